From an optimization exercise on the open Yosys and OpenROAD flow, aimed at small area; shortcuts taken in it are not production practice.
At most, simulation tests tie the RTL to the original design; equivalence was not proved.
Order is by start time. A run may have started before the one above it ended, and the first run may already hold edits.
Some runs may be left out. An edit can pass the tests and still lose a function that they never use.
For run 1, only the layout was checked, not whether the RTL still works.
Power and IR drop assume default switching activity.

--- flow/config.mk ---
export PLATFORM = sky130hd
export DESIGN_NAME = riscv_final
export DESIGN_NICKNAME = riscv_final
export VERILOG_FILES = /design/flow/design.v
export SDC_FILE = /design/flow/constraint.sdc
export NUM_CORES = 4
export LEC_CHECK = 0
export CAP_MARGIN = 20
export CORE_MARGIN = 2
export CORE_UTILIZATION = 40
export SLEW_MARGIN = 20
--- flow/constraint.sdc ---
create_clock -name core_clock -period 11.0 [get_ports {clk}]
set_input_delay 2.2000 -clock core_clock [delete_from_list [all_inputs] [get_ports {clk}]]
set_output_delay 2.2000 -clock core_clock [all_outputs]
set_load 0.01 [all_outputs]
--- flow/design.v ---
`timescale 1 ns / 1 ps 
module alu(op1, op2, alu_op, zero, result);
    input wire logic [31:0] op1, op2;
    input wire logic [3:0] alu_op;
    output logic zero;
    output logic [31:0] result;
localparam[3:0] ALUOP_AND = 4'b0000;
localparam[3:0] ALUOP_OR = 4'b0001;
localparam[3:0] ALUOP_ADD = 4'b0010;
localparam[3:0] ALUOP_SUB = 4'b0110;
localparam[3:0] ALUOP_LESS = 4'b0111;
localparam[3:0] ALUOP_SRL = 4'b1000;
localparam[3:0] ALUOP_SLL = 4'b1001;
localparam[3:0] ALUOP_SRA = 4'b1010;
localparam[3:0] ALUOP_XOR = 4'b1101;
    assign zero = (result == 0);
    always_comb
        case(alu_op)
            ALUOP_AND: result = op1 & op2;
            ALUOP_OR: result = op1 | op2;
            ALUOP_ADD: result = op1 + op2;
            ALUOP_SUB: result = op1 - op2;
            ALUOP_LESS: result = $signed(op1) < $signed(op2);
            ALUOP_SRL: result = op1 >> op2[4:0];
            ALUOP_SLL: result = op1 << op2[4:0];
            ALUOP_SRA: result = $unsigned($signed(op1) >>> op2[4:0]);
            ALUOP_XOR: result = op1 ^ op2; 
            default: result = op1 + op2;
        endcase
endmodule
`timescale 1ns / 1ps
module regfile(clk, readReg1, readReg2, writeReg, writeData, write, readData1, readData2);
    input wire logic clk;
    input wire logic [4:0] readReg1, readReg2, writeReg;
    input wire logic [31:0] writeData;
    input wire logic write;
    output logic [31:0] readData1, readData2;
    logic [31:0] register[31:0];
    always_ff@(posedge clk) begin
        readData1 <= (readReg1 == 0) ? 32'd0 : register[readReg1];
        readData2 <= (readReg2 == 0) ? 32'd0 : register[readReg2];
        if (write && (writeReg!=0)) begin
          register[writeReg] <= writeData;
          if (readReg1 == writeReg)
              readData1 <= writeData;
          if (readReg2 == writeReg)
              readData2 <= writeData;
       end
     end
endmodule
`timescale 1 ns / 1 ps 
module riscv_final(clk, rst, instruction, ALUResult, dReadData, PC, dAddress,
    dWriteData, MemRead, MemWrite, WriteBackData, iMemRead);
    parameter INITIAL_PC = 32'h00400000;
localparam[31:0] SINGLE_INSTRUCTION_OFFSET = 32'h00000004;
localparam[6:0] I_TYPE_OP = 7'b0010011;
localparam[6:0] LOAD_OP = 7'b0000011;
localparam[6:0] R_TYPE_OP = 7'b0110011;
localparam[6:0] U_TYPE_OP = 7'b0110111;
localparam[6:0] S_TYPE_OP = 7'b0100011;
localparam[6:0] SB_TYPE_OP = 7'b1100011;
localparam[6:0] JAL_OP = 7'b1101111;
localparam[6:0] JALR_OP = 7'b1100111;
localparam[2:0] ADD_SUB_F3 = 3'b000;
localparam[2:0] SL_F3 = 3'b001;
localparam[2:0] SLL_F3 = 3'b001;
localparam[2:0] SRL_F3 = 3'b101;
localparam[2:0] SRA_F3 = 3'b101;
localparam[6:0] LOGICAL_F7 = 7'b0000000;
localparam[2:0] SLT_F3 = 3'b010;
localparam[2:0] SLTU_F3 = 3'b011;
localparam[2:0] XOR_F3 = 3'b100;
localparam[2:0] SR_F3 = 3'b101;
localparam[2:0] OR_F3 = 3'b110;
localparam[2:0] AND_F3 = 3'b111;
localparam[6:0] SUB_F7 = 7'b0100000;
localparam[2:0] BEQ = 3'b000;
localparam[2:0] BNE = 3'b001;
localparam[2:0] BLT = 3'b100;
localparam[2:0] BGE = 3'b101;
localparam[3:0] ALUOP_AND = 4'b0000;
localparam[3:0] ALUOP_OR = 4'b0001;
localparam[3:0] ALUOP_ADD = 4'b0010;
localparam[3:0] ALUOP_SUB = 4'b0110;
localparam[3:0] ALUOP_LESS = 4'b0111;
localparam[3:0] ALUOP_SRL = 4'b1000;
localparam[3:0] ALUOP_SLL = 4'b1001;
localparam[3:0] ALUOP_SRA = 4'b1010;
localparam[3:0] ALUOP_XOR = 4'b1101;
    input wire logic clk;
    input wire logic rst;
    input wire logic [31:0] instruction;
    input wire logic [31:0] dReadData;
    output logic [31:0] PC;
    output logic [31:0] ALUResult;
    output logic [31:0] dAddress;
    output logic [31:0] dWriteData;
    output logic [31:0] WriteBackData;
    output logic MemRead;
    output logic MemWrite;
    output logic iMemRead;
    logic Zero;
    logic [4:0] readReg1;
    logic [4:0] readReg2;
    logic [4:0] write_Reg;
    logic LESS_THAN;
    logic [2:0] funct_3;
    logic [31:0] if_PC;
    logic [31:0] id_immediateData;
    logic [31:0] id_PC;
    logic id_ALUSrc;
    logic [3:0] id_ALUCtrl;
    logic id_RegWrite;
    logic id_MemToReg;
    logic id_MemWrite;
    logic id_MemRead;
    logic [31:0] id_op2;   
    logic [4:0] id_writeReg;
    logic [31:0] id_readData1;
    logic [31:0] id_readData2;
    logic id_Branch;
    logic[4:0] id_rs1;
    logic[4:0] id_rs2;
    logic id_isImmed;
    logic [6:0] id_opcode;
    logic [6:0] opcode;
    assign opcode = instruction[6:0];
    logic [31:0] ex_PC;
    logic [31:0] ex_immediateData;
    logic ex_RegWrite;
    logic ex_MemToReg;
    logic ex_MemWrite;
    logic ex_MemRead;  
    logic [4:0] ex_writeReg;
    logic [31:0] ex_readData2;
    logic [31:0] ex_ALUResult;
    logic ex_Branch;
    logic ex_Zero;
    logic [2:0] ex_funct_3;
    logic [31:0] ex_PC_plus_4;
    logic [6:0] ex_opcode;
    logic [31:0] ex_NEW_ALUResult;
    logic ex_jump;
    logic [31:0] ex_readData1;
    logic mem_PCSrc;
    logic mem_RegWrite;
    logic [4:0] mem_writeReg;
    logic mem_MemToReg;
    logic [31:0] mem_ReadData;
    logic [31:0] mem_branchTarget;
    logic [31:0] mem_ALUResult;
    logic mem_LESS_THAN;
    logic [2:0] mem_funct_3;
    logic mem_jump;
    logic [31:0] mem_op1;
    logic wb_regWrite;
    logic [4:0] wb_writeReg;
    logic wb_PCSrc;
    logic wb_jump;
    logic wbwb_jump;
    logic load_use_hazard;
    logic branch_mem_taken;
    logic branch_wb_taken;
    always_comb begin
        iMemRead = 0;
        branch_mem_taken = 0;
        load_use_hazard = 0;
        if(id_MemRead && (id_writeReg == readReg1 || id_writeReg == readReg2) && !ex_jump && !wb_jump) begin
            load_use_hazard = 1'b1;
            iMemRead = 0;
        end
        else begin
            load_use_hazard = 1'b0;
            iMemRead = 1;
        end
        if(ex_Branch && ex_Zero && mem_funct_3 == BNE)
            branch_mem_taken = 1'b0;
        else if(ex_Branch && !ex_Zero && mem_funct_3 == BNE)
            branch_mem_taken = 1'b1;
        else if(ex_Branch && !ex_Zero && mem_funct_3 == BLT && mem_LESS_THAN)
            branch_mem_taken = 1'b1;
        else if(ex_Branch && mem_funct_3 == BGE && !mem_LESS_THAN)
            branch_mem_taken = 1'b1;
        else if(ex_Branch && ex_Zero && mem_funct_3 == BEQ)
            branch_mem_taken = 1'b1;
        else
            branch_mem_taken = 1'b0;
        if(wb_PCSrc)
            branch_wb_taken = 1'b1;
        else
            branch_wb_taken = 1'b0;
        if(load_use_hazard && (branch_mem_taken || branch_wb_taken)) begin
            load_use_hazard = 1'b0;
            iMemRead = 1;
        end
    end
    always_comb begin
        PC = if_PC;
    end
    always_ff@(posedge clk) begin
        if(rst) begin
            if_PC <= INITIAL_PC;
        end
        else if(mem_PCSrc || wb_jump) begin
            if_PC <= mem_branchTarget;
        end
        else if(!load_use_hazard)begin
            if_PC <= PC + SINGLE_INSTRUCTION_OFFSET;
        end
    end    
    logic ALUSrc;
    logic [31:0] immediateData;    
    logic [3:0] ALUCtrl;
    logic RegWrite;
    logic MemToReg;
    logic MemWriteLocal;     
    logic MemReadLocal;
    logic Branch;
    logic isImmediate;
    always_comb begin
        ALUSrc = 0;
        if(instruction[6:0] == LOAD_OP || instruction[6:0] == S_TYPE_OP
            || instruction[6:0] == I_TYPE_OP)
            ALUSrc = 1'b1;
        else
            ALUSrc = 1'b0;
    end   
    always_comb begin
        ALUCtrl = 0;
        if(instruction[6:0] == LOAD_OP || instruction[6:0] == S_TYPE_OP)
            ALUCtrl = ALUOP_ADD;
        else if(instruction[6:0] == SB_TYPE_OP)
            ALUCtrl = ALUOP_SUB;                
        else if(instruction[6:0] == I_TYPE_OP || instruction[6:0] == R_TYPE_OP)
            if(instruction[14:12] == ADD_SUB_F3) begin
                if(instruction[6:0] == R_TYPE_OP && instruction[31:25] == SUB_F7)
                    ALUCtrl = ALUOP_SUB;
                else
                    ALUCtrl = ALUOP_ADD;
            end
            else if(instruction[14:12] == SLT_F3)
                ALUCtrl = ALUOP_LESS;
            else if(instruction[14:12] == AND_F3)
                ALUCtrl = ALUOP_AND;
            else if(instruction[14:12] == OR_F3)
                ALUCtrl = ALUOP_OR;
            else if(instruction[14:12] == XOR_F3)
                ALUCtrl = ALUOP_XOR;
            else if(instruction[14:12] == SLL_F3)
                ALUCtrl = ALUOP_SLL;
            else if(instruction[14:12] == SRL_F3 && instruction[31:25] == LOGICAL_F7)
                ALUCtrl = ALUOP_SRL;
            else if(instruction[14:12] == SRA_F3 && instruction[31:25] == SUB_F7)
                ALUCtrl = ALUOP_SRA;
            else
                ALUCtrl = ALUOP_AND;
        else
            ALUCtrl = ALUOP_ADD;
    end
    always_comb begin
        MemReadLocal = 0;
        if(instruction[6:0] == LOAD_OP)
            MemReadLocal = 1'b1;
        else
            MemReadLocal = 1'b0;
    end
    always_comb begin
        MemWriteLocal = 0;
        if(instruction[6:0] == S_TYPE_OP)
            MemWriteLocal = 1'b1;
        else
            MemWriteLocal = 1'b0;
    end
    always_comb begin
        MemToReg = 0;
        if(instruction[6:0] == LOAD_OP)
            MemToReg = 1'b1;
        else
            MemToReg = 1'b0;
    end
    always_comb begin
        RegWrite = 0;
        if(instruction[6:0] == LOAD_OP || instruction[6:0] == I_TYPE_OP || instruction[6:0] == R_TYPE_OP || instruction[6:0] == U_TYPE_OP || instruction[6:0] == JAL_OP || instruction[6:0] == JALR_OP)
            RegWrite = 1'b1;
        else
            RegWrite = 1'b0;
    end  
    regfile myRegister(.clk(clk), .readReg1(readReg1), .readReg2(readReg2),
	   .writeReg(wb_writeReg), .writeData(WriteBackData), .write(wb_regWrite),
	   .readData1(id_readData1), .readData2(id_readData2));
    always_comb begin
       readReg1 = 0;
       readReg2 = 0;
       write_Reg = 0;
       immediateData = 0;
       isImmediate = 0;
       Branch = 0;
       funct_3 = instruction[14:12];
       if(instruction[6:0] == SB_TYPE_OP)                
           Branch = 1'b1;
       else
           Branch = 1'b0;
	   if(instruction[6:0] == I_TYPE_OP || instruction[6:0] == LOAD_OP || instruction[6:0] == JALR_OP) begin
	       immediateData = {{20{instruction[31]}}, instruction[31:20] };
	       readReg1 = instruction[19:15];
	       write_Reg = instruction[11:7];
	       isImmediate = 1'b1;
	   end
	   else if(instruction[6:0] == JAL_OP) begin
	       immediateData = {{12{instruction[31]}}, instruction[19:12], instruction[20], instruction[30:21], 1'b0 };
	       write_Reg = instruction[11:7];
	       isImmediate = 1'b1;
	   end
	   else if(instruction[6:0] == R_TYPE_OP) begin
	       readReg1 = instruction[19:15];
	       readReg2 = instruction[24:20];
	       write_Reg = instruction[11:7];
	       isImmediate = 1'b0;
	   end
	   else if(instruction[6:0] == S_TYPE_OP) begin
	       readReg1 = instruction[19:15];
	       readReg2 = instruction[24:20];
	       immediateData = {{20{instruction[31]}}, instruction[31:25], instruction[11:7] };
	       isImmediate = 1'b1;
	   end
	   else if(instruction[6:0] == SB_TYPE_OP) begin
	       readReg1 = instruction[19:15];
	       readReg2 = instruction[24:20];
	       immediateData = {{20{instruction[31]}}, instruction[7], instruction[30:25], instruction[11:8], 1'b0 };
	       isImmediate = 1'b0;
	   end
	   else if(instruction[6:0] == U_TYPE_OP) begin
	       readReg1 = 5'b00000;
	       readReg2 = instruction[24:20];
	       immediateData = { instruction[31:12], 12'b000000000000}; 
	       write_Reg = instruction[11:7];
	       isImmediate = 1'b1;      
       end
	end
	always_ff@(posedge clk) begin
	   if(rst) begin
           id_PC <= INITIAL_PC;
           id_ALUSrc <= 0;
           id_immediateData <= 0;
           id_ALUCtrl <= 0;
           id_RegWrite <= 0;
           id_MemToReg <= 0;
           id_MemWrite <= 0;
           id_MemRead <= 0;
           id_writeReg <= 0;
           id_Branch <= 0;
           id_rs1 <= 0;
           id_rs2 <= 0;
           id_isImmed <= 0;
           id_opcode <= 0;
       end
       else begin
           if(!load_use_hazard)
	           id_PC <= if_PC;
           id_ALUSrc <= ALUSrc;
           id_immediateData <= immediateData;
           id_ALUCtrl <= ALUCtrl;
           id_opcode <= instruction[6:0];
           if(!load_use_hazard && !branch_mem_taken && !branch_wb_taken && !wb_jump && !wbwb_jump) begin
               id_RegWrite <= RegWrite;
               id_MemToReg <= MemToReg;
               id_MemWrite <= MemWriteLocal;
               id_MemRead <= MemReadLocal;
               id_rs1 <= readReg1;
               id_rs2 <= readReg2;
               id_writeReg <= write_Reg;
               id_Branch <= Branch; 
           end
           else begin
               id_opcode <= 0;
               id_RegWrite <= 0;
               id_MemToReg <= 0;
               id_MemWrite <= 0;
               id_MemRead <= 0;
               id_rs1 <= 0;
               id_rs2 <= 0;
               id_writeReg <= 0;
               id_Branch <= 0; 
           end          
           id_isImmed <= isImmediate;
       end
	end
    logic [31:0] op1;
    logic [31:0] op2;
    logic[31:0] forwardedValue;
    assign ex_PC_plus_4 = ex_PC + 4;
    always_comb begin
        op1 = 0;
        op2 = 0;
        if(id_rs1 == ex_writeReg && ex_RegWrite && ex_writeReg != 0)
            op1 = ex_ALUResult;
        else if(id_rs1 == mem_writeReg && mem_RegWrite && !mem_MemToReg && mem_writeReg != 0 && !mem_jump)
            op1 = mem_ALUResult;
        else if(id_rs1 == mem_writeReg && mem_RegWrite && mem_MemToReg && mem_writeReg != 0 && !wb_jump)
            op1 = dReadData;
        else
            op1 = id_readData1;
        if(id_rs2 == ex_writeReg && ex_RegWrite && ex_writeReg != 0)
            forwardedValue = ex_ALUResult;
        else if(id_rs2 == mem_writeReg && mem_RegWrite && !mem_MemToReg && mem_writeReg != 0)
            forwardedValue = mem_ALUResult;
        else if(id_rs2 == mem_writeReg && mem_RegWrite && mem_MemToReg && mem_writeReg != 0)
            forwardedValue = dReadData;
        else
            forwardedValue = id_readData2;
        if(id_isImmed)
            op2 = id_immediateData;
        else 
            op2 = forwardedValue;
    end
	alu myAlu(.op1(op1), .op2(op2), .alu_op(id_ALUCtrl), .zero(Zero), .result(ALUResult));
	assign LESS_THAN = (ALUResult[31]) ? 1 : 0;
	always_ff@(posedge clk) begin
	   if(rst ) begin
           ex_PC <= INITIAL_PC;
           ex_RegWrite <= 0;
           ex_MemToReg <= 0;
           ex_MemWrite <= 0;
           ex_MemRead <= 0;  
           ex_Branch <= 0;
           ex_Zero <= 0;
           ex_immediateData <= 0;
           ex_funct_3 <= 0;
           ex_opcode <= 0;
           ex_ALUResult <= 0;
           ex_writeReg <= 0;
           ex_readData2 <= 0;
           ex_readData1 <= 0;
       end
       else begin
	       ex_PC <= id_PC;
	       if(!branch_wb_taken && !branch_mem_taken && !mem_jump) begin
               ex_RegWrite <= id_RegWrite;
               ex_MemToReg <= id_MemToReg;
               ex_MemWrite <= id_MemWrite;
               ex_MemRead <= id_MemRead;
               ex_ALUResult <= ALUResult;
               ex_Branch <= id_Branch;
               ex_writeReg <= id_writeReg;
               ex_funct_3 <= funct_3;
               ex_opcode <= id_opcode;
           end
           else begin
               ex_RegWrite <= 0;
               ex_MemToReg <= 0;
               ex_MemWrite <= 0;
               ex_MemRead <= 0;
               ex_ALUResult <= 0;
               ex_Branch <= 0;
               ex_writeReg <= 0;
               ex_funct_3 <= 0;
               ex_opcode <= 0;
           end
           ex_readData2 <= forwardedValue;
           ex_readData1 <= id_readData1;
           ex_Zero <= Zero;
           ex_immediateData <= id_immediateData;
       end
	end	
	always_comb begin
	   ex_NEW_ALUResult = 0;
	   if(ex_opcode == JAL_OP)
	       ex_NEW_ALUResult = ex_PC;
	   else if(ex_opcode == JALR_OP)
	       ex_NEW_ALUResult = ex_PC;
       else 
           ex_NEW_ALUResult = ex_ALUResult;
	end
    always_comb begin
        ex_jump = 0;
           if(ex_opcode == JAL_OP || ex_opcode == JALR_OP && !ex_jump)
                ex_jump = 1;
           else
                ex_jump = 0;
        dAddress = ex_ALUResult;
        if(mem_jump)
            MemRead = 0;
        else 
            MemRead = ex_MemRead;
        MemWrite = ex_MemWrite;
        dWriteData = ex_readData2;
        mem_PCSrc = branch_mem_taken;
        if(wbwb_jump)
             mem_PCSrc = 0;
        mem_branchTarget = ex_PC + ex_immediateData - SINGLE_INSTRUCTION_OFFSET;
        if(ex_opcode == JAL_OP)
            mem_branchTarget = ex_PC + ex_immediateData - SINGLE_INSTRUCTION_OFFSET;
        else if(ex_opcode == JALR_OP)
            mem_branchTarget = mem_op1 + ex_immediateData;
        else
            mem_branchTarget = ex_PC + ex_immediateData - SINGLE_INSTRUCTION_OFFSET;
    end
	always_ff@(posedge clk) begin
       if(rst) begin
           mem_writeReg <= 0;
           mem_ALUResult <= 0;
           mem_LESS_THAN <= 0;
       end
       if(rst || mem_jump) begin
           mem_RegWrite <= 0;
           mem_MemToReg <= 0; 
           mem_funct_3 <= 0;
       end
       else begin
           mem_RegWrite <= ex_RegWrite;
           mem_MemToReg <= ex_MemToReg;  
           mem_writeReg <= ex_writeReg;
           mem_ALUResult <= ex_NEW_ALUResult;
           mem_LESS_THAN <= LESS_THAN;
           mem_funct_3 <= ex_funct_3;
       end
       if((id_opcode == JAL_OP || id_opcode == JALR_OP) && !wb_jump && !mem_jump && !mem_PCSrc)
            wb_jump <= 1;
        else if(wb_jump) begin
            wb_jump <= 0;
        end
        else
            wb_jump <= 0;
       mem_op1 <= op1;
       wb_PCSrc <= mem_PCSrc;
       mem_jump <= ex_jump;
       wbwb_jump <= wb_jump;
       if(rst) begin
           wb_jump <= 0;
           mem_op1 <= 0;
           wb_PCSrc <= 0;
           mem_jump <= 0;
           wbwb_jump <= 0;
       end
	end	
    always_comb begin
        WriteBackData = 0;
       if(mem_MemToReg)
           WriteBackData = dReadData;
       else
           WriteBackData = mem_ALUResult;
       wb_regWrite = mem_RegWrite;
       wb_writeReg = mem_writeReg;
    end 
endmodule
--- flow/run.sh ---
#!/bin/bash
# synth_recipe.tcl (not shown) runs the flow's synth.tcl, then flattens the netlist and writes it again
# the make line also repeats each setting of config.mk as NAME=value (left out here)
make -C /OpenROAD-flow-scripts/flow DESIGN_CONFIG=/design/flow/config.mk WORK_HOME=/design/flow/orfs CLKGATE_MAP_FILE= SYNTH_SCRIPT=/design/flow/synth_recipe.tcl finish
==> impl_metrics.py, run 1 <==
metrics = {
    "status": {
        "status": "finished clean",
    },
    "layout": {
        "syn_to_final_growth_pct": 13.24,
        "fin_nets": 8470,
        "fin_cells": 10979,
        "drive_gt1_share_pct": 7.752,
    },
    "synth": {
        "synth.distinct_cells": 109,
        "avgSynthCellArea_um2": 9.672,
        "ys_ff_latch": 1442,
        "seq_area_frac_synth_pct": 49.76,
        "netlist_top_cells_area": "edfxtp_1, dfxtp_1, nand2_1",
        "syn-instance-count": 8207,
        "synth-main-ff-cell": "edfxtp_1",
        "yosysMostFrequentCell": "nand2_1",
        "synth_edf_count": 1062,
        "async_reset_ff_share_pct": 0,
        "yosysTopAreaCell": "edfxtp_1",
        "ys.warnings.count": 3,
        "syn-cell-area_mm2": 0.07938,
        "synth_common_cells": "nand2_1, edfxtp_1, clkbuf_1",
        "synth_top_area_share_pct": 40.18,
    },
    "power_and_ir_drop": {
        "p_clk_share_pct": 43.5,
        "swShare_pct": 25.04,
        "ir_drop_mv": 0.1779,
        "power_density_mw_per_mm2": 134.6,
        "power_frac_seq_pct": 48.4,
        "p_sw_mw": 3.031,
        "p_int_mw": 9.072,
        "p_leak_nw": 33.03,
        "p_comb_share_pct": 8.1,
    },
    "critical_path": {
        "setup.worst_path.end": "ALUResult[28]",
        "start_kind": "flop",
        "rr_startpoint": "ex_writeReg[1]",
        "cp.arrival_ns": 8.34,
        "rr_endpoint": "ex_Zero",
        "end_kind": "primary output",
        "reg2reg_depth": 24,
        "crit_path_max_fanout": 29,
        "cp-startpoint": "mem_writeReg[3]",
        "r2r_slack_ns": 3.06,
        "worstPathRequired_ns": 8.80,
        "path_class": "flop to primary output",
    },
    "die": {
        "rows": 163,
        "die_x_um": 449.5,
        "start_util_pct": 40.25,
        "design.core.area_mm2": 0.1972,
        "io_pins": 229,
        "dieArea_mm2": 0.2020,
        "die_h_um": 449.5,
    },
    "drt": {
        "dr.pass1.iters": 9,
        "via_count": 69968,
        "top_layer_used": "met5",
        "drt-initial-drc-count": 9030,
        "wire_per_inst_um": 31.75,
        "wl_um": 348600,
        "drc": 0,
        "met2_length_um": 150800,
        "route.met3.wl_um": 39020,
        "via_per_inst": 6.373,
        "met1Wirelength_um": 135500,
        "drtAntennaViolNets": 0,
    },
    "cts": {
        "clk_path_buf_depth": 3,
        "clkLatencyLatePin_ns": 0.84,
        "cts_tree": "done",
        "cts_hold_buf": 0,
        "htreeDepth": 4,
        "clkSlewWorstSetupHoldPaths_ns": 0.06,
        "cts_num_sinks": 1442,
        "root_buffer": "clkbuf_16",
        "numCtsBuffers": 158,
    },
    "grt": {
        "antenna_found_initial": 25,
        "grt_pass1_vias": 65810,
        "grt_overflow_total": 0,
        "grt_max_degree": 173,
        "grt_first_pass_wirelength_um": 488300,
        "grt_use_total_pct": 33.22,
    },
    "timing": {
        "post-route-period-util_pct": 95.86,
        "fmax_ghz": 0.09484,
        "fin_setup_tns_ns": 0,
        "rsz0062_at_grt": "no",
        "slew_violations": 0,
        "slew_headroom_pct": 19.38,
        "setup_viol": 0,
        "fin_crit_ns": 10.54,
        "tightest_slew_ns": 1.209,
        "finalClockSkew_ns": 0.04034,
        "hold_viol": 0,
    },
    "placed_design": {
        "gp_congestion": 1.033,
        "placed_cells": 10686,
        "dp_hpwl_um": 223800,
        "portBuffers": 228,
    },
    "job": {
        "drv_cap": 0,
    },
    "hold_path": {
        "min_path_type": "flop to flop",
    },
}
registers in the layout (all words and copies together), names as in the netlist, 3 cells and up:
register              cells
myRegister.register    1024
ex_ALUResult             32
ex_PC                    32
ex_immediateData         32
ex_readData2             32
id_PC                    32
id_immediateData         32
if_PC                    32
mem_ALUResult            32
mem_op1                  32
myRegister.readData1     32
myRegister.readData2     32
ex_opcode                 7
id_opcode                 7
ex_writeReg               5
id_rs1                    5
id_rs2                    5
id_writeReg               5
mem_writeReg              5
id_ALUCtrl                4
ex_funct_3                3
mem_funct_3               3
through the flow:
step | hold WS (ns) | worst slack (ns) | area, um^2 | power [mW] | util, %
finish | 0.4473 | 0.4554 | 89890 | 12.10 | 45.58
global route | 0.4609 | 0.1119 | 89870 | 12.39 | 45.57
CTS | 0.4464 | 0.4692 | 89820 | 12.12 | 45.54
detailed placement | 0.4121 | 0.6253 | 84810 | 6.918 | 43.00
global placement | 0.4165 | 0.6117 | 84800 | 6.917 | 43.00
floorplan | 0.4057 | 1.771 | 79490 | 6.498 | -
cell families after synthesis:
| family | Yosys count | share of synthesized area (%) |
|---|---|---|
| AND/OR/NAND/NOR | 3049 | 17.29 |
| AO/OA/AOI/OAI | 1947 | 17.21 |
| flip-flops | 1442 | 49.76 |
| buffers and inverters | 946 | 4.716 |
| multiplexers | 531 | 6.854 |
| adder cells (fa/ha/maj) | 194 | 3.096 |
| XOR/XNOR | 97 | 1.070 |
| other | 1 | 0.004724 |
worst max-delay path: stages, from the launching register on:
cell and delay, ns:
edfxtp_1 0.62, xnor2_1 0.32, nand4_1 0.39, nor2_4 0.70, buf_4 0.35, o21ai_0 0.11, o21ai_0 0.73, mux2i_1 0.32
ha_1 0.51, inv_1 0.12, o21bai_1 0.12, a21oi_1 0.29, nand3b_1 0.11, o211ai_1 0.21, a21oi_1 0.16, o41a_1 0.44
a31oi_1 0.30, o21bai_1 0.11, a21o_1 0.20, nor2b_1 0.12, a21oi_1 0.14, o22ai_1 0.09, a21oi_1 0.42, clkdlybuf4s50_1 0.63
worst min-delay path by stage:
| stage | from | end | slack, ns | cells after the start |
|---|---|---|---|---|
| finish | id_opcode[0] | wb_jump | 0.45 | 2 |
| global route | ex_funct_3[2] | mem_funct_3[2] | 0.46 | 1 |
| CTS | id_opcode[0] | wb_jump | 0.45 | 2 |
| detailed placement | ex_funct_3[2] | mem_funct_3[2] | 0.41 | 1 |
| global placement | ex_funct_3[2] | mem_funct_3[2] | 0.42 | 1 |
| floorplan | ex_funct_3[0] | mem_funct_3[0] | 0.41 | 1 |
layout make-up:
| type | instances | area [um^2] |
|---|---|---|
| clock buffers | 216 | 4325 |
| inverters | 288 | 1082 |
| multi-input cells | 5850 | 36690 |
| diodes | 6 | 15.01 |
| flip-flops and latches | 1442 | 39500 |
| repair buffers | 470 | 4282 |
| clock inverters | 67 | 688.2 |
| fillers | 18512 | 107300 |
| well taps | 2640 | 3303 |
per-layer routing:
layer | vias up | track usage (%)
met5 | - | 0
met1 | 34374 | 43.27
li1 | 30332 | -
met4 | 16 | 19.00
met2 | 4340 | 50.14
met3 | 906 | 8.332
cell usage in the layout (no fill, tap or decap), types with 43 or more instances in the layout:
cell type,count
buf_4,228
nand4_1,43
o211ai_1,55
dfxtp_1,379
and2_1,61
edfxtp_1,1062
clkbuf_1,46
a311oi_1,192
and3_1,173
mux2i_1,506
nor2b_1,137
inv_1,282
a211oi_1,183
nor4_1,45
nand3_1,365
clkdlybuf4s50_1,224
ha_1,190
o21ai_0,300
nor2_1,484
nand2_1,1403
a221oi_1,212
a21oi_1,432
xnor2_1,61
a31oi_1,133
clkbuf_16,161
nor3_1,136
a22oi_1,65
o22ai_1,50
power by group through the flow:
stage | clock network, mW | logic [mW] | registers (mW)
after floorplan | 0 | 0.541 | 5.96
after global placement | 0 | 0.941 | 5.98
after detailed placement | 0 | 0.942 | 5.98
after CTS | 5.31 | 0.947 | 5.86
after global routing | 5.51 | 1.02 | 5.86
final | 5.26 | 0.979 | 5.86
timing repair:
action | CTS | global route
gates resized for setup | 0 | 2
buffers inserted | 0 | 2
setup endpoints to repair | 0 | 1
==> run 2, diff against run 1 <==
==> flow/design.v (replaced) <==
`timescale 1 ns / 1 ps
module alu(op1, op2, sub, lt, sh, shl, sra, lg, lg_op, sum, result);
    input wire logic [31:0] op1, op2;
    input wire logic sub, lt, sh, shl, sra, lg;
    input wire logic [1:0] lg_op;
    output logic [31:0] sum;
    output logic [31:0] result;
    logic [31:0] b;
    logic less;
    logic [31:0] sin, sout, rev_in, rev_out;
    logic [31:0] logic_r;
    assign b = sub ? ~op2 : op2;
    assign sum = op1 + b + {31'd0, sub};
    assign less = (op1[31] ^ op2[31]) ? op1[31] : sum[31];
    always_comb
        for (int i = 0; i < 32; i++) rev_in[i] = op1[31-i];
    assign sin = shl ? rev_in : op1;
    assign sout = $unsigned($signed({sra & op1[31], sin}) >>> op2[4:0]);
    always_comb
        for (int i = 0; i < 32; i++) rev_out[i] = sout[31-i];
    always_comb
        case (lg_op)
            2'b00: logic_r = op1 & op2;
            2'b01: logic_r = op1 | op2;
            default: logic_r = op1 ^ op2;
        endcase
    always_comb begin
        if (lt) result = {31'd0, less};
        else if (sh) result = shl ? rev_out : sout;
        else if (lg) result = logic_r;
        else result = sum;
    end
endmodule
`timescale 1ns / 1ps
module regfile(clk, readReg1, readReg2, writeReg, writeData, write, readData1, readData2);
    input wire logic clk;
    input wire logic [4:0] readReg1, readReg2, writeReg;
    input wire logic [31:0] writeData;
    input wire logic write;
    output logic [31:0] readData1, readData2;
    logic [31:0] register[31:1];
    always_ff @(posedge clk)
        if (write && writeReg != 0)
            register[writeReg] <= writeData;
    always_comb begin
        readData1 = 0;
        readData2 = 0;
        for (int i = 1; i < 32; i++) begin
            if (readReg1 == i) readData1 = register[i];
            if (readReg2 == i) readData2 = register[i];
        end
    end
endmodule
`timescale 1 ns / 1 ps
module riscv_final(clk, rst, instruction, ALUResult, dReadData, PC, dAddress,
    dWriteData, MemRead, MemWrite, WriteBackData, iMemRead);
    parameter INITIAL_PC = 32'h00400000;
    input wire logic clk;
    input wire logic rst;
    input wire logic [31:0] instruction;
    input wire logic [31:0] dReadData;
    output logic [31:0] PC;
    output logic [31:0] ALUResult;
    output logic [31:0] dAddress;
    output logic [31:0] dWriteData;
    output logic [31:0] WriteBackData;
    output logic MemRead;
    output logic MemWrite;
    output logic iMemRead;
    localparam [3:0] C_OTHER = 4'd0;
    localparam [3:0] C_LOAD  = 4'd1;
    localparam [3:0] C_I     = 4'd2;
    localparam [3:0] C_R     = 4'd3;
    localparam [3:0] C_U     = 4'd4;
    localparam [3:0] C_S     = 4'd5;
    localparam [3:0] C_SB    = 4'd6;
    localparam [3:0] C_JAL   = 4'd7;
    localparam [3:0] C_JALR  = 4'd8;
    function automatic [3:0] op_class(input [6:0] op);
        case (op)
            7'b0000011: op_class = C_LOAD;
            7'b0010011: op_class = C_I;
            7'b0110011: op_class = C_R;
            7'b0110111: op_class = C_U;
            7'b0100011: op_class = C_S;
            7'b1100011: op_class = C_SB;
            7'b1101111: op_class = C_JAL;
            7'b1100111: op_class = C_JALR;
            default:    op_class = C_OTHER;
        endcase
    endfunction
    function automatic reads_rs1(input [3:0] c);
        reads_rs1 = (c == C_LOAD || c == C_I || c == C_R || c == C_S || c == C_SB || c == C_JALR);
    endfunction
    function automatic reads_rs2(input [3:0] c);
        reads_rs2 = (c == C_R || c == C_S || c == C_SB || c == C_U);
    endfunction
    logic [31:0] if_PC;
    logic [31:7] d_ins;       
    logic [3:0]  d_cls;       
    logic        d_rst;       
    logic        d_v;         
    logic [31:0] id_PC;
    logic [31:0] ex_PC_WD;    
    logic [31:0] ex_btgt;     
    logic [31:0] ex_ALUResult;
    logic        ex_RegWrite, ex_MemRead, ex_MemWrite, ex_Branch;
    logic        ex_jump, ex_jalr;
    logic [4:0]  ex_writeReg;
    logic        ex_Zero;
    logic        mem_LESS_THAN;
    logic        ex_f3_v;     
    logic [2:0]  mem_funct_3;
    logic        mem_RegWrite, mem_MemToReg;
    logic [4:0]  mem_writeReg;
    logic [31:0] mem_ALUResult;
    logic        mem_jump, wb_jump, wbwb_jump, wb_PCSrc;
    logic [3:0] cls;
    logic [4:0] readReg1, readReg2;
    assign cls = op_class(instruction[6:0]);
    assign readReg1 = reads_rs1(cls) ? instruction[19:15] : 5'd0;
    assign readReg2 = reads_rs2(cls) ? instruction[24:20] : 5'd0;
    logic id_MemRead, id_MemWrite, id_RegWrite, id_Branch, id_jump, id_jalr;
    logic [4:0] id_writeReg, id_rs1, id_rs2, rf_rs1, rf_rs2;
    assign id_MemRead  = d_v && d_cls == C_LOAD;
    assign id_MemWrite = d_v && d_cls == C_S;
    assign id_Branch   = d_v && d_cls == C_SB;
    assign id_jump     = d_v && (d_cls == C_JAL || d_cls == C_JALR);
    assign id_jalr     = d_v && d_cls == C_JALR;
    assign id_RegWrite = d_v && (d_cls == C_LOAD || d_cls == C_I || d_cls == C_R ||
                                 d_cls == C_U || d_cls == C_JAL || d_cls == C_JALR);
    assign id_writeReg = d_ins[11:7];
    assign rf_rs1 = reads_rs1(d_cls) ? d_ins[19:15] : 5'd0;
    assign rf_rs2 = reads_rs2(d_cls) ? d_ins[24:20] : 5'd0;
    assign id_rs1 = d_v ? rf_rs1 : 5'd0;
    assign id_rs2 = d_v ? rf_rs2 : 5'd0;
    logic branch_mem_taken, mem_PCSrc, lu_hazard, load_use_hazard, kill_id, squash_ex;
    assign branch_mem_taken = ex_Branch && (
        (mem_funct_3 == 3'b001 && !ex_Zero) ||
        (mem_funct_3 == 3'b100 && !ex_Zero && mem_LESS_THAN) ||
        (mem_funct_3 == 3'b101 && !mem_LESS_THAN) ||
        (mem_funct_3 == 3'b000 && ex_Zero));
    assign mem_PCSrc = branch_mem_taken && !wbwb_jump;
    assign lu_hazard = id_MemRead && (id_writeReg == readReg1 || id_writeReg == readReg2)
                       && !ex_jump && !wb_jump;
    assign load_use_hazard = lu_hazard && !branch_mem_taken && !wb_PCSrc;
    assign iMemRead = !load_use_hazard;
    assign kill_id = lu_hazard || branch_mem_taken || wb_PCSrc || wb_jump || wbwb_jump;
    assign squash_ex = wb_PCSrc || branch_mem_taken || mem_jump;
    logic [31:0] mem_branchTarget;
    assign PC = if_PC;
    assign mem_branchTarget = ex_jalr ? ex_ALUResult : ex_btgt;
    always_ff @(posedge clk) begin
        if (rst)
            if_PC <= INITIAL_PC;
        else if (mem_PCSrc || wb_jump)
            if_PC <= mem_branchTarget;
        else if (!load_use_hazard)
            if_PC <= {if_PC[31:2] + 30'd1, if_PC[1:0]};
    end
    always_ff @(posedge clk) begin
        d_ins <= instruction[31:7];
        d_cls <= cls;
        d_rst <= rst;
        d_v <= !rst && !kill_id;
        if (!load_use_hazard)
            id_PC <= if_PC;
    end
    logic [2:0] f3;
    logic [6:0] f7;
    logic a_sub, a_lt, a_sh, a_shl, a_sra, a_lg;
    logic [1:0] a_lg_op;
    assign f3 = d_ins[14:12];
    assign f7 = d_ins[31:25];
    always_comb begin
        a_sub = 0; a_lt = 0; a_sh = 0; a_shl = 0; a_sra = 0; a_lg = 0; a_lg_op = 2'b00;
        if (d_rst) begin
            a_lg = 1;                        
        end else if (d_cls == C_SB) begin
            a_sub = 1;
        end else if (d_cls == C_I || d_cls == C_R) begin
            case (f3)
                3'b000: a_sub = (d_cls == C_R && f7 == 7'b0100000);
                3'b010: begin a_sub = 1; a_lt = 1; end
                3'b110: begin a_lg = 1; a_lg_op = 2'b01; end
                3'b100: begin a_lg = 1; a_lg_op = 2'b10; end
                3'b001: begin a_sh = 1; a_shl = 1; end
                3'b101:
                    if (f7 == 7'b0000000) a_sh = 1;
                    else if (f7 == 7'b0100000) begin a_sh = 1; a_sra = 1; end
                    else a_lg = 1;
                default: a_lg = 1;           
            endcase
        end
    end
    logic [31:0] imm;
    logic isImmed;
    always_comb begin
        case (d_cls)
            C_I, C_LOAD, C_JALR: imm = {{20{d_ins[31]}}, d_ins[31:20]};
            C_JAL: imm = {{12{d_ins[31]}}, d_ins[19:12], d_ins[20], d_ins[30:21], 1'b0};
            C_S:   imm = {{20{d_ins[31]}}, d_ins[31:25], d_ins[11:7]};
            C_SB:  imm = {{20{d_ins[31]}}, d_ins[7], d_ins[30:25], d_ins[11:8], 1'b0};
            C_U:   imm = {d_ins[31:12], 12'd0};
            default: imm = 32'd0;
        endcase
    end
    assign isImmed = !d_rst && (d_cls == C_I || d_cls == C_LOAD || d_cls == C_JALR ||
                                d_cls == C_JAL || d_cls == C_S || d_cls == C_U);
    logic [31:0] rd1, rd2;
    regfile myRegister(.clk(clk), .readReg1(rf_rs1), .readReg2(rf_rs2),
        .writeReg(mem_writeReg), .writeData(WriteBackData), .write(mem_RegWrite),
        .readData1(rd1), .readData2(rd2));
    logic [31:0] op1, op2, fwd2;
    logic ex_fwd1, mem_fwd1, ld_fwd1, ex_fwd2, mem_fwd2, ld_fwd2;
    assign ex_fwd1  = ex_RegWrite && id_rs1 == ex_writeReg && id_rs1 != 0;
    assign mem_fwd1 = mem_RegWrite && !mem_MemToReg && id_rs1 == mem_writeReg && id_rs1 != 0 && !mem_jump;
    assign ld_fwd1  = mem_MemToReg && id_rs1 == mem_writeReg && id_rs1 != 0 && !wb_jump;
    assign ex_fwd2  = ex_RegWrite && id_rs2 == ex_writeReg && id_rs2 != 0;
    assign mem_fwd2 = mem_RegWrite && !mem_MemToReg && id_rs2 == mem_writeReg && id_rs2 != 0;
    assign ld_fwd2  = mem_MemToReg && id_rs2 == mem_writeReg && id_rs2 != 0;
    always_comb begin
        if (ex_fwd1) op1 = ex_ALUResult;
        else if (mem_fwd1) op1 = mem_ALUResult;
        else if (ld_fwd1) op1 = dReadData;
        else op1 = rd1;
        if (ex_fwd2) fwd2 = ex_ALUResult;
        else if (mem_fwd2) fwd2 = mem_ALUResult;
        else if (ld_fwd2) fwd2 = dReadData;
        else fwd2 = rd2;
        op2 = isImmed ? imm : fwd2;
    end
    logic [31:0] sum;
    alu myAlu(.op1(op1), .op2(op2), .sub(a_sub), .lt(a_lt), .sh(a_sh), .shl(a_shl),
        .sra(a_sra), .lg(a_lg), .lg_op(a_lg_op), .sum(sum), .result(ALUResult));
    logic ex_load;
    assign ex_load = !rst && !squash_ex;
    always_ff @(posedge clk) begin
        ex_RegWrite  <= ex_load && id_RegWrite;
        ex_MemRead   <= ex_load && id_MemRead;
        ex_MemWrite  <= ex_load && id_MemWrite;
        ex_Branch    <= ex_load && id_Branch;
        ex_jump      <= ex_load && id_jump;
        ex_jalr      <= ex_load && id_jalr;
        ex_ALUResult <= ex_load ? ALUResult : 32'd0;
        ex_writeReg  <= id_writeReg;
        ex_PC_WD     <= (ex_load && id_MemWrite) ? fwd2 : id_PC;
        ex_btgt      <= id_PC + imm - 32'd4;
        ex_Zero      <= (sum == 32'd0);
        mem_LESS_THAN <= sum[31];
        ex_f3_v      <= ex_load;
        mem_funct_3  <= ex_f3_v ? f3 : 3'd0;
    end
    assign dAddress = ex_ALUResult;
    assign dWriteData = ex_PC_WD;
    assign MemRead = ex_MemRead && !mem_jump;
    assign MemWrite = ex_MemWrite;
    always_ff @(posedge clk) begin
        mem_RegWrite <= !rst && !mem_jump && ex_RegWrite;
        mem_MemToReg <= !rst && !mem_jump && ex_MemRead;
        mem_writeReg <= ex_writeReg;
        if (!mem_jump)
            mem_ALUResult <= ex_jump ? ex_PC_WD : ex_ALUResult;
        wb_jump   <= !rst && id_jump && !wb_jump && !mem_jump && !mem_PCSrc;
        wb_PCSrc  <= !rst && mem_PCSrc;
        mem_jump  <= !rst && ex_jump;
        wbwb_jump <= !rst && wb_jump;
    end
    assign WriteBackData = mem_MemToReg ? dReadData : mem_ALUResult;
endmodule
==> run 2 against run 1 <==
Final cell count fell by 15%. Critical path type unchanged. Combinational power rose by 21%. Worst hold slack got worse by 0.055 ns. Non-clock buffer count rose by 395. Clock-buffer cell count fell by 38. Now fails the layout checks on negative setup slack. Routed wire length rose by 28%. Via count rose by 1.6%. Critical endpoint is now ALUResult[19]. Largest cell class unchanged. Cell area fell by 7.9%. Synthesized cell count fell by 21%. Critical path depth fell by 1. Utilization rose by 3.2 points. Area after synthesis fell by 14%.
==> impl_metrics.py, run 2 <==
metrics = {
    "status": {
        "status": "complete, but fails checks",
        "violations": "negative setup slack",
    },
    "drt": {
        "wl_um": 445700,
        "via_count": 71110,
        "dr.pass1.iters": 15,
        "via_per_inst": 7.587,
        "drt-initial-drc-count": 15864,
        "drtAntennaViolNets": 0,
        "drc": 0,
        "wire_per_inst_um": 47.56,
    },
    "placed_design": {
        "gp_congestion": 1.099,
        "portBuffers": 228,
        "dp_hpwl_um": 322100,
    },
    "die": {
        "design.core.area_mm2": 0.1697,
        "die_x_um": 417.4,
        "die_h_um": 417.4,
        "start_util_pct": 40.29,
        "io_pins": 229,
        "dieArea_mm2": 0.1742,
        "rows": 151,
    },
    "layout": {
        "layout_commonest_cell": "edfxtp_1",
        "fin_util_pct": 48.80,
        "syn_to_final_growth_pct": 21.12,
        "largest_reg_flops": 992,
        "regMostFlops": "myRegister.register",
        "drive_gt1_share_pct": 17.48,
        "layout_common_cells": "edfxtp_1, buf_4, nand2_1",
        "fin_nets": 7201,
    },
    "synth": {
        "synth_top_area_share_pct": 46.39,
        "netlist_top_cells_area": "edfxtp_1, dfxtp_1, ha_1",
        "synth.distinct_cells": 106,
        "ys.warnings.count": 3,
        "yosysMostFrequentCell": "edfxtp_1",
        "syn-instance-count": 6459,
        "async_reset_ff_share_pct": 0,
        "avgSynthCellArea_um2": 10.58,
        "synth_edf_count": 1056,
        "synth_common_cells": "edfxtp_1, nand2_1, nor2_1",
        "yosysTopAreaCell": "edfxtp_1",
        "ys_ff_latch": 1243,
        "synth-main-ff-cell": "edfxtp_1",
        "syn-cell-area_mm2": 0.06835,
        "seq_area_frac_synth_pct": 51.87,
    },
    "cts": {
        "numCtsBuffers": 142,
        "clk_path_buf_depth": 3,
        "clkLatencyLatePin_ns": 0.86,
        "root_buffer": "clkbuf_16",
        "clkSlewWorstSetupHoldPaths_ns": 0.06,
        "cts_num_sinks": 1243,
        "htreeDepth": 4,
        "cts_tree": "done",
    },
    "critical_path": {
        "rr_endpoint": "ex_Zero",
        "rr_startpoint": "d_cls[0]",
        "crit_path_max_fanout": 29,
        "end_kind": "primary output",
        "path_class": "flop to primary output",
        "start_kind": "flop",
        "reg2reg_depth": 24,
        "worstPathRequired_ns": 8.80,
        "r2r_slack_ns": 2.26,
        "cp.arrival_ns": 8.89,
    },
    "job": {
        "drv_cap": 0,
    },
    "timing": {
        "post-route-period-util_pct": 100.8,
        "setup_viol": 14,
        "fin_setup_tns_ns": -0.6146,
        "fin_ws_ns": -0.08992,
        "hold_viol": 0,
        "tightest_slew_ns": 1.344,
        "slew_violations": 0,
        "finalClockSkew_ns": 0.05799,
        "fin_crit_ns": 11.09,
        "fmax_ghz": 0.09017,
        "slew_headroom_pct": 10.43,
        "rsz0062_at_grt": "yes",
    },
    "grt": {
        "antenna_found_initial": 61,
        "grt_pass1_vias": 64251,
        "grt_max_degree": 87,
        "grt_first_pass_wirelength_um": 583000,
        "grt_overflow_total": 0,
        "grt_use_total_pct": 49.47,
    },
    "hold_path": {
        "min_path_type": "flop to flop",
        "min_to": "mem_writeReg[0]",
        "whs_path_depth": 0,
        "min_from": "ex_writeReg[0]",
    },
    "power_and_ir_drop": {
        "p_leak_nw": 29.42,
        "power_density_mw_per_mm2": 137.4,
        "ir_drop_mv": 0.1793,
    },
}
## run 2: cell types whose count changed after synthesis, sizes merged, moves of 135 or more
cell,delta
a22oi,+135
a311oi,-182
clkbuf,-221
dfxtp,-193
mux2i,-365
nand2,-920
nand3,-143
## run 2: critical path: stages, from the launching register on
cell and delay, ns:
dfxtp_4 0.84, buf_4 0.39, buf_4 0.21, nand2b_1 0.36, nor3_4 1.06, a221o_1 0.30
a221oi_1 0.07, o211ai_1 0.77, o21ai_0 0.21, and2_1 0.25, inv_1 0.11, ha_1 0.28
inv_1 0.14, nand2_1 0.10, o41ai_2 0.10, o31ai_1 0.66, o211ai_1 0.22, nand2b_1 0.15
a21boi_0 0.12, xor2_1 0.18, o221a_2 0.30, nor4_1 0.51, clkdlybuf4s50_1 0.66
## run 2: metal layers
| metal | track usage [%] | part of all wire (%) |
|---|---|---|
| met3 | 22.69 | 16 |
| met5 | 2.417 | 0.26 |
| met2 | 66.38 | 39 |
| met1 | 62.41 | 36 |
| met4 | 34.34 | 9.0 |
## run 2: stage by stage
stage	total power [mW]	cell area (um^2)	hold WS [ns]	worst slack, ns	cells
5_1_grt	11.52	82650	0.3987	-0.02863	9315
3_3_place_gp	6.400	77320	0.3827	-0.1493	9032
4_1_cts	11.25	82180	0.3939	0.0003526	9297
6_report	11.38	82790	0.3918	-0.08992	9372
3_5_place_dp	6.396	77340	0.3850	-0.2281	9032
2_1_floorplan	5.808	68350	0.3291	2.567	6459
## run 2: repair_timing
item,CTS,global route
pin swaps,2,14
setup buffers,4,12
gates resized for setup,12,69
endpoints found under the setup margin,14,15
hold buffers,0,0
gates cloned,0,1
## run 2: worst max path at each step
stage / start / endpoint / slack [ns] / depth (start not counted)
global placement: d_cls[2] / ALUResult[25] / -0.15 / 30
floorplan: dReadData[1] / ALUResult[24] / 2.57 / 25
CTS: d_cls[1] / ALUResult[25] / 0.0004 / 34
global route: d_cls[1] / ALUResult[28] / -0.03 / 32
finish: d_ins[18] / ALUResult[19] / -0.09 / 22
detailed placement: d_cls[1] / ALUResult[25] / -0.23 / 30
## run 2: cell type report
type,count,area [um^2]
Timing Repair Buffer,865,7669
Clock buffer,178,3844
Inverter,237,893.4
Multi-Input combinational cell,4488,31080
Tap cell,2218,2775
Clock inverter,83,894.6
Fill cell,15571,86870
Sequential cell,1243,35490
Antenna cell,60,150.1
## run 2: logic make-up after synthesis
family,synth area share (%)
AND/OR/NAND/NOR,13.27
AO/OA/AOI/OAI,21.88
flip-flops,51.87
XOR/XNOR,1.461
multiplexers,4.296
adder cells (fa/ha/maj),2.914
buffers and inverters,4.307
## run 2: power by group
| group | switching, mW | total, mW | internal, mW | leakage (nW) |
|---|---|---|---|---|
| Sequential | 0.0741 | 5.22 | 5.14 | 11.3 |
| Clock | 2.14 | 4.99 | 2.84 | 2.31 |
| Combinational | 0.803 | 1.18 | 0.372 | 15.8 |
| Total | 3.02 | 11.4 | 8.36 | 29.4 |
==> run 3, diff against run 2 <==
--- a/flow/design.v
+++ b/flow/design.v
@@ -44,10 +44,18 @@
             register[writeReg] <= writeData;
-    always_comb begin
-        readData1 = 0;
-        readData2 = 0;
-        for (int i = 1; i < 32; i++) begin
-            if (readReg1 == i) readData1 = register[i];
-            if (readReg2 == i) readData2 = register[i];
-        end
-    end
+    function automatic [31:0] read_port(input [4:0] a, input [33*32-1:0] r);
+        logic [32:0] s;
+        logic [31:0] t [0:10];
+        for (int i = 0; i < 33; i++) s[i] = (i != 0) && (i < 32) && a == i;
+        for (int k = 0; k < 11; k++)
+            t[k] = ({32{s[3*k]}} & r[32*(3*k) +: 32]) | ({32{s[3*k+1]}} & r[32*(3*k+1) +: 32]) |
+                   ({32{s[3*k+2]}} & r[32*(3*k+2) +: 32]);
+        read_port = ((t[0] | t[1] | t[2] | t[3]) | (t[4] | t[5] | t[6] | t[7])) | (t[8] | t[9] | t[10]);
+    endfunction
+    logic [33*32-1:0] rr;
+    always_comb begin
+        rr = 0;
+        for (int i = 1; i < 32; i++) rr[32*i +: 32] = register[i];
+    end
+    assign readData1 = read_port(readReg1, rr);
+    assign readData2 = read_port(readReg2, rr);
 endmodule
@@ -100,5 +108,6 @@
     logic [3:0]  d_cls;       
+    logic        d_r1, d_r2;  
     logic        d_rst;       
     logic        d_v;         
-    logic [31:0] id_PC;
+    logic [31:0] id_PC;       
     logic [31:0] ex_PC_WD;    
@@ -132,4 +141,4 @@
     assign id_writeReg = d_ins[11:7];
-    assign rf_rs1 = reads_rs1(d_cls) ? d_ins[19:15] : 5'd0;
-    assign rf_rs2 = reads_rs2(d_cls) ? d_ins[24:20] : 5'd0;
+    assign rf_rs1 = d_r1 ? d_ins[19:15] : 5'd0;
+    assign rf_rs2 = d_r2 ? d_ins[24:20] : 5'd0;
     assign id_rs1 = d_v ? rf_rs1 : 5'd0;
@@ -163,6 +172,6 @@
         d_cls <= cls;
+        d_r1 <= reads_rs1(cls);
+        d_r2 <= reads_rs2(cls);
         d_rst <= rst;
         d_v <= !rst && !kill_id;
-        if (!load_use_hazard)
-            id_PC <= if_PC;
     end
@@ -209,2 +218,19 @@
                                 d_cls == C_JAL || d_cls == C_S || d_cls == C_U);
+    logic [32:0] pc_bw;
+    always_comb begin
+        pc_bw[2] = 1'b1;
+        for (int i = 2; i < 32; i++) begin
+            id_PC[i] = if_PC[i] ^ pc_bw[i];
+            pc_bw[i+1] = pc_bw[i] & !if_PC[i];
+        end
+        id_PC[1:0] = if_PC[1:0];
+    end
+    localparam [31:0] MINUS8 = 32'hFFFFFFF8;
+    logic [31:0] bt_s, bt_c, btgt;
+    always_comb
+        for (int i = 0; i < 32; i++) begin
+            bt_s[i] = if_PC[i] ^ imm[i] ^ MINUS8[i];
+            bt_c[i] = MINUS8[i] ? (if_PC[i] | imm[i]) : (if_PC[i] & imm[i]);
+        end
+    assign btgt = bt_s + {bt_c[30:0], 1'b0};
     logic [31:0] rd1, rd2;
@@ -247,3 +273,3 @@
         ex_PC_WD     <= (ex_load && id_MemWrite) ? fwd2 : id_PC;
-        ex_btgt      <= id_PC + imm - 32'd4;
+        ex_btgt      <= btgt;
         ex_Zero      <= (sum == 32'd0);
==> flow/flow/run.sh (new file) <==
#!/bin/bash
# Layout flow: the standard flow, with synthesis mapped by an area
# oriented ABC script (flow/abc_area.script) instead of ORFS's speed script.
set -euo pipefail
W=$(pwd)
{ head -n 1 synth_recipe.tcl; cat flow/synth_hook.tcl; tail -n +2 synth_recipe.tcl; } > my_synth.tcl
sed "s#SYNTH_SCRIPT=[^ ]*#SYNTH_SCRIPT=$W/my_synth.tcl#" standard.sh > my_standard.sh
export MY_ABC_SCRIPT=$W/flow/abc_area.script
bash my_standard.sh synth > synth.log 2>&1
bash standard.sh > layout.log 2>&1
==> flow/flow/abc_area.script (new file) <==
strash
&get -n
&st
&dch
&nf
&put
==> flow/flow/synth_hook.tcl (new file) <==
# Inserted after the first line of the standard flow's synthesis script: once ORFS's
# synthesis preamble has set up the ABC arguments, swap the ABC script for
# the one in MY_ABC_SCRIPT. Everything else (registers, their names and
# cell types, flattening, renaming) is the standard synthesis.
rename source _bench_source
proc source {args} {
  set r [uplevel 1 [list _bench_source {*}$args]]
  if {[string match *synth_preamble.tcl [lindex $args end]] && [info exists ::env(MY_ABC_SCRIPT)]} {
    set i [lsearch -exact $::abc_args -script]
    lset ::abc_args [expr {$i + 1}] $::env(MY_ABC_SCRIPT)
    puts "abc script replaced: $::abc_args"
  }
  return $r
}
==> flow/standard.sh (new file) <==
#!/bin/bash
# synth_recipe.tcl (not shown) runs the flow's synth.tcl, then flattens the netlist and writes it again
# the make line also repeats each setting of config.mk as NAME=value (left out here)
make -C /OpenROAD-flow-scripts/flow DESIGN_CONFIG=/design/flow/config.mk WORK_HOME=/design/flow/orfs CLKGATE_MAP_FILE= SYNTH_SCRIPT=/design/flow/synth_recipe.tcl "${@:-finish}"
removed: flow/run.sh
==> run 3 against run 2 <==
Now clean on timing, DRC and antenna. Combinational power decreased by 44%. Sequential power decreased by 2%. Global-route usage decreased by 15 points. Critical path depth increased by 2. Via count decreased by 28%. Setup slack improved by 0.38 ns. Maximum frequency increased by 3.6%. Clock skew increased by 0.0024 ns. Synthesized cell count decreased by 28%. First-iteration DRC count decreased by 28%. Final cell count decreased by 21%. Critical path type unchanged. Critical endpoint is now ALUResult[27]. Largest cell class unchanged.
==> impl_metrics.py, run 3 <==
metrics = {
    "status": {
        "status": "finished clean",
    },
    "timing": {
        "fmax_ghz": 0.09341,
        "rsz0062_at_grt": "no",
        "post-route-period-util_pct": 97.33,
        "finalClockSkew_ns": 0.06037,
        "fin_setup_tns_ns": 0,
        "fin_crit_ns": 10.71,
        "hold_viol": 0,
        "fin_ws_ns": 0.2941,
        "slew_violations": 0,
        "whs_ns": 0.4061,
        "tightest_slew_ns": 1.228,
        "slew_headroom_pct": 17.82,
        "setup_viol": 0,
    },
    "layout": {
        "syn_to_final_growth_pct": 20.91,
        "fin_nets": 5595,
        "drive_gt1_share_pct": 11.35,
        "layout_commonest_cell": "edfxtp_1",
        "largest_reg_flops": 992,
        "final_area_mm2": 0.07047,
        "regMostFlops": "myRegister.register",
        "fin_util_pct": 48.53,
        "layout_common_cells": "edfxtp_1, a222oi_1, a21oi_1",
    },
    "synth": {
        "yosysTopAreaCell": "edfxtp_1",
        "yosysMostFrequentCell": "edfxtp_1",
        "ys.warnings.count": 5,
        "synth.distinct_cells": 60,
        "synth-main-ff-cell": "edfxtp_1",
        "ys_ff_latch": 1213,
        "synth_common_cells": "edfxtp_1, a222oi_1, a21oi_1",
        "seq_area_frac_synth_pct": 59.25,
        "syn-cell-area_mm2": 0.05828,
        "synth_edf_count": 1024,
        "syn-instance-count": 4676,
        "async_reset_ff_share_pct": 0,
        "avgSynthCellArea_um2": 12.46,
        "synth_top_area_share_pct": 52.76,
        "netlist_top_cells_area": "edfxtp_1, a222oi_1, dfxtp_1",
    },
    "critical_path": {
        "crit_path_max_fanout": 20,
        "crit_chain": "nand3b_1 -> buf_4 -> nor3_2 -> buf_4 -> buf_4 -> a222oi_1 -> nand4_1 -> nor3_1 -> a21oi_1 -> a21oi_1 -> a21oi_1 -> o21ai_0 -> xnor2_1 -> ha_1 -> nand2_1 -> o21ai_0 -> a21oi_1 -> o21ai_0 -> a21oi_1 -> o21ai_0 -> xnor2_1 -> o211ai_1 -> o211a_1 -> clkdlybuf4s50_1",
        "cp_common_cell": "a21oi_1",
        "path_class": "flop to primary output",
        "end_kind": "primary output",
        "worst_path_max_delay_cell": "o21ai_0",
        "crit_path_max_incr_delay_ns": 0.89,
        "worstPathRequired_ns": 8.80,
        "start_kind": "flop",
        "cp.arrival_ns": 8.51,
    },
    "die": {
        "rows": 140,
        "dieArea_mm2": 0.1488,
        "io_pins": 229,
        "start_util_pct": 40.13,
        "design.core.area_mm2": 0.1452,
        "die_x_um": 385.7,
        "die_h_um": 385.7,
    },
    "drt": {
        "wl_um": 260600,
        "drt-initial-drc-count": 11386,
        "drtAntennaViolNets": 0,
        "drc": 0,
        "via_count": 51423,
        "wire_per_inst_um": 35.35,
        "dr.pass1.iters": 14,
        "via_per_inst": 6.975,
    },
    "grt": {
        "grt_use_total_pct": 34.21,
        "grt_max_degree": 63,
        "grt_overflow_total": 0,
        "grt_first_pass_wirelength_um": 363200,
        "grt_pass1_vias": 48038,
        "antenna_found_initial": 14,
    },
    "placed_design": {
        "dp_slack_ns": 0.7179,
        "portBuffers": 228,
        "dp_hpwl_um": 187500,
        "placed_area_mm2": 0.06579,
        "gp_congestion": 1.040,
    },
    "hold_path": {
        "min_path_type": "flop to flop",
    },
    "power_and_ir_drop": {
        "p_clk_share_pct": 44.7,
        "p_leak_nw": 23.96,
        "ir_drop_mv": 0.09875,
        "power_frac_seq_pct": 48.9,
        "power_density_mw_per_mm2": 147.7,
        "p_sw_mw": 2.484,
        "p_int_mw": 7.924,
        "swShare_pct": 23.87,
        "p_comb_share_pct": 6.4,
    },
    "cts": {
        "cts_tree": "done",
        "clkLatencyLatePin_ns": 0.81,
        "numCtsBuffers": 135,
        "clk_path_buf_depth": 3,
        "root_buffer": "clkbuf_16",
        "clkSlewWorstSetupHoldPaths_ns": 0.06,
        "cts_num_sinks": 1213,
        "htreeDepth": 4,
    },
    "job": {
        "drv_cap": 0,
    },
}
## run 3: cell types whose count changed in the layout (fill, tap and decap cells not counted), sizes merged, moves of 147 or more
cell | previous run | this run
a222oi | 82 | 543
buf | 638 | 302
nand2 | 494 | 212
inv | 240 | 6
clkinv | 61 | 223
nor2 | 443 | 284
o21ai | 397 | 250
## run 3: routing by layer
metal / share of wire [%] / GRT usage, % / up-vias
li1: - / - / 21507
met1: 37 / 44.68 / 25324
met2: 45 / 53.49 / 3986
met3: 12 / 8.081 / 590
met4: 5.8 / 16.59 / 16
met5: 0.042 / 0 / -
## run 3: worst paths after layout
path / slack (ns) / to / startpoint / cells past startpoint
worst max-delay path: 0.29 / ALUResult[27] / d_ins[21] / 24
worst min-delay path: 0.41 / mem_writeReg[0] / ex_writeReg[0] / 0
worst max register to register: 2.60 / ex_Zero / d_r1 / 25
worst min register to register: 0.41 / mem_writeReg[0] / ex_writeReg[0] / 0
## run 3: stage by stage
stage	std cells	total power [mW]
final	7372	10.41
after global routing	7370	10.67
after CTS	7366	10.42
after detailed placement	7120	5.823
after global placement	7119	5.824
after floorplan	4676	5.476
## run 3: layout make-up
type,count,area (um^2)
flip-flops and latches,1213,34540
clock inverters,83,1003
diodes,3,7.507
fillers,12828,74750
inverters,167,626.9
well taps,1917,2399
repair buffers,530,4594
multi-input cells,3296,23760
clock buffers,163,3535
## run 3: logic make-up (layout without fill, tap and decap cells)
group,after synthesis,after routing,synth area share [%]
AND/OR/NAND/NOR,1274,1274,11.16
other,0,3,0
multiplexers,107,107,1.986
buffers and inverters,167,943,1.076
XOR/XNOR,144,144,2.164
adder cells (fa/ha/maj),186,186,4.019
flip-flops,1213,1213,59.25
AO/OA/AOI/OAI,1585,1585,20.35
## run 3: power by group through the flow
stage	clock [mW]	combinational, mW	sequential, mW
final	4.66	0.665	5.09
after global routing	4.88	0.701	5.09
after CTS	4.69	0.648	5.08
after detailed placement	0	0.642	5.18
after global placement	0	0.643	5.18
after floorplan	0	0.314	5.16
## run 3: critical path, delay by kind of cell (launching register included)
family	cells	cell delay (ns)
flip-flops	1	0.48
buffers and inverters	4	1.32
AO/OA/AOI/OAI	12	3.91
AND/OR/NAND/NOR	5	1.23
XOR/XNOR	2	0.34
adder cells (fa/ha/maj)	1	0.38
## run 3: repair_timing
| action | in CTS | in global routing |
|---|---|---|
| cloned | 0 | 0 |
| hold buffers | 0 | 0 |
| buffers inserted | 0 | 2 |
| gates resized for setup | 1 | 23 |
| setup endpoints to repair | 2 | 4 |
| pin swaps | 0 | 2 |
==> run 4, diff against run 3 <==
--- a/flow/flow/run.sh
+++ b/flow/flow/run.sh
@@ -3,2 +3,3 @@
 # oriented ABC script (flow/abc_area.script) instead of ORFS's speed script.
+# Ports are buffered with the smallest buffer.
 set -euo pipefail
@@ -9,2 +10,2 @@
 bash my_standard.sh synth > synth.log 2>&1
-bash standard.sh > layout.log 2>&1
+bash standard.sh BUFFER_PORTS_ARGS="-buffer_cell sky130_fd_sc_hd__buf_1" finish > layout.log 2>&1
--- a/flow/config.mk
+++ b/flow/config.mk
@@ -7,5 +7,8 @@
 export LEC_CHECK = 0
-export CAP_MARGIN = 20
+export CAP_MARGIN = 5
 export CORE_MARGIN = 2
 export CORE_UTILIZATION = 40
-export SLEW_MARGIN = 20
+export CTS_BUF_LIST = sky130_fd_sc_hd__clkbuf_8
+export CTS_CLUSTER_DIAMETER = 60
+export CTS_CLUSTER_SIZE = 14
+export SLEW_MARGIN = 5
==> run 4 against run 3 <==
Synthesized cell count unchanged. Area after synthesis unchanged. Combinational power down about 10%. Clock power down 39%. Clock skew up 0.046 ns. Critical path type unchanged. Largest cell class unchanged.
==> impl_metrics.py, run 4 <==
metrics = {
    "timing": {
        "fin_setup_tns_ns": 0,
        "whs_ns": 0.4038,
        "fin_crit_ns": 10.65,
        "finalClockSkew_ns": 0.1069,
        "post-route-period-util_pct": 96.81,
        "setup_viol": 0,
        "rsz0062_at_grt": "no",
        "fin_ws_ns": 0.3507,
        "slew_violations": 0,
        "slew_headroom_pct": 20.51,
        "fmax_ghz": 0.09390,
        "tightest_slew_ns": 1.192,
        "hold_viol": 0,
    },
    "synth": {
        "yosysTopAreaCell": "edfxtp_1",
        "ys_ff_latch": 1213,
        "ys.warnings.count": 5,
        "synth_common_cells": "edfxtp_1, a222oi_1, a21oi_1",
        "netlist_top_cells_area": "edfxtp_1, a222oi_1, dfxtp_1",
        "async_reset_ff_share_pct": 0,
        "avgSynthCellArea_um2": 12.46,
        "synth_top_area_share_pct": 52.76,
        "syn-cell-area_mm2": 0.05828,
        "synth_edf_count": 1024,
        "seq_area_frac_synth_pct": 59.25,
        "syn-instance-count": 4676,
        "yosysMostFrequentCell": "edfxtp_1",
        "synth-main-ff-cell": "edfxtp_1",
        "synth.distinct_cells": 60,
    },
    "critical_path": {
        "crit_path_max_fanout": 34,
        "cp.arrival_ns": 8.45,
        "worstPathRequired_ns": 8.80,
        "start_kind": "flop",
        "cp-startpoint": "d_ins[18]",
        "end_kind": "primary output",
        "path_class": "flop to primary output",
        "rr_startpoint": "d_ins[18]",
    },
    "layout": {
        "largest_reg_flops": 992,
        "fin_util_pct": 45.65,
        "fin_cells": 7259,
        "layout_common_cells": "edfxtp_1, a222oi_1, a21oi_1",
        "drive_gt1_share_pct": 9.687,
        "n_fill_cell": 13318,
        "layout_commonest_cell": "edfxtp_1",
        "syn_to_final_growth_pct": 13.74,
        "fin_nets": 5523,
        "regMostFlops": "myRegister.register",
        "final_area_mm2": 0.06629,
    },
    "die": {
        "dieArea_mm2": 0.1488,
        "rows": 140,
        "die_h_um": 385.7,
        "io_pins": 229,
        "design.core.area_mm2": 0.1452,
        "start_util_pct": 40.13,
        "die_x_um": 385.7,
    },
    "cts": {
        "clkLatencyLatePin_ns": 0.96,
        "cts_tree": "done",
        "root_buffer": "clkbuf_8",
        "cts_num_sinks": 1213,
        "numCtsBuffers": 115,
        "htreeDepth": 3,
        "clkSlewWorstSetupHoldPaths_ns": 0.10,
        "clk_path_buf_depth": 3,
    },
    "job": {
        "drv_cap": 0,
    },
    "grt": {
        "grt_overflow_total": 0,
        "grt_pass1_vias": 47618,
        "grt_first_pass_wirelength_um": 356700,
        "grt_use_total_pct": 33.35,
        "grt_max_degree": 63,
        "antenna_found_initial": 31,
    },
    "drt": {
        "drt-initial-drc-count": 10841,
        "via_count": 50852,
        "drtAntennaViolNets": 0,
        "wl_um": 255100,
        "drc": 0,
        "wire_per_inst_um": 35.14,
        "dr.pass1.iters": 15,
        "via_per_inst": 7.005,
    },
    "power_and_ir_drop": {
        "power_frac_seq_pct": 59.7,
        "p_sw_mw": 2.201,
        "p_clk_share_pct": 33.3,
        "total_power_mw": 8.519,
        "power_density_mw_per_mm2": 128.5,
        "p_comb_share_pct": 7.0,
        "swShare_pct": 25.83,
        "ir_drop_mv": 0.1062,
        "p_int_mw": 6.318,
        "p_leak_nw": 22.05,
    },
    "hold_path": {
        "min_path_type": "flop to flop",
        "min_from": "ex_writeReg[0]",
    },
    "placed_design": {
        "placed_area_mm2": 0.06388,
        "dp_slack_ns": 0.8623,
        "dp_hpwl_um": 185700,
        "placed_cells": 7061,
        "portBuffers": 228,
        "gp_congestion": 1.046,
    },
    "status": {
        "status": "finished clean",
    },
}
[run 4: power groups by stage]
stage / logic (mW) / clock network [mW] / registers, mW
4_1_cts: 0.582 / 2.86 / 5.08
6_report: 0.598 / 2.84 / 5.08
5_1_grt: 0.636 / 3.02 / 5.09
3_3_place_gp: 0.574 / 0 / 5.18
2_1_floorplan: 0.314 / 0 / 5.16
3_5_place_dp: 0.575 / 0 / 5.18
[run 4: path summary, 6_finish.rpt]
| check | endpoint | slack [ns] | cells past startpoint |
|---|---|---|---|
| min | mem_writeReg[0] | 0.40 | 0 |
| max reg2reg | ex_Zero | 2.63 | 23 |
| max | ALUResult[30] | 0.35 | 25 |
| min reg2reg | mem_writeReg[0] | 0.40 | 0 |
[run 4: layer usage]
layer | track usage [%] | vias to the layer above | share of wire (%)
met3 | 7.696 | 572 | 12
met5 | 0 | - | 0.062
met4 | 15.52 | 26 | 5.5
met2 | 52.33 | 3912 | 45
met1 | 43.78 | 25038 | 38
li1 | - | 21304 | -
[run 4: worst max-delay path, cell delays in order, from the launching register on]
cell and delay (ns):
dfxtp_1 0.63, and3b_1 0.24, buf_4 0.24, and3_1 0.47, a222oi_1 0.44, nand4_1 0.29
nor4b_1 0.87, o21a_1 0.35, nor2_1 0.13, ha_1 0.43, nand4_1 0.13, o221ai_1 0.27
a21o_1 0.17, a21oi_1 0.11, o21ai_1 0.28, a31oi_1 0.22, o31ai_2 0.38, a21oi_1 0.17
o31ai_1 0.35, a31oi_1 0.24, o31a_1 0.30, xor2_1 0.20, a211oi_1 0.10, a21oi_1 0.27
nor2_1 0.07, buf_1 0.14
[run 4: cell type report]
class                      count  area, um^2  share of cell area [%]
timing repair buffer         478        2734                   4.124
sequential                  1213       34540                   52.11
antenna                       15       37.54                 0.05663
clock inverter                57       558.0                  0.8418
inverter                     167       626.9                  0.9456
tap                         1917        2399                   3.618
clock buffer                 116        1597                   2.408
multi-input combinational   3296       23790                   35.89
[run 4: cells by family (layout without fill, tap and decap cells)]
logic type	after synthesis	in the layout	synth area share, %
multiplexers	107	107	1.986
AND/OR/NAND/NOR	1274	1274	11.16
buffers and inverters	167	818	1.076
other	0	15	0
XOR/XNOR	144	144	2.164
flip-flops	1213	1213	59.25
AO/OA/AOI/OAI	1585	1585	20.35
adder cells (fa/ha/maj)	186	186	4.019
[run 4: timing repair]
item / in CTS / in global routing
endpoints found under the setup margin: 2 / 6
pin swaps: 4 / 0
setup buffers: 10 / 0
resized for setup: 16 / 15
hold buffers: 0 / 0
==> run 5, diff against run 4 <==
--- a/flow/design.v
+++ b/flow/design.v
@@ -20,7 +20,10 @@
         for (int i = 0; i < 32; i++) rev_out[i] = sout[31-i];
+    logic [31:0] l_and, l_xor;
+    assign l_and = op1 & b;
+    assign l_xor = op1 ^ b;
     always_comb
         case (lg_op)
-            2'b00: logic_r = op1 & op2;
-            2'b01: logic_r = op1 | op2;
-            default: logic_r = op1 ^ op2;
+            2'b00: logic_r = l_and;
+            2'b01: logic_r = l_and | l_xor;
+            default: logic_r = l_xor;
         endcase
--- a/flow/config.mk
+++ b/flow/config.mk
@@ -11,4 +11,4 @@
 export CTS_BUF_LIST = sky130_fd_sc_hd__clkbuf_8
-export CTS_CLUSTER_DIAMETER = 60
-export CTS_CLUSTER_SIZE = 14
+export CTS_CLUSTER_DIAMETER = 50
+export CTS_CLUSTER_SIZE = 12
 export SLEW_MARGIN = 5
==> run 5 against run 4 <==
Still clean on timing, DRC and antenna. Clock-buffer cell count up 36. Maximum frequency down 0.96%. Cell area up 0.14%. First-iteration DRC count up 10%. Sequential cell count unchanged. Total power up 6.3%. Via count up 2.9%. Worst hold slack worse by 0.0019 ns. Global-route usage up 3.5 points. Clock power up 14%. Critical endpoint is now ALUResult[16].
==> impl_metrics.py, run 5 <==
metrics = {
    "critical_path": {
        "crit_path_max_fanout": 16,
        "worstPathRequired_ns": 8.80,
        "end_kind": "primary output",
        "start_kind": "flop",
        "path_class": "flop to primary output",
        "cp.arrival_ns": 8.55,
    },
    "timing": {
        "setup_viol": 0,
        "post-route-period-util_pct": 97.75,
        "tightest_slew_ns": 1.266,
        "finalClockSkew_ns": 0.07429,
        "hold_viol": 0,
        "whs_ns": 0.4019,
        "fin_crit_ns": 10.75,
        "slew_headroom_pct": 15.14,
        "fin_setup_tns_ns": 0,
        "rsz0062_at_grt": "no",
        "slew_violations": 0,
        "fmax_ghz": 0.09300,
    },
    "synth": {
        "seq_area_frac_synth_pct": 59.67,
        "netlist_top_cells_area": "edfxtp_1, a222oi_1, dfxtp_1",
        "synth_top_area_share_pct": 53.13,
        "async_reset_ff_share_pct": 0,
        "synth_common_cells": "edfxtp_1, a222oi_1, a21oi_1",
        "synth_edf_count": 1024,
        "syn-instance-count": 4615,
        "yosysTopAreaCell": "edfxtp_1",
        "ys.warnings.count": 5,
        "synth-main-ff-cell": "edfxtp_1",
        "syn-cell-area_mm2": 0.05788,
        "ys_ff_latch": 1213,
        "yosysMostFrequentCell": "edfxtp_1",
        "synth.distinct_cells": 62,
        "avgSynthCellArea_um2": 12.54,
    },
    "grt": {
        "grt_overflow_total": 0,
        "grt_first_pass_wirelength_um": 381300,
        "grt_use_total_pct": 36.84,
        "grt_pass1_vias": 47733,
        "grt_max_degree": 66,
        "antenna_found_initial": 32,
    },
    "power_and_ir_drop": {
        "total_power_mw": 9.057,
        "p_int_mw": 6.688,
        "p_clk_share_pct": 35.7,
        "p_leak_nw": 22.03,
        "p_comb_share_pct": 8.0,
        "power_density_mw_per_mm2": 136.4,
        "power_frac_seq_pct": 56.3,
        "swShare_pct": 26.16,
        "p_sw_mw": 2.369,
        "ir_drop_mv": 0.1159,
    },
    "drt": {
        "wl_um": 280100,
        "via_count": 52345,
        "drc": 0,
        "drtAntennaViolNets": 0,
        "wire_per_inst_um": 38.62,
        "via_per_inst": 7.217,
        "dr.pass1.iters": 22,
        "drt-initial-drc-count": 11964,
    },
    "layout": {
        "fin_util_pct": 46.21,
        "largest_reg_flops": 992,
        "fin_nets": 5479,
        "layout_common_cells": "edfxtp_1, a222oi_1, a21oi_1",
        "drive_gt1_share_pct": 10.69,
        "seqCellArea_mm2": 0.03455,
        "layout_commonest_cell": "edfxtp_1",
        "syn_to_final_growth_pct": 14.69,
        "multi_input_area_mm2": 0.02322,
        "regMostFlops": "myRegister.register",
        "n_fill_cell": 13283,
    },
    "placed_design": {
        "portBuffers": 228,
        "dp_hpwl_um": 200700,
        "gp_congestion": 1.067,
    },
    "cts": {
        "clkSlewWorstSetupHoldPaths_ns": 0.09,
        "htreeDepth": 4,
        "cts_tree": "done",
        "numCtsBuffers": 143,
        "post_cts_buffers": 0,
        "cts_hold_buf": 0,
        "cts_num_sinks": 1213,
        "clkLatencyLatePin_ns": 0.95,
        "clk_path_buf_depth": 3,
        "root_buffer": "clkbuf_8",
    },
    "die": {
        "die_x_um": 384.4,
        "dieArea_mm2": 0.1478,
        "start_util_pct": 40.29,
        "die_h_um": 384.4,
        "rows": 139,
        "design.core.area_mm2": 0.1437,
        "io_pins": 229,
    },
    "hold_path": {
        "min_path_type": "flop to flop",
    },
    "job": {
        "drv_cap": 0,
    },
    "status": {
        "status": "finished clean",
    },
}
-- run 5: power groups by stage --
stage / sequential, mW / combinational [mW] / clock, mW
2_1_floorplan: 5.17 / 0.353 / 0
3_3_place_gp: 5.20 / 0.689 / 0
3_5_place_dp: 5.20 / 0.689 / 0
4_1_cts: 5.09 / 0.693 / 3.25
5_1_grt: 5.10 / 0.758 / 3.43
6_report: 5.10 / 0.727 / 3.23
-- run 5: path summary, 6_finish.rpt --
kind	to	start	depth (start not counted)	slack (ns)
max	ALUResult[16]	d_ins[17]	18	0.25
min	mem_writeReg[4]	ex_writeReg[4]	0	0.40
max reg2reg	ex_Zero	d_ins[15]	22	2.29
min reg2reg	mem_writeReg[4]	ex_writeReg[4]	0	0.40
-- run 5: layout make-up --
class                      count  area share [%]
clock buffer                 152           3.152
timing repair buffer         497           4.330
clock inverter                77          0.9575
multi-input combinational   3239           34.98
inverter                     163          0.9217
sequential                  1213           52.04
antenna                        9         0.03393
tap                         1903           3.587
-- run 5: timing repair --
action	CTS	global route
endpoints found under the setup margin	5	7
hold endpoints to repair	0	0
pin swaps	0	0
resized for setup	6	20
-- run 5: per-layer routing --
layer / wire, um / part of all wire (%) / global-route usage (%)
met5: 176 / 0.063 / 0.2924
met4: 16090 / 5.7 / 17.61
met3: 44430 / 16 / 13.39
met2: 111100 / 40 / 49.78
met1: 108400 / 39 / 51.85
-- run 5: kinds of logic (layout without fill, tap and decap cells) --
family          Yosys count  count (layout)  share of synthesized area, %
other cells               0               9                             0
flops                  1213            1213                         59.67
simple gates           1222            1222                         10.93
fa+ha+maj               156             156                         3.398
buf+inv                 163             889                         1.057
xor+xnor                144             144                         2.179
mux                     115             115                         2.136
compound gates         1602            1602                         20.63
-- run 5: worst max-delay path: stages (launching register included) --
cell	delay (ns)
dfxtp_1	0.75
and3b_1	0.41
and2_1	0.66
buf_4	0.37
buf_4	0.19
a222oi_1	0.55
nand4_1	0.54
or4_1	0.72
a31oi_1	0.65
nor3_1	0.14
o21ai_0	0.53
nand3_1	0.25
a21oi_1	0.24
o31ai_1	0.11
a21oi_1	0.24
nor2_1	0.11
a211oi_1	0.77
nor3_1	0.15
buf_1	0.18
-- run 5: stage by stage --
| stage | cells | setup slack, ns | area, um^2 |
|---|---|---|---|
| after detailed placement | 7015 | 0.5660 | 63560 |
| after global routing | 7247 | 0.09712 | 66370 |
| final | 7253 | 0.2474 | 66380 |
| after floorplan | 4615 | 1.075 | 57880 |
| after CTS | 7244 | 0.07577 | 66300 |
| after global placement | 7014 | 0.4824 | 63550 |
==> run 6, diff against run 5 <==
--- a/flow/config.mk
+++ b/flow/config.mk
@@ -11,4 +11,5 @@
 export CTS_BUF_LIST = sky130_fd_sc_hd__clkbuf_8
-export CTS_CLUSTER_DIAMETER = 50
-export CTS_CLUSTER_SIZE = 12
+export CTS_CLUSTER_DIAMETER = 70
+export CTS_CLUSTER_SIZE = 16
+export SETUP_SLACK_MARGIN = 0.15
 export SLEW_MARGIN = 5
==> run 6 against run 5 <==
Clock power is 19% lower. Highest routed layer unchanged. Worst hold slack better by 0.0067 ns. Largest cell class unchanged. Largest power group unchanged. Clock skew is 0.014 ns higher. Critical path depth is 3 higher. Maximum frequency is 0.92% lower. Register-to-register slack worse by 0.30 ns.
==> impl_metrics.py, run 6 <==
metrics = {
    "status": {
        "status": "finished clean",
    },
    "hold_path": {
        "min_from": "ex_writeReg[1]",
        "min_path_type": "flop to flop",
        "whs_path_depth": 0,
        "min_to": "mem_writeReg[1]",
    },
    "timing": {
        "fin_crit_ns": 10.85,
        "rsz0062_at_grt": "no",
        "fin_setup_tns_ns": 0,
        "post-route-period-util_pct": 98.66,
        "setup_viol": 0,
        "finalClockSkew_ns": 0.08786,
        "whs_ns": 0.4086,
        "tightest_slew_ns": 1.271,
        "hold_viol": 0,
        "slew_violations": 0,
        "fmax_ghz": 0.09215,
        "slew_headroom_pct": 14.78,
    },
    "critical_path": {
        "rr_endpoint": "ex_Zero",
        "cp.arrival_ns": 8.65,
        "end_kind": "primary output",
        "start_kind": "flop",
        "crit_chain": "and2_0 -> and3_2 -> buf_4 -> a222oi_1 -> nand4_1 -> nor4_1 -> o21a_1 -> nor2_1 -> ha_1 -> nand2_1 -> o21ai_1 -> nand3_1 -> nand2_1 -> a31oi_1 -> o31ai_2 -> a31oi_1 -> o21ai_0 -> xor2_1 -> a21oi_1 -> nor3b_1 -> buf_1",
        "r2r_slack_ns": 1.99,
        "crit_path_max_fanout": 18,
        "crit_path_max_incr_delay_ns": 0.68,
        "worst_path_max_delay_cell": "a222oi_1",
        "rr_startpoint": "d_r1",
        "cp-startpoint": "d_r1",
        "path_class": "flop to primary output",
        "worstPathRequired_ns": 8.80,
        "reg2reg_depth": 22,
    },
    "cts": {
        "cts_tree": "done",
        "clk_path_buf_depth": 3,
        "clkLatencyLatePin_ns": 0.93,
        "cts_resized": 7,
        "cts_hold_buf": 0,
        "post_cts_buffers": 0,
        "htreeDepth": 3,
        "numCtsBuffers": 98,
        "cts_num_sinks": 1213,
        "clkSlewWorstSetupHoldPaths_ns": 0.11,
        "root_buffer": "clkbuf_8",
    },
    "power_and_ir_drop": {
        "p_int_mw": 6.179,
        "swShare_pct": 26.77,
        "p_sw_mw": 2.259,
        "p_leak_nw": 21.54,
        "total_power_mw": 8.438,
        "ir_drop_mv": 0.09891,
        "power_frac_seq_pct": 60.4,
        "power_density_mw_per_mm2": 128.8,
        "p_clk_share_pct": 31.0,
        "p_comb_share_pct": 8.6,
    },
    "drt": {
        "dr.pass1.iters": 22,
        "wl_um": 279700,
        "drt-initial-drc-count": 12422,
        "wire_per_inst_um": 38.94,
        "via_count": 52172,
        "via_per_inst": 7.262,
        "drtAntennaViolNets": 0,
        "drc": 0,
    },
    "layout": {
        "fin_nets": 5434,
        "layout_commonest_cell": "edfxtp_1",
        "regMostFlops": "myRegister.register",
        "fin_cells": 7184,
        "largest_reg_flops": 992,
        "drive_gt1_share_pct": 9.542,
        "syn_to_final_growth_pct": 13.19,
        "final_area_mm2": 0.06551,
        "layout_common_cells": "edfxtp_1, a222oi_1, a21oi_1",
    },
    "synth": {
        "avgSynthCellArea_um2": 12.54,
        "syn-cell-area_mm2": 0.05788,
        "yosysTopAreaCell": "edfxtp_1",
        "netlist_top_cells_area": "edfxtp_1, a222oi_1, dfxtp_1",
        "ys_ff_latch": 1213,
        "synth_common_cells": "edfxtp_1, a222oi_1, a21oi_1",
        "seq_area_frac_synth_pct": 59.67,
        "synth-main-ff-cell": "edfxtp_1",
        "syn-instance-count": 4615,
        "synth_edf_count": 1024,
        "ys.warnings.count": 5,
        "yosysMostFrequentCell": "edfxtp_1",
        "synth_top_area_share_pct": 53.13,
        "synth.distinct_cells": 62,
        "async_reset_ff_share_pct": 0,
    },
    "grt": {
        "grt_max_degree": 66,
        "grt_overflow_total": 0,
        "grt_first_pass_wirelength_um": 379500,
        "grt_pass1_vias": 47159,
        "antenna_found_initial": 37,
        "grt_use_total_pct": 36.56,
    },
    "job": {
        "drv_cap": 0,
    },
    "placed_design": {
        "placed_area_mm2": 0.06356,
        "portBuffers": 228,
        "placed_cells": 7015,
        "dp_hpwl_um": 200700,
        "gp_congestion": 1.067,
    },
    "die": {
        "start_util_pct": 40.29,
        "dieArea_mm2": 0.1478,
        "design.core.area_mm2": 0.1437,
        "io_pins": 229,
        "die_h_um": 384.4,
        "rows": 139,
        "die_x_um": 384.4,
    },
}
[run 6: how the worst max path moves through the flow]
stage	end	slack (ns)	depth (start not counted)
2_1_floorplan	ALUResult[18]	1.07	14
3_3_place_gp	ALUResult[28]	0.48	26
3_5_place_dp	ALUResult[30]	0.57	26
4_1_cts	ALUResult[28]	0.23	23
5_1_grt	ALUResult[28]	0.16	24
6_report	ALUResult[26]	0.15	21
[run 6: worst max-delay path: cells and delay by family, from the launching register on]
kind | cells | cell delay (ns)
fa+ha+maj | 1 | 0.47
xor+xnor | 1 | 0.24
flops | 1 | 0.52
buf+inv | 2 | 0.51
compound gates | 8 | 2.64
simple gates | 9 | 3.32
[run 6: final cells by class]
cell class,instances,area [um^2]
well taps,1903,2381
fillers,13327,78150
flip-flops and latches,1213,34540
inverters,163,611.8
diodes,20,50.05
multi-input cells,3239,23210
clock inverters,48,442.9
clock buffers,101,1390
repair buffers,497,2874
[run 6: metrics by stage]
stage / setup slack [ns] / util, %
after floorplan: 1.075 / -
after global placement: 0.4824 / 44.24
after detailed placement: 0.5660 / 44.24
after CTS: 0.2263 / 45.53
after global routing: 0.1608 / 45.58
final: 0.1479 / 45.60
[run 6: power groups by stage]
| stage | registers, mW | clock network [mW] | logic [mW] |
|---|---|---|---|
| after floorplan | 5.17 | 0 | 0.353 |
| after global placement | 5.20 | 0 | 0.689 |
| after detailed placement | 5.20 | 0 | 0.689 |
| after CTS | 5.09 | 2.61 | 0.692 |
| after global routing | 5.10 | 2.77 | 0.756 |
| final | 5.10 | 2.61 | 0.727 |
[run 6: logic make-up (layout without fill, tap and decap cells)]
logic type	Yosys count	in the layout	share of synthesized area, %
other	0	20	0
AO/OA/AOI/OAI	1602	1602	20.63
XOR/XNOR	144	144	2.179
AND/OR/NAND/NOR	1222	1222	10.93
multiplexers	115	115	2.136
buffers and inverters	163	809	1.057
flip-flops	1213	1213	59.67
adder cells (fa/ha/maj)	156	156	3.398
[run 6: metal layers]
| metal | up-vias | GRT usage (%) | routed length (um) | share of wire [%] |
|---|---|---|---|---|
| met3 | 616 | 11.81 | 44100 | 16 |
| met5 | - | 1.592 | 115 | 0.041 |
| li1 | 21045 | - | - | - |
| met2 | 4703 | 50.18 | 112700 | 40 |
| met4 | 14 | 16.01 | 14480 | 5.2 |
| met1 | 25794 | 52.22 | 108400 | 39 |
==> run 7, diff against run 6 <==
--- a/flow/config.mk
+++ b/flow/config.mk
@@ -11,5 +11,5 @@
 export CTS_BUF_LIST = sky130_fd_sc_hd__clkbuf_8
-export CTS_CLUSTER_DIAMETER = 70
-export CTS_CLUSTER_SIZE = 16
-export SETUP_SLACK_MARGIN = 0.15
+export CTS_CLUSTER_DIAMETER = 60
+export CTS_CLUSTER_SIZE = 14
+export SETUP_SLACK_MARGIN = 0.1
 export SLEW_MARGIN = 5
==> run 7 against run 6 <==
Combinational power about the same. Area after synthesis unchanged. Sequential share of layout area is 0.23 points lower. Total power grew 2.1%. Clock-buffer cell count increased by 15. Die area is the same. Setup slack gained 0.047 ns. First-iteration DRC count decreased by 2.2%.
==> impl_metrics.py, run 7 <==
metrics = {
    "critical_path": {
        "cp_common_cell": "a21oi_1",
        "cp.arrival_ns": 8.61,
        "crit_chain": "and3b_1 -> and2_1 -> buf_4 -> a222oi_1 -> nand4_1 -> nor4_1 -> o21a_1 -> nor2_1 -> ha_1 -> a21oi_1 -> o21ai_0 -> a21oi_1 -> nand4_1 -> a31oi_1 -> xnor2_1 -> a21oi_1 -> nor3_1 -> buf_1",
        "start_kind": "flop",
        "worst_path_max_delay_cell": "nor4_1",
        "crit_path_max_incr_delay_ns": 1.13,
        "crit_path_max_fanout": 16,
        "end_kind": "primary output",
        "worstPathRequired_ns": 8.80,
        "path_class": "flop to primary output",
    },
    "timing": {
        "whs_ns": 0.4078,
        "finalClockSkew_ns": 0.04625,
        "fin_setup_tns_ns": 0,
        "slew_headroom_pct": 16.03,
        "fmax_ghz": 0.09255,
        "slew_violations": 0,
        "fin_crit_ns": 10.81,
        "rsz0062_at_grt": "no",
        "setup_viol": 0,
        "fin_ws_ns": 0.1947,
        "hold_viol": 0,
        "tightest_slew_ns": 1.253,
        "post-route-period-util_pct": 98.23,
    },
    "grt": {
        "grt_max_degree": 66,
        "grt_first_pass_wirelength_um": 379900,
        "globalRouteMet1Util_pct": 52.55,
        "grt_overflow_total": 0,
        "grt_use_total_pct": 36.62,
        "antenna_found_initial": 44,
        "grt_use_met3_pct": 11.89,
        "grt_pass1_vias": 47249,
        "use_met2_pct": 50.00,
        "gr-max-usage-layer": "met1",
    },
    "die": {
        "die_h_um": 384.4,
        "start_util_pct": 40.29,
        "io_pins": 229,
        "die_x_um": 384.4,
        "dieArea_mm2": 0.1478,
        "design.core.area_mm2": 0.1437,
        "rows": 139,
    },
    "power_and_ir_drop": {
        "total_power_mw": 8.619,
        "power_density_mw_per_mm2": 131.0,
        "ir_drop_mv": 0.1359,
        "p_leak_nw": 21.73,
    },
    "cts": {
        "root_buffer": "clkbuf_8",
        "cts_hold_buf": 0,
        "clkSlewWorstSetupHoldPaths_ns": 0.09,
        "cts_num_sinks": 1213,
        "clkLatencyLatePin_ns": 0.90,
        "cts_tree": "done",
        "htreeDepth": 3,
        "numCtsBuffers": 113,
        "clk_path_buf_depth": 3,
    },
    "hold_path": {
        "min_path_type": "flop to flop",
    },
    "layout": {
        "fin_nets": 5453,
        "layout_common_cells": "edfxtp_1, a222oi_1, a21oi_1",
        "seqCellArea_mm2": 0.03455,
        "syn_to_final_growth_pct": 13.70,
        "drive_gt1_share_pct": 10.01,
        "largest_reg_flops": 992,
        "n_fill_cell": 13328,
        "fin_util_pct": 45.81,
        "regMostFlops": "myRegister.register",
        "multi_input_area_mm2": 0.02322,
        "layout_commonest_cell": "edfxtp_1",
    },
    "synth": {
        "ys_ff_latch": 1213,
        "synth_edf_count": 1024,
        "synth_top_area_share_pct": 53.13,
        "synth-main-ff-cell": "edfxtp_1",
        "seq_area_frac_synth_pct": 59.67,
        "synth_common_cells": "edfxtp_1, a222oi_1, a21oi_1",
        "async_reset_ff_share_pct": 0,
        "synth.distinct_cells": 62,
        "yosysMostFrequentCell": "edfxtp_1",
        "yosysTopAreaCell": "edfxtp_1",
        "syn-instance-count": 4615,
        "avgSynthCellArea_um2": 12.54,
        "syn-cell-area_mm2": 0.05788,
        "netlist_top_cells_area": "edfxtp_1, a222oi_1, dfxtp_1",
        "ys.warnings.count": 5,
    },
    "drt": {
        "drtAntennaViolNets": 0,
        "wire_per_inst_um": 38.79,
        "dr.pass1.iters": 22,
        "via_per_inst": 7.238,
        "drt-initial-drc-count": 12151,
        "drc": 0,
        "via_count": 52197,
        "wl_um": 279800,
    },
    "placed_design": {
        "dp_hpwl_um": 200700,
        "dp_slack_ns": 0.5660,
        "portBuffers": 228,
        "gp_congestion": 1.067,
    },
    "job": {
        "drv_cap": 0,
    },
    "status": {
        "status": "finished clean",
    },
}
==> run 7: cell counts after synthesis <==
No cell type changed its count.
==> run 7: kinds of logic (layout without fill, tap and decap cells) <==
family	count (synthesis)	in the layout	synth area share, %
AND/OR/NAND/NOR	1222	1222	10.93
flip-flops	1213	1213	59.67
multiplexers	115	115	2.136
XOR/XNOR	144	144	2.179
other	0	12	0
adder cells (fa/ha/maj)	156	156	3.398
AO/OA/AOI/OAI	1602	1602	20.63
buffers and inverters	163	845	1.057
==> run 7: what timing repair did <==
action / in CTS / in global routing
hold endpoints to repair: 0 / 0
buffers inserted: 0 / 4
endpoints found under the setup margin: 10 / 7
pin swaps: 0 / 1
gates resized for setup: 6 / 22
==> run 7: critical path: cells and delay by family, from the launching register on <==
family                   cells  cell delay [ns]
AND/OR/NAND/NOR              7             3.20
AO/OA/AOI/OAI                7             2.33
flip-flops                   1             0.77
buffers and inverters        2             0.55
adder cells (fa/ha/maj)      1             0.48
XOR/XNOR                     1             0.35
==> run 7: final timing paths <==
kind                       start         endpoint  slack [ns]  cells past startpoint
hold / removal    ex_writeReg[1]  mem_writeReg[1]        0.41                      0
hold reg to reg   ex_writeReg[1]  mem_writeReg[1]        0.41                      0
setup reg to reg            d_r1          ex_Zero        2.20                     22
setup / recovery       d_ins[17]    ALUResult[31]        0.19                     18
==> run 7: layout make-up <==
class,instances,area share (%)
Clock buffer,116,2.426
Antenna cell,12,0.04563
Tap cell,1903,3.618
Sequential cell,1213,52.50
Clock inverter,65,0.7815
Timing Repair Buffer,501,4.413
Inverter,163,0.9298
Multi-Input combinational cell,3239,35.29
==> run 7: stage by stage <==
stage | instance area (um^2) | instances
2_1_floorplan | 57880 | 4615
3_3_place_gp | 63550 | 7014
3_5_place_dp | 63560 | 7015
4_1_cts | 65690 | 7196
5_1_grt | 65780 | 7203
6_report | 65800 | 7212
==> run 7: where the power goes <==
group / internal (mW) / switching [mW] / leakage [nW]
clock network: 1.10 / 1.70 / 1.15
logic: 0.213 / 0.515 / 9.58
registers: 5.03 / 0.0689 / 11.0
==> run 7: per-layer routing <==
metal,vias up,routed length (um),share of wire [%]
met5,-,394,0.14
met2,4609,111600,40
met1,25842,108600,39
li1,21100,-,-
met3,616,44000,16
met4,30,15170,5.4
==> run 8, diff against run 7 <==
--- a/flow/config.mk
+++ b/flow/config.mk
@@ -11,5 +11,5 @@
 export CTS_BUF_LIST = sky130_fd_sc_hd__clkbuf_8
-export CTS_CLUSTER_DIAMETER = 60
-export CTS_CLUSTER_SIZE = 14
-export SETUP_SLACK_MARGIN = 0.1
+export CTS_CLUSTER_DIAMETER = 70
+export CTS_CLUSTER_SIZE = 16
+export SETUP_SLACK_MARGIN = 0.3
 export SLEW_MARGIN = 5
==> run 8 against run 7 <==
Final cell count shrank 0.43%. Via count shrank 0.39%. Critical path depth grew 3. Highest routed layer unchanged. Sequential power is essentially flat. Critical path type unchanged. Largest cell class unchanged.
==> impl_metrics.py, run 8 <==
metrics = {
    "synth": {
        "synth-main-ff-cell": "edfxtp_1",
        "synth.distinct_cells": 62,
        "async_reset_ff_share_pct": 0,
        "seq_area_frac_synth_pct": 59.67,
        "netlist_top_cells_area": "edfxtp_1, a222oi_1, dfxtp_1",
        "yosysMostFrequentCell": "edfxtp_1",
        "avgSynthCellArea_um2": 12.54,
        "ys.warnings.count": 5,
        "synth_top_area_share_pct": 53.13,
        "synth_edf_count": 1024,
        "yosysTopAreaCell": "edfxtp_1",
        "syn-instance-count": 4615,
        "synth_common_cells": "edfxtp_1, a222oi_1, a21oi_1",
        "ys_ff_latch": 1213,
        "syn-cell-area_mm2": 0.05788,
    },
    "layout": {
        "drive_gt1_share_pct": 9.694,
        "syn_to_final_growth_pct": 13.24,
        "layout_commonest_cell": "edfxtp_1",
        "fin_nets": 5434,
        "regMostFlops": "myRegister.register",
        "layout_common_cells": "edfxtp_1, a222oi_1, a21oi_1",
        "largest_reg_flops": 992,
    },
    "placed_design": {
        "dp_slack_ns": 0.5660,
        "dp_hpwl_um": 200700,
        "portBuffers": 228,
        "gp_congestion": 1.067,
    },
    "power_and_ir_drop": {
        "power_frac_seq_pct": 60.5,
        "swShare_pct": 26.67,
        "p_int_mw": 6.179,
        "p_leak_nw": 21.55,
        "power_density_mw_per_mm2": 128.6,
        "p_comb_share_pct": 8.6,
        "p_clk_share_pct": 30.9,
        "p_sw_mw": 2.248,
        "ir_drop_mv": 0.09891,
        "total_power_mw": 8.427,
    },
    "cts": {
        "clk_path_buf_depth": 3,
        "post_cts_buffers": 0,
        "cts_tree": "done",
        "clkSlewWorstSetupHoldPaths_ns": 0.11,
        "numCtsBuffers": 98,
        "cts_num_sinks": 1213,
        "cts_resized": 12,
        "root_buffer": "clkbuf_8",
        "clkLatencyLatePin_ns": 0.92,
        "htreeDepth": 3,
        "cts_hold_buf": 0,
    },
    "grt": {
        "grt_overflow_total": 0,
        "antenna_found_initial": 38,
        "grt_pass1_vias": 47247,
        "grt_first_pass_wirelength_um": 379300,
        "grt_use_total_pct": 36.55,
        "grt_max_degree": 66,
    },
    "timing": {
        "slew_headroom_pct": 13.22,
        "finalClockSkew_ns": 0.08606,
        "tightest_slew_ns": 1.302,
        "fin_crit_ns": 10.57,
        "fmax_ghz": 0.09462,
        "fin_setup_tns_ns": 0,
        "setup_viol": 0,
        "post-route-period-util_pct": 96.08,
        "whs_ns": 0.4072,
        "fin_ws_ns": 0.4309,
        "rsz0062_at_grt": "no",
        "slew_violations": 0,
        "hold_viol": 0,
    },
    "drt": {
        "wl_um": 279300,
        "drtAntennaViolNets": 0,
        "via_count": 51992,
        "drt-initial-drc-count": 12354,
        "drc": 0,
        "wire_per_inst_um": 38.89,
        "via_per_inst": 7.240,
        "dr.pass1.iters": 22,
    },
    "critical_path": {
        "cp_common_cell": "a21oi_1",
        "end_kind": "primary output",
        "crit_path_max_incr_delay_ns": 1.07,
        "critPathBufInv": 2,
        "crit_path_max_fanout": 26,
        "cp.arrival_ns": 8.37,
        "path_class": "flop to primary output",
        "start_kind": "flop",
        "worstPathRequired_ns": 8.80,
        "r2r_slack_ns": 2.52,
        "critical-path-top-delay-family": "simple AND/OR/NAND/NOR gates",
        "worst_path_max_delay_cell": "nor3_2",
        "crit_chain": "nand3b_1 -> nor3_2 -> buf_4 -> a222oi_1 -> nand4_1 -> nor3_1 -> a21oi_1 -> a21oi_1 -> a21oi_1 -> o21ai_0 -> xnor2_1 -> ha_1 -> nand2_1 -> nor2_1 -> nand2_1 -> o21ai_0 -> a31oi_1 -> xnor2_1 -> a21oi_1 -> nor3_1 -> buf_1",
    },
    "die": {
        "design.core.area_mm2": 0.1437,
        "die_h_um": 384.4,
        "rows": 139,
        "io_pins": 229,
        "start_util_pct": 40.29,
        "die_x_um": 384.4,
        "dieArea_mm2": 0.1478,
    },
    "job": {
        "drv_cap": 0,
    },
    "hold_path": {
        "min_path_type": "flop to flop",
    },
    "status": {
        "status": "finished clean",
    },
}
## run 8: cell counts after synthesis
Identical to the previous run, type by type.
## run 8: power by group through the flow
stage / Combinational (mW) / Sequential (mW) / Clock, mW
final: 0.726 / 5.10 / 2.60
after global routing: 0.757 / 5.10 / 2.77
after CTS: 0.692 / 5.09 / 2.61
after detailed placement: 0.689 / 5.20 / 0
after global placement: 0.689 / 5.20 / 0
after floorplan: 0.353 / 5.17 / 0
## run 8: final timing paths
check                 startpoint              end  cells after the start
hold / removal    ex_writeReg[1]  mem_writeReg[1]                      0
hold reg to reg   ex_writeReg[1]  mem_writeReg[1]                      0
setup reg to reg       d_ins[24]          ex_Zero                     28
setup / recovery            d_r2    ALUResult[31]                     21
## run 8: final cells by class
type | count | area [um^2]
clock inverter | 48 | 442.9
antenna | 17 | 42.54
timing repair buffer | 497 | 2874
sequential | 1213 | 34550
multi-input combinational | 3239 | 23250
inverter | 163 | 611.8
fill | 13328 | 78120
tap | 1903 | 2381
clock buffer | 101 | 1390
## run 8: logic make-up after synthesis
group | after synthesis | share of synthesized area (%)
muxes | 115 | 2.136
xor gates and xnor gates | 144 | 2.179
buffers and inverters | 163 | 1.057
DFF | 1213 | 59.67
and+or+nand+nor | 1222 | 10.93
adders and majority gates | 156 | 3.398
AOI/OAI and AO/OA | 1602 | 20.63
## run 8: stage by stage
stage	instance area, um^2	instances	util, %
2_1_floorplan	57880	4615	-
3_3_place_gp	63550	7014	44.24
3_5_place_dp	63560	7015	44.24
4_1_cts	65430	7164	45.55
5_1_grt	65520	7172	45.61
6_report	65540	7181	45.62
## run 8: layer usage
metal | wire (um) | track usage, % | vias up
met2 | 111800 | 50.06 | 4612
met1 | 107700 | 52.13 | 25683
met3 | 44790 | 11.98 | 635
met5 | 92 | 1.397 | -
li1 | - | - | 21046
met4 | 14790 | 16.13 | 16

## re-timing with driven ports
The results above use ideal ports. As a check the final layouts listed here were re-extracted and re-timed, cells and wires unchanged.
Step 1 sets driving cells, clkbuf_16 on the clock port and buf_2 on the other inputs (assumed; they add their load-dependent delay and slew).
Step 2 moves the port delays by t, midway between the first and last clock arrival at a register: inputs arrive t later, outputs are due t later. That takes back most of the time a late clock gives input paths.
Slacks: no drivers / after step 1 / after step 2; pairs: no drivers / after step 1.
| run | t, ns | slack for setup (ns) | clock arrival spread, ns | pins driven straight from the clock port |
|---|---|---|---|---|
| run 1 | 0.903 | 0.455 / 0.364 / 0.505 | 0.060 / 0.061 | 1 |
| run 2 | 0.920 | -0.090 / -0.182 / 0.574 | 0.058 / 0.058 | 1 |
| run 3 | 0.869 | 0.294 / 0.209 / 0.718 | 0.060 / 0.061 | 1 |
| run 4 | 0.984 | 0.351 / 0.272 / 1.256 | 0.108 / 0.107 | 1 |
| run 5 | 0.983 | 0.247 / 0.173 / 1.156 | 0.074 / 0.074 | 1 |
| run 6 | 0.956 | 0.148 / 0.074 / 1.030 | 0.088 / 0.088 | 1 |
| run 7 | 0.950 | 0.195 / 0.119 / 1.068 | 0.046 / 0.047 | 1 |
| run 8 | 0.952 | 0.431 / 0.356 / 1.307 | 0.096 / 0.095 | 1 |
